This is an optimization exercise on Yosys and OpenROAD, whose aim is small area, not a production implementation. Function was checked by simulation only, so behaviour that the tests miss may differ from the original. Order is by start time. A run may have started before the one above it ended, and the first run may already hold edits. Not every run is shown, and edits may drop behaviour that the tests do not exercise. Power figures rest on the tool's default switching activity, not on a simulated workload.

==> design/flow/design.v <==
`timescale 1ns/10ps
module decoder(out,
               in);
  parameter no_vc=13;
  parameter floorplusone_log2_no_vc=4;
  output reg [(no_vc-1):0] out;
  input [(floorplusone_log2_no_vc-1):0] in;
  integer i;
 always@*
  begin
   out={no_vc{1'b0}};
   for(i=0;i<=(no_vc-1);i=i+1)
    begin
     if(i==in) out[i]=1'b1;
    end
  end
endmodule
`timescale 1ns/10ps
module counter_on_ones(out,
                       hold,
                       in,
                       rs,
                       clk);
parameter no_vc=13;
output [(no_vc-1):0] out;
output [(no_vc-1):0] hold;
input [(no_vc-1):0] in;
input rs,clk;
reg [no_vc-1:0] count;
wire allcount_zero,all_zero;
wire [no_vc-1:0] input_bypass,count_input;
wire [no_vc-1:0] tmp;
genvar i;
assign allcount_zero=~(|((tmp|{{(no_vc-1){1'b0}},count[0]})&count));
assign input_bypass={no_vc{allcount_zero}}|(tmp&{{(no_vc-1){1'b1}},1'b0});
assign count_input=input_bypass&in;
assign tmp[0]=0;
assign tmp[1]=count[0];
assign all_zero=~|count;
assign out=(all_zero?in:count&(~tmp));
assign hold={no_vc{all_zero}}|(count&(~tmp));
generate for (i=2;i<no_vc;i=i+1) begin:tmp_loop
          assign tmp[i]= tmp[i-1]|count[i-1];
         end
endgenerate     
always@(posedge clk)
begin
  if(rs) count<=0;
  else count<=count_input;
end
endmodule
`timescale 1ns/10ps
module rcvc_arbiter(rc_ens,
                    rc_holds,
                    vc_ens,
                    handshakes,
                    rc_dones,
                    vc_dones,
                    rs,
                    clk);
 parameter no_vc=12;
 output [(no_vc-1):0] rc_ens;
 output [(no_vc-1):0] rc_holds;
 output [(no_vc-1):0] vc_ens;
 input [(no_vc-1):0] handshakes,rc_dones,vc_dones;
 input rs,clk;
 wire [no_vc:0] tmp_vc_ens,tmp_rc_ens,tmp_rc_holds,unused_vc_holds;
 wire [(no_vc-1):0] rc_needs,vc_needs;
 reg [(no_vc-1):0] tmp_rc_needs,tmp_vc_needs;
 assign rc_ens= tmp_rc_ens[no_vc:1];
 assign rc_holds= tmp_rc_holds[no_vc:1];
 assign vc_ens= tmp_vc_ens[no_vc:1];
 assign rc_needs= tmp_rc_needs|handshakes;
 assign vc_needs= tmp_vc_needs|rc_dones;
 defparam rcvc_arbiter_counter_on_ones_rc_needs.no_vc=no_vc+1;
 counter_on_ones rcvc_arbiter_counter_on_ones_rc_needs(tmp_rc_ens,tmp_rc_holds,{rc_needs,1'b0},rs,clk);
 defparam rcvc_arbiter_counter_on_ones_vc_needs.no_vc=no_vc+1;
 counter_on_ones rcvc_arbiter_counter_on_ones_vc_needs(tmp_vc_ens,unused_vc_holds,{vc_needs,1'b0},rs,clk);
 always@(posedge clk)
  begin
   if(rs)
    begin
     tmp_rc_needs<=0;
     tmp_vc_needs<=0;
    end
   else
    begin
     tmp_rc_needs<=(rc_needs|handshakes)&~rc_dones;
     tmp_vc_needs<=(vc_needs|rc_dones)&~vc_dones;
    end
 end
endmodule
`timescale 1ns/10ps
module phit_rec(outdata,
                valid,
                indata,
                new_f,
                en,
                rs,
                clk);
 parameter flit_size=1;                 
 parameter floorplusone_log2_flit_size=1;
 parameter phit_size=16;                
 output [(flit_size*phit_size)-1:0] outdata;
 output valid;
 input [(phit_size-1):0] indata;
 input new_f,en,rs,clk;
 reg [(floorplusone_log2_flit_size-1):0] pointer;
 reg [(phit_size-1):0] tmp_outdata [(flit_size-2):0];
 reg [(floorplusone_log2_flit_size-1):0] j;
 genvar i;
 assign outdata[(flit_size*phit_size)-1:(flit_size-1)*phit_size]=indata;
 generate for (i=0;i<flit_size-1;i=i+1) begin:outdata_loop
   assign outdata[((i+1)*phit_size)-1:(i*phit_size)]=tmp_outdata[i];
  end
 endgenerate
 assign valid= en & new_f & (pointer==flit_size-1);
 always@(posedge clk)
  begin
    if(rs) 
     begin
      pointer<=0;
      for(j=0;j<flit_size-1;j=j+1) tmp_outdata[j]<=0;
     end
    else
     begin
      if(en&new_f)
       begin
        if(pointer<flit_size-1)
         begin
          tmp_outdata[pointer]<=indata;
          pointer<=pointer+1;
         end
        else if(pointer==flit_size-1)
         begin
          pointer<=0;
         end
       end
     end
  end
endmodule
`timescale 1ns/10ps
module routing_computation(outport_vec,
                           allow_vcs,
                           rc_valid,
                           header,
                           rc_req,
                           busies,
                           my_addr,
                           node_links_directions,
                           have_fork_port,
                           have_express_port,
                           clk);
parameter each_cluster_dimension=2;
parameter cluster_topology=0;  
parameter cluster_first_dimension_up_bound=1;
parameter cluster_second_dimension_up_bound=1;
parameter cluster_third_dimension_up_bound=1;
parameter no_clusters=5;
parameter cluster_first_dimension_no_addr_bits=1;
parameter cluster_second_dimension_no_addr_bits=1;
parameter cluster_third_dimension_no_addr_bits=1;
parameter no_cluster_no_addr_bits=1;
parameter no_outport=6;
parameter floorplusone_log2_no_outport=2;
parameter no_vc=13;
parameter floorplusone_log2_no_vc=4;
parameter flit_size=1;                 
parameter phit_size=16;                
parameter addr_length=10;
parameter addr_place_in_header=0;      
parameter portid=0;
output [(no_outport-1):0] outport_vec;
output reg [(no_vc-1):0] allow_vcs;
output reg rc_valid;
input [(flit_size*phit_size)-1:0] header;
input rc_req;
input [(no_outport*floorplusone_log2_no_vc)-1:0] busies;
input [(addr_length-1):0] my_addr;
input [31:0] node_links_directions;
input have_fork_port,have_express_port;
input clk;
wire [(floorplusone_log2_no_vc-1):0] busy [(no_outport-1):0];
wire [3:0] links_directions [8:0];
wire [(no_cluster_no_addr_bits-1):0] des_c,cur_c;
wire [(cluster_third_dimension_no_addr_bits-1):0] des_z,cur_z;
wire [(cluster_second_dimension_no_addr_bits-1):0] des_y,cur_y;
wire [(cluster_first_dimension_no_addr_bits-1):0] des_x,cur_x;
reg [(floorplusone_log2_no_outport-1):0] outport;
genvar i;
defparam routing_computation_decoder.no_vc= no_outport;
defparam routing_computation_decoder.floorplusone_log2_no_vc=floorplusone_log2_no_outport;
decoder routing_computation_decoder(outport_vec,outport);
generate
 for(i=0;i<no_outport;i=i+1) begin: busy_loop
  assign busy[i]=busies[((i+1)*floorplusone_log2_no_vc)-1:(i*floorplusone_log2_no_vc)];
 end
endgenerate
assign links_directions[0]=0;
generate
 for(i=0;i<8;i=i+1) begin: links_directions_loop
  assign links_directions[i+1]= node_links_directions[((i+1)*4)-1:(i*4)];
 end
endgenerate
assign des_c=header[(addr_place_in_header+addr_length-1):(addr_place_in_header+addr_length-no_cluster_no_addr_bits)];
assign des_z=header[(addr_place_in_header+cluster_third_dimension_no_addr_bits+cluster_second_dimension_no_addr_bits+cluster_first_dimension_no_addr_bits-1):
                  (addr_place_in_header+cluster_second_dimension_no_addr_bits+cluster_first_dimension_no_addr_bits)];
assign des_y=header[(addr_place_in_header+cluster_second_dimension_no_addr_bits+cluster_first_dimension_no_addr_bits-1):
                                                        (addr_place_in_header+cluster_first_dimension_no_addr_bits)];
assign des_x=header[(addr_place_in_header+cluster_first_dimension_no_addr_bits-1):addr_place_in_header];
assign cur_c=my_addr[(addr_length-1):(addr_length-no_cluster_no_addr_bits)];
assign cur_z=my_addr[(cluster_third_dimension_no_addr_bits+cluster_second_dimension_no_addr_bits+cluster_first_dimension_no_addr_bits-1):
                                       (cluster_second_dimension_no_addr_bits+cluster_first_dimension_no_addr_bits)];
assign cur_y=my_addr[(cluster_second_dimension_no_addr_bits+cluster_first_dimension_no_addr_bits-1):
                                                                               cluster_first_dimension_no_addr_bits];
assign cur_x=my_addr[(cluster_first_dimension_no_addr_bits-1):0]; 
always@(posedge clk)
 begin
  if(rc_req)
   begin
    allow_vcs<={no_vc{1'b1}};
    rc_valid<=1;
    rc_valid<=1;
    if(des_x<cur_x) outport<=links_directions[2];
    else if(des_x>cur_x) outport<=links_directions[1];
    else if((des_x==cur_x) && (des_y<cur_y)) outport<=links_directions[4];
    else if((des_x==cur_x) && (des_y>cur_y)) outport<=links_directions[3];
    else if((des_x==cur_x) && (des_y==cur_y) && (des_z<cur_z)) outport<=links_directions[6];
    else if((des_x==cur_x) && (des_y==cur_y) && (des_z>cur_z)) outport<=links_directions[5];                                                                                         
    else outport<=links_directions[0]; 
   end
  else rc_valid<=0;
 end
endmodule
`timescale 1ns/10ps
module state(output [1:0] state,
             output reset,
             input hand_shake_done,rc_done,vc_done,all_done,vc_en,rs,clk);
reg [1:0] tmp_state;
assign reset= all_done || rs;
assign state[1]= tmp_state[1]?(tmp_state[0]?~all_done:1'b1):(tmp_state[0]?rc_done:1'b0);
assign state[0]= tmp_state[1]?(tmp_state[0]?~all_done:vc_done):(tmp_state[0]?~rc_done:hand_shake_done);
always@(posedge clk)
 begin
  if(rs) tmp_state<=0;
  else if(tmp_state==0 && hand_shake_done) tmp_state<=1;
  else if(tmp_state==1 && rc_done) tmp_state<=2;
  else if(tmp_state==2 && vc_done) tmp_state<=3;
  else if(tmp_state==3 && all_done) tmp_state<=0;    
 end
endmodule
`timescale 1ns/10ps
module inport_in_interface_leftside(outdata,
                                    new_f,
                                    head,
                                    tail,
                                    outport_vec,
                                    allow_vcs,
                                    header,
                                    rc_req,
                                    handshake,
                                    in_new_to_buf,
                                    valid,rc_done,
                                    full,
                                    indata,
                                    rc_valid,
                                    outport_vec_from_rc,
                                    allow_vcs_from_rc,
                                    state,
                                    insent_req,
                                    in_new,
                                    data_en,
                                    rc_en,
                                    rc_hold,
                                    reset,
                                    clk);
parameter no_outport=6;
parameter no_vc=13;
parameter flit_size=3;              
parameter floorplusone_log2_flit_size=2;
parameter phit_size=8;              
parameter switching_method=1;          
output reg [(flit_size*phit_size)-1:0] outdata;
output [(no_outport-1):0] outport_vec;
output [(no_vc-1):0] allow_vcs;
output [(flit_size*phit_size)-1:0] header;
output rc_req,rc_done;
output reg new_f,head,tail;
output handshake,in_new_to_buf,valid;
input [(phit_size-1):0] indata;
input [(no_outport-1):0] outport_vec_from_rc;
input [(no_vc-1):0] allow_vcs_from_rc;
input [1:0] state;
input rc_valid,full,insent_req,in_new,data_en,rc_en,rc_hold,reset,clk;
wire [(flit_size*phit_size)-1:0] phit_rec_outdata;
wire valid,phit_rec_en;
reg [(flit_size*phit_size)-1:0] header_reg;
reg head_zeroforce,rc_req_reg,rc_en_reg;
reg [(no_vc-1):0] allow_vcs_reg;
reg [(no_outport-1):0] outport_vec_reg;
defparam inport_in_interface_leftside_phit_rec.flit_size=flit_size;
defparam inport_in_interface_leftside_phit_rec.floorplusone_log2_flit_size=floorplusone_log2_flit_size;
defparam inport_in_interface_leftside_phit_rec.phit_size=phit_size;
phit_rec inport_in_interface_leftside_phit_rec(phit_rec_outdata,valid,indata,in_new,phit_rec_en,reset,clk);
 assign rc_req= rc_en & rc_req_reg;
 assign phit_rec_en= ~full & data_en;
 assign header= {(flit_size*phit_size){rc_en}} & header_reg;
 assign handshake= ~state[1] & ~(rc_hold & rc_req_reg) & insent_req & data_en;
 assign rc_done= rc_en_reg & rc_valid; 
 assign allow_vcs={no_vc{rc_req & rc_valid}}&allow_vcs_from_rc | allow_vcs_reg;
 assign outport_vec= {no_outport{rc_req & rc_valid}}&outport_vec_from_rc | outport_vec_reg;
 assign in_new_to_buf= in_new;
 always@(posedge clk)
  begin
   if(reset)
    begin
     allow_vcs_reg<= 0;
     outport_vec_reg<= 0;
     rc_en_reg<=0;
    end
   else
    begin
     if(rc_en_reg & rc_valid)
      begin
       allow_vcs_reg<= allow_vcs_from_rc;
       outport_vec_reg<= outport_vec_from_rc;
      end
     rc_en_reg<=rc_en;
    end
  end
  reg [(flit_size*phit_size)-1:0] outdata_n,header_reg_n;
 reg new_f_n,head_n,tail_n,head_zeroforce_n,rc_req_reg_n;
 always@*
  begin
   head_zeroforce_n=head_zeroforce;
   header_reg_n=header_reg;
   rc_req_reg_n=rc_req_reg;
   outdata_n=outdata;
   head_n=head;
   tail_n=tail;
   new_f_n=new_f;
   case(state)
     2'b00:
      begin
       if(valid)
        begin
         new_f_n= ~tail_n;
         outdata_n= phit_rec_outdata;
         header_reg_n= ({(flit_size*phit_size){~head_zeroforce_n}} & phit_rec_outdata) |
                                                              ({(flit_size*phit_size){head_zeroforce_n}} & header_reg_n);
         head_n= ~head_zeroforce_n;
         head_zeroforce_n=1;
         rc_req_reg_n= ~rc_done & ~(rc_req_reg_n & rc_valid) & (switching_method!=1);
        end
       else  
        begin
         new_f_n=0;
        end
      end
     2'b01:
      begin
       if(valid)
        begin
         rc_req_reg_n= ~rc_done & ~(rc_req_reg_n & rc_valid) & ((tail_n && switching_method==1)|
                                                            (head_zeroforce_n && switching_method!=1));
         new_f_n= ~tail_n;
         outdata_n= phit_rec_outdata;
         tail_n= ~insent_req|tail_n;
         header_reg_n= ({(flit_size*phit_size){~head_zeroforce_n}} & phit_rec_outdata) |
                                                              ({(flit_size*phit_size){head_zeroforce_n}} & header_reg_n);
         rc_req_reg_n= ~rc_done & ~(rc_req_reg_n & rc_valid) & ((tail_n && switching_method==1)||
                                                            (head_zeroforce_n && switching_method!=1));                                                              
         head_n= ~head_zeroforce_n;
         head_zeroforce_n=1;
        end
       else  
        begin
         rc_req_reg_n= ~rc_done & ~(rc_req_reg_n & rc_valid) & ((tail_n && switching_method==1)||
                                                            (head_zeroforce_n && switching_method!=1));
         new_f_n=0;
        end
      end
     2'b10:
      begin
       if(valid)
        begin
         new_f_n= ~tail_n;
         outdata_n= phit_rec_outdata;
         tail_n= (~full & ~insent_req)|tail_n;
         tail_n= ~insent_req|tail_n;
         header_reg_n= ({(flit_size*phit_size){~head_zeroforce_n}} & phit_rec_outdata) |
                                                              ({(flit_size*phit_size){head_zeroforce_n}} & header_reg_n);
         head_n= ~head_zeroforce_n;
         head_zeroforce_n=1;
         rc_req_reg_n=0;
        end
       else  
        begin
         new_f_n=0;
         rc_req_reg_n=0;
        end 
      end
     2'b11:
      begin
       if(valid)
        begin
         new_f_n= ~tail_n;
         outdata_n= phit_rec_outdata;
         tail_n= (~full & ~insent_req)|tail_n; 
         tail_n= ~insent_req|tail_n;
         head_n= ~head_zeroforce_n;
         head_zeroforce_n=1;
        end
       else  
        begin
         new_f_n=0;
        end 
      end
    endcase
  end
 always@(posedge clk)
  begin
   if(reset)
    begin
     new_f<=0;
     head<=0;
     head_zeroforce<=0;
     tail<=0;
     outdata<=0;
     header_reg<=0;
     rc_req_reg<=0;
    end
   else
    begin
     head_zeroforce<=head_zeroforce_n;
     header_reg<=header_reg_n;
     rc_req_reg<=rc_req_reg_n;
     outdata<=outdata_n;
     head<=head_n;
     tail<=tail_n;
     new_f<=new_f_n;
    end
  end
endmodule
`timescale 1ns/10ps
module inport_in_interface_buf(outdata,
                               pre_full,
                               full,
                               empty,
                               out_head,
                               out_tail,
                               indata,
                               new_f,
                               in_head,
                               in_tail,
                               want,
                               in_new,
                               valid,
                               reset,
                               clk);
parameter flit_size=2;       
parameter phit_size=16;              
parameter buf_size=10;                 
parameter floorplusone_log2_buf_size=4;
output reg [(flit_size*phit_size)-1:0] outdata;
output pre_full;
output reg full;
output reg empty,out_head,out_tail;
input [(flit_size*phit_size)-1:0] indata;
input new_f,in_head,in_tail,want,in_new,valid,reset,clk;
wire [(floorplusone_log2_buf_size-1):0] buf_head_pre,buf_tail_pre;
reg [(flit_size*phit_size)-1:0] buffer [(buf_size-1):0];
reg [1:0] ftype [(buf_size-1):0];       
reg [(floorplusone_log2_buf_size-1):0] buf_head;
reg [(floorplusone_log2_buf_size-1):0] buf_tail,pre_buf_tail_reg;
reg [(floorplusone_log2_buf_size-1):0] i; 
assign buf_head_pre= want?((buf_head<buf_size-1)?buf_head+1:0):buf_head;
assign buf_tail_pre= (in_new&valid)?((pre_buf_tail_reg<buf_size-1)?pre_buf_tail_reg+1:0):pre_buf_tail_reg;
assign pre_full=((((buf_tail_pre+1==buf_head_pre)||(buf_head_pre==0 && buf_tail_pre==buf_size-1))&& ((in_new&valid)&new_f))
                                                    || ((buf_head_pre==buf_tail_pre)&&((in_new&valid)|new_f))) | in_tail;
always@(posedge clk)
 begin
  if(reset)
   begin
    empty<=1;
    full<=0;
    outdata<=0;
    buf_head<=0;
    buf_tail<=0;
    out_head<=0;
    out_tail<=0;
    pre_buf_tail_reg<=0;
    for(i=0;i<buf_size;i=i+1)ftype[i]<=0;
   end
  else if(~reset)
   begin
    if(in_new&valid) pre_buf_tail_reg<=(pre_buf_tail_reg<buf_size-1)?pre_buf_tail_reg+1:0; 
    if(new_f & ~want)
     begin
      buffer[buf_tail]<=indata;
      ftype[buf_tail][0]<=in_head;
      ftype[buf_tail][1]<=in_tail;
      if((((buf_tail+1==buf_head)&&(buf_tail<buf_size-1))||((buf_head==0)&&(buf_tail==buf_size-1))) && new_f) full<=1;
      if(buf_tail<buf_size-1)buf_tail<=buf_tail+1;
      else if (buf_tail==buf_size-1) buf_tail<=0;
      empty<=0;
     end
    else if(~new_f & want)
     begin
      if(~empty)
       begin
        outdata<=buffer[buf_head];    
        out_head<=ftype[buf_head][0];
        out_tail<=ftype[buf_head][1];
        if(((buf_head+1==buf_tail)&&(buf_head<buf_size-1))||((buf_tail==0)&&(buf_head==buf_size-1))) empty<=1;
        if(buf_head<buf_size-1)buf_head<=buf_head+1;
        else if (buf_head==buf_size-1) buf_head<=0;
        full<=0;
       end
     end
    else if(new_f & want)
     begin
      if(~empty & ~full)
       begin  
        outdata<=buffer[buf_head];
        out_head<=ftype[buf_head][0];
        out_tail<=ftype[buf_head][1];     
        buffer[buf_tail]<=indata;
        ftype[buf_tail][0]<=in_head;
        ftype[buf_tail][1]<=in_tail;
        if(buf_head<buf_size-1)buf_head<=buf_head+1;
        else if (buf_head==buf_size-1) buf_head<=0;
        if(buf_tail<buf_size-1)buf_tail<=buf_tail+1;
        else if (buf_tail==buf_size-1) buf_tail<=0;   
       end
      else if(~empty & full)
       begin
        outdata<=buffer[buf_head];
        out_head<=ftype[buf_head][0];
        out_tail<=ftype[buf_head][1];     
        buffer[buf_tail]<=indata; 
        ftype[buf_tail][0]<=in_head;
        ftype[buf_tail][1]<=in_tail; 
        if(buf_head<buf_size-1)buf_head<=buf_head+1;
        else if (buf_head==buf_size-1) buf_head<=0;
        if(buf_tail<buf_size-1)buf_tail<=buf_tail+1;
        else if (buf_tail==buf_size-1) buf_tail<=0;
       end
      else if(empty  & ~full)
       begin
        outdata<=indata;
        out_head<=in_head;
        out_tail<=in_tail;
       end
     end
   end
 end
endmodule
`timescale 1ns/10ps
module inport_in_interface_rightside_counter(out,
                                             inc,
                                             rs_to_end,
                                             rs_to_first,
                                             clk);
parameter flit_size=1;
parameter floorplusone_log2_flit_size=1;
output [(floorplusone_log2_flit_size-1):0] out;
input inc,rs_to_end,rs_to_first,clk;
reg [(floorplusone_log2_flit_size-1):0] out_tmp;
assign out=out_tmp;
always@(posedge clk)
 begin
  if(rs_to_end) out_tmp<=flit_size;
  else if(rs_to_first) out_tmp<=0;
  else if(inc) out_tmp<=out_tmp+1;
 end
endmodule
`timescale 1ns/10ps
module inport_in_interface_rightside(outdata,
                                     sent_req_vec,
                                     new_vec,
                                     want,
                                     all_done,
                                     indata,
                                     ready_vec,
                                     calls,
                                     outport_vec,
                                     state,
                                     head,
                                     tail,
                                     empty,
                                     reset,
                                     clk);
parameter no_outport=6;
parameter floorplusone_log2_no_outport=3;
parameter flit_size=1;                 
parameter floorplusone_log2_flit_size=1;
parameter phit_size=16;                
output [(no_outport*phit_size)-1:0] outdata;
output [(no_outport-1):0] sent_req_vec;
output [(no_outport-1):0] new_vec;
output want;
output reg all_done;
input [(flit_size*phit_size)-1:0] indata;
input [(no_outport-1):0] ready_vec,calls,outport_vec;
input [1:0] state;
input head,tail,empty,reset,clk;
wire all_complete,valid;
wire [(no_outport-1):0] finish,finished,complete,my_ready_vec,tmp_finish;
wire [(floorplusone_log2_flit_size-1):0] counters [(no_outport-1):0];
wire [(floorplusone_log2_flit_size-1):0] remains [(no_outport-1):0];
wire [(phit_size-1):0] indatas [(flit_size-1):0];
wire [(phit_size-1):0] outdatas [(no_outport-1):0];
reg tmp_valid,sent_req_time;
reg [(no_outport-1):0] my_ready_vec_reg;
genvar i;
generate for(i=0;i<no_outport;i=i+1) begin:counters_loop
  inport_in_interface_rightside_counter #(flit_size,
                                          floorplusone_log2_flit_size)
  inport_in_interface_rightside_counter(counters[i],
                                        (my_ready_vec[i]&~finished[i]&valid),
                                        reset,
                                        want,
                                        clk);
 end
endgenerate
generate for(i=0;i<no_outport;i=i+1) begin:remains_loop
  assign remains[i]=flit_size-counters[i];
 end
endgenerate
generate for(i=0;i<no_outport;i=i+1) begin:finished_loop
  assign finished[i]=((~|remains[i])&outport_vec[i])|~outport_vec[i];
 end
endgenerate
generate if(flit_size>1) begin:tmp_finish_if_outloop
 for(i=0;i<no_outport;i=i+1) begin:tmp_finish_if_inloop
   assign tmp_finish[i]=~|remains[i][(floorplusone_log2_flit_size-1):1];
  end
 end
         else begin:tmp_finish_else_outloop
 for(i=0;i<no_outport;i=i+1) begin:tmp_finish_else_inloop
   assign tmp_finish[i]=1'b1;
  end
 end
endgenerate
generate for(i=0;i<no_outport;i=i+1) begin:finish_loop
  assign finish[i]=(remains[i][0]&tmp_finish[i])&(outport_vec[i]&my_ready_vec_reg[i]);
 end
endgenerate
generate for(i=0;i<no_outport;i=i+1) begin:complete_loop
  assign complete[i]=finish[i]|finished[i];
 end
endgenerate
generate for(i=0;i<no_outport;i=i+1) begin:outdata_loop
  assign outdata[((i+1)*phit_size)-1:(i*phit_size)]=outdatas[i];
 end
endgenerate
generate for(i=0;i<flit_size;i=i+1) begin:indatas_loop
  assign indatas[i]=indata[((i+1)*phit_size)-1:(i*phit_size)];
 end
endgenerate
generate for(i=0;i<no_outport;i=i+1) begin:outdatas_loop
  assign  outdatas[i]={phit_size{my_ready_vec_reg[i]}} & {phit_size{valid}} & {phit_size{~finished[i]}} & indatas[counters[i]];
 end
endgenerate
assign all_complete= &complete;
assign my_ready_vec= ready_vec&calls;
assign want= all_complete&~empty&|my_ready_vec;
assign sent_req_vec= {no_outport{(sent_req_time)}} & outport_vec & ~({no_outport{tail}}&(finish|finished)) & ~{no_outport{all_done}};
assign valid= (tmp_valid|want) & ~&finished;
assign new_vec= my_ready_vec_reg & {no_outport{valid}}&~finished;
always@(posedge clk)
 begin
  if(reset)
   begin
    tmp_valid<=0;
    all_done<=0;
    my_ready_vec_reg<=0;
    sent_req_time<=0;
   end
  else if (state==2'b11)
   begin
    my_ready_vec_reg<=my_ready_vec;
    all_done<= all_complete&tail;
    sent_req_time<= (|my_ready_vec) | sent_req_time;
    if(want) tmp_valid<=1;
   end
 end
endmodule
`timescale 1ns/10ps
`timescale 1ns/10ps
module inport_in_interface_updater(invc_req,
                                   out_vec,
                                   out_allow_vcs,
                                   vc_done,
                                   state,
                                   outport_vec,
                                   allow_vcs,
                                   ok_vec,
                                   en,
                                   reset,
                                   clk);
parameter no_outport=6;
parameter no_vc=13;
parameter floorplusone_log2_no_vc=4;
parameter vc_no=1;
output reg [(floorplusone_log2_no_vc-1):0] invc_req;
output reg [(no_outport-1):0] out_vec;
output reg [(no_vc-1):0] out_allow_vcs;
output vc_done;
input [1:0] state;
input [(no_outport-1):0] outport_vec;
input [(no_vc-1):0] allow_vcs;
input [(no_outport-1):0] ok_vec;
input en,reset,clk;
reg after_update_flag,en_reg;
reg internal_state;
reg [(no_outport-1):0] tmp_outport_vec;
wire [(no_outport-1):0] tmp_outport_vec_sig;
assign tmp_outport_vec_sig= outport_vec ^ ok_vec;
assign vc_done= en_reg & state[1] & ~|tmp_outport_vec_sig;
always@(posedge clk)
begin
  if(reset)
   begin
    internal_state<=0;
    after_update_flag<=0;
    invc_req<=0;
    out_vec<=0;
    out_allow_vcs<=0;
   end
  else if(~reset)
   begin
    if(state==2'b10 && en==1 && internal_state==0)
     begin
      invc_req<=vc_no;
      out_vec<=outport_vec;
      out_allow_vcs<=allow_vcs;
      tmp_outport_vec<=outport_vec;
      internal_state<=1;
      after_update_flag<=1;
     end
    else if(state==2'b10 && en==0 && internal_state==1)
     begin
      if (after_update_flag)
       begin
        if(|tmp_outport_vec_sig)
         begin 
          out_vec<=0;
          invc_req<=0;
          tmp_outport_vec<=tmp_outport_vec_sig;
          after_update_flag<=0;
          out_allow_vcs<=0;
         end
        if(~|tmp_outport_vec_sig)
         begin
          out_vec<=0;
          invc_req<=0;
          tmp_outport_vec<=tmp_outport_vec_sig;
          after_update_flag<=0;
          out_allow_vcs<=0;
         end
       end
      else if(~after_update_flag)
       begin
        out_vec<=0;
        invc_req<=0;
        out_allow_vcs<=0;
       end
     end
    else if(state==2'b10 && en==1 && internal_state==1)
     begin
      if(after_update_flag)
       begin
        if(|tmp_outport_vec_sig)
         begin 
          tmp_outport_vec<=tmp_outport_vec_sig;
          out_vec<=tmp_outport_vec_sig;
          invc_req<=vc_no;
          out_allow_vcs<=allow_vcs;
          after_update_flag<=1;
         end
        if(~|tmp_outport_vec_sig)
         begin
          tmp_outport_vec<=tmp_outport_vec_sig;
          out_vec<=0;
          invc_req<=0;
          out_allow_vcs<=0;
          after_update_flag<=0;
         end
       end
      if(~after_update_flag)
       begin
        if(|tmp_outport_vec_sig)
         begin
          out_vec<=tmp_outport_vec;
          invc_req<=vc_no;
          out_allow_vcs<=allow_vcs;
          after_update_flag<=1;
         end
        if(~|tmp_outport_vec_sig)
         begin
          out_vec<=0;
          invc_req<=0;
          out_allow_vcs<=0;
          after_update_flag<=0;
         end             
       end 
     end
    else
     begin
      out_allow_vcs<=0;
      invc_req<=0;
      out_vec<=0;
      out_allow_vcs<=0;
     end
   end
end
always @(posedge clk) en_reg<=en;
endmodule
`timescale 1ns/10ps
module inport_in_interface(outdatas,
                           out_sent_req_vec,
                           out_new_vec,
                           invc_req,
                           allowed_vcs,
                           out_vec_update,
                           header,
                           pre_full,
                           full,
                           rc_req,
                           handshake_done,
                           rc_done,
                           vc_done,
                           indata,
                           in_new,
                           insent_req,
                           calls,
                           ready_vec,
                           ok_vec,
                           outport_vec_from_rc,
                           allowed_vcs_from_rc,
                           rc_valid,
                           data_en,
                           rc_en,
                           rc_hold,
                           vc_en,
                           rs,
                           clk);
parameter no_outport=6;
parameter floorplusone_log2_no_outport=3;
parameter no_vc=13;
parameter floorplusone_log2_no_vc=4;
parameter flit_size=1;                
parameter floorplusone_log2_flit_size=1;
parameter phit_size=16;               
parameter buf_size=4;                 
parameter floorplusone_log2_buf_size=4;
parameter switching_method=1;         
parameter addr_length=10;             
parameter vc_no=3;      
output [(no_outport*phit_size)-1:0] outdatas;
output [(no_outport-1):0]out_sent_req_vec,out_new_vec;
output [(floorplusone_log2_no_vc-1):0] invc_req;
output [(no_vc-1):0] allowed_vcs;
output [(no_outport-1):0] out_vec_update;
output [(flit_size*phit_size)-1:0] header;
output pre_full,full;
output rc_req,handshake_done,rc_done,vc_done;
input [(phit_size)-1:0]indata;
input in_new,insent_req;
input [(no_outport-1):0] calls,ready_vec,ok_vec,outport_vec_from_rc;
input [(no_vc-1):0] allowed_vcs_from_rc;
input rc_valid,data_en,rc_en,rc_hold,vc_en,rs,clk;
wire [(flit_size*phit_size)-1:0] data_from_left_to_buf,data_from_buf_to_right;
wire [(no_outport-1):0] outport_vec_from_left;
wire [(no_vc-1):0] allowed_vcs_from_left;
wire [1:0] state;
wire reset,all_done,empty,head_from_left_to_buf,valid,
     head_from_buf_to_right,tail_from_left_to_buf,tail_from_buf_to_right,want,new_from_left,in_new_from_left_to_buf;
state inport_in_interface_state(state,
                                reset,
                                handshake_done,
                                rc_done,
                                vc_done,
                                all_done,
                                vc_en,
                                rs,
                                clk);
defparam inport_in_interface_leftside.no_outport=no_outport;
defparam inport_in_interface_leftside.no_vc=no_vc;
defparam inport_in_interface_leftside.flit_size=flit_size;              
defparam inport_in_interface_leftside.floorplusone_log2_flit_size=floorplusone_log2_flit_size;
defparam inport_in_interface_leftside.phit_size=phit_size;              
defparam inport_in_interface_leftside.switching_method=switching_method;
inport_in_interface_leftside inport_in_interface_leftside(data_from_left_to_buf,
                                                          new_from_left,
                                                          head_from_left_to_buf,
                                                          tail_from_left_to_buf,
                                                          outport_vec_from_left,
                                                          allowed_vcs_from_left,
                                                          header,
                                                          rc_req,
                                                          handshake_done,
                                                          in_new_from_left_to_buf,
                                                          valid,
                                                          rc_done,
                                                          full,
                                                          indata,
                                                          rc_valid,
                                                          outport_vec_from_rc,
                                                          allowed_vcs_from_rc,
                                                          state,
                                                          insent_req,
                                                          in_new,
                                                          data_en,
                                                          rc_en,
                                                          rc_hold,
                                                          reset,
                                                          clk);
defparam inport_in_interface_buf.flit_size=flit_size;       
defparam inport_in_interface_buf.phit_size=phit_size;              
defparam inport_in_interface_buf.buf_size=buf_size;                 
defparam inport_in_interface_buf.floorplusone_log2_buf_size=floorplusone_log2_buf_size;  
inport_in_interface_buf inport_in_interface_buf(data_from_buf_to_right,
                                                pre_full,
                                                full,
                                                empty,
                                                head_from_buf_to_right,
                                                tail_from_buf_to_right,
                                                data_from_left_to_buf,
                                                new_from_left,
                                                head_from_left_to_buf,
                                                tail_from_left_to_buf,
                                                want,
                                                in_new_from_left_to_buf,
                                                valid,
                                                reset,
                                                clk);
defparam inport_in_interface_rightside.no_outport=no_outport;
defparam inport_in_interface_rightside.floorplusone_log2_no_outport=floorplusone_log2_no_outport;
defparam inport_in_interface_rightside.flit_size=flit_size;
defparam inport_in_interface_rightside.floorplusone_log2_flit_size=floorplusone_log2_flit_size;
defparam inport_in_interface_rightside.phit_size=phit_size;
inport_in_interface_rightside inport_in_interface_rightside(outdatas,
                                                            out_sent_req_vec,
                                                            out_new_vec,
                                                            want,
                                                            all_done,
                                                            data_from_buf_to_right,
                                                            ready_vec,
                                                            calls,
                                                            outport_vec_from_left,
                                                            state,
                                                            head_from_buf_to_right,
                                                            tail_from_buf_to_right,
                                                            empty,
                                                            reset,
                                                            clk);
defparam inport_in_interface_updater.no_outport=no_outport;
defparam inport_in_interface_updater.no_vc=no_vc;
defparam inport_in_interface_updater.floorplusone_log2_no_vc=floorplusone_log2_no_vc;
defparam inport_in_interface_updater.vc_no=vc_no;
inport_in_interface_updater inport_in_interface_updater(invc_req,
                                                        out_vec_update,
                                                        allowed_vcs,
                                                        vc_done,
                                                        state,
                                                        outport_vec_from_left,
                                                        allowed_vcs_from_left,
                                                        ok_vec,
                                                        vc_en,
                                                        reset,
                                                        clk);
endmodule
`timescale 1ns/10ps
module inport_out_interface(call_invc,
                            ok_vec,
                            ready_vec,
                            outdata,
                            out_update,
                            invc_req_no_to_out,
                            in_allowed_vcs,
                            new_f,
                            sent_req,
                            ok,
                            ready,
                            invc_req_no_from_in,
                            out_allowed_vcs,
                            outdatas,
                            news,
                            sent_reqs,
                            in_update,
                            invc_no_from_outport,
                            en,
                            clk);
parameter no_outport=6;
parameter no_vc=13;
parameter floorplusone_log2_no_vc=4;
parameter phit_size=16;
parameter iden_no=0;  
parameter [(no_outport-1):0] iden_vec=2**iden_no;
output [(no_vc-1):0] call_invc;
output [(no_outport-1):0] ok_vec,ready_vec;
output [(phit_size-1):0] outdata;
output out_update;
output [(floorplusone_log2_no_vc-1):0] invc_req_no_to_out;
output [(no_vc-1):0] out_allowed_vcs;
output new_f,sent_req;
input ok;
input ready;
input [(floorplusone_log2_no_vc-1):0] invc_req_no_from_in;
input [(no_vc-1):0] in_allowed_vcs;
input [(no_vc-1):0] news;
input [(no_vc*phit_size)-1:0] outdatas;
input [(no_vc-1):0] sent_reqs;
input in_update;
input [(floorplusone_log2_no_vc)-1:0] invc_no_from_outport;
input en,clk;
wire [(no_vc-1):0] tmp_call_invc;
wire [(phit_size-1):0] out_datas [(no_vc-1):0];
wire [(floorplusone_log2_no_vc-1):0] in_vc_reqs [(no_vc-1):0];
wire [(no_vc-1):0] tmp_invc_req_no [(floorplusone_log2_no_vc-1):0];
reg en_reg;
reg [(floorplusone_log2_no_vc)-1:0] invc_no_from_outport_reg;
genvar i,j,k,l,m;
generate for(i=0;i<no_vc;i=i+1) begin: out_datas_loop
  assign out_datas[i]=outdatas[((i+1)*phit_size)-1:(i*phit_size)];
end
endgenerate
defparam inport_out_interface_decoder.no_vc=no_vc;
defparam inport_out_interface_decoder.floorplusone_log2_no_vc=floorplusone_log2_no_vc;
decoder inport_out_interface_decoder(tmp_call_invc,
                                     invc_no_from_outport);
assign call_invc={no_vc{en}}&tmp_call_invc;
assign ok_vec={no_outport{ok}}&iden_vec;
assign ready_vec=en?{no_outport{ready}}&iden_vec:0;
assign out_update= in_update;
assign out_allowed_vcs= in_allowed_vcs;
assign invc_req_no_to_out= invc_req_no_from_in;
assign outdata= {phit_size{en_reg}} & out_datas[invc_no_from_outport_reg];
assign new_f= en_reg & news[invc_no_from_outport_reg];
assign sent_req= en_reg & sent_reqs[invc_no_from_outport_reg];
always@(posedge clk)
 begin
  en_reg<=en;
  invc_no_from_outport_reg<=invc_no_from_outport;
 end
endmodule
`timescale 1ns/10ps
`timescale 1ns/10ps
module inport(outdatas,
              out_new_vec,
              outsent_req_vec,
              allow_vcs_vec,
              update_vec,
              invc_req_nos,
              ready,
              indata,
              in_new,
              insent_req,
              invc_no,
              active_vecs,
              ready_vec_from_outports,
              ok_vec_from_outports,
              invc_nos_from_outports,
              busies,
              my_addr,
              node_links_directions,
              have_fork_port,
              have_express_port,
              rs,
              clk);
parameter each_cluster_dimension=2;
parameter cluster_topology=0;  
parameter cluster_first_dimension_up_bound=7;
parameter cluster_second_dimension_up_bound=6;
parameter cluster_third_dimension_up_bound=0;
parameter no_clusters=1;
parameter cluster_first_dimension_no_addr_bits=3;
parameter cluster_second_dimension_no_addr_bits=3;
parameter cluster_third_dimension_no_addr_bits=1;
parameter no_cluster_no_addr_bits=1;
parameter no_outport=5;
parameter floorplusone_log2_no_outport=3;
parameter no_vc=4;
parameter floorplusone_log2_no_vc=3;
parameter flit_size=1;                
parameter floorplusone_log2_flit_size=1;
parameter phit_size=32;               
parameter buf_size=1;                 
parameter floorplusone_log2_buf_size=1;
parameter switching_method=3;         
parameter addr_length=8;             
parameter addr_place_in_header=0;
parameter portid=0;
output [(no_outport*phit_size)-1:0] outdatas;
output [(no_outport-1):0] out_new_vec,outsent_req_vec;
output [(no_outport*no_vc)-1:0] allow_vcs_vec;
output [(no_outport-1):0] update_vec;
output [(no_outport*floorplusone_log2_no_vc)-1:0] invc_req_nos;
output ready;
input [(phit_size-1):0] indata;
input in_new,insent_req;
input [(floorplusone_log2_no_vc-1):0] invc_no;
input [(no_outport-1):0] active_vecs;
input [(no_outport-1):0] ready_vec_from_outports;
input [(no_outport-1):0] ok_vec_from_outports;
input [(no_outport*floorplusone_log2_no_vc)-1:0] invc_nos_from_outports;
input [(no_outport*floorplusone_log2_no_vc)-1:0] busies;
input [(addr_length-1):0] my_addr;
input [31:0] node_links_directions;
input have_fork_port,have_express_port;
input rs,clk;
wire [(no_outport-1):0] ok_vec_from_out_interfaces [(no_outport-1):0];
wire [(no_outport-1):0] tmp_ok_vec_from_out_interfaces [(no_outport-1):0];
wire [(no_outport-1):0] all_ok_vec_to_in_interface;
wire [(no_outport-1):0] ready_vec_from_out_interfaces [(no_outport-1):0];
wire [(no_outport-1):0] tmp_ready_vec_from_out_interfaces [(no_outport-1):0];
wire [(no_outport-1):0] all_ready_vec_to_in_interface;
wire [(no_vc-1):0] handshakes_to_arbiter,rc_dones_to_arbiter,vc_dones_to_arbiter;
wire [(no_vc-1):0] data_en_from_decoder,rc_ens_from_arbiter,vc_ens_from_arbiter,rc_holds_from_arbiter;
wire [(no_vc-1):0] calls_from_out_interface [(no_outport-1):0];
wire [(no_outport-1):0] calls_to_in_interface [(no_vc-1):0];
wire [(no_vc-1):0] news_to_out_interfaces [(no_outport-1):0];
wire [(no_outport-1):0] news_from_in_interfaces [(no_vc-1):0];
wire [(no_vc-1):0] sent_reqs_to_out_interfaces [(no_outport-1):0];
wire [(no_outport-1):0] sent_reqs_from_in_interfaces [(no_vc-1):0];
wire [(floorplusone_log2_no_vc-1):0] invc_req_no_from_in [(no_outport-1):0];
wire all_rc_req,rc_valid_from_rc;
wire [(no_vc-1):0] rc_req_vec;
wire [(no_outport-1):0] outport_vec_from_rc;
wire [(no_vc-1):0] allowed_vcs_from_rc;
wire [(flit_size*phit_size)-1:0] header_from_in_vec [(no_vc-1):0];
wire [(no_vc-1):0] tmp_header_from_in_vec [(flit_size*phit_size)-1:0];
wire [(flit_size*phit_size)-1:0] all_header;
wire [(no_vc-1):0] allowed_vcs [(no_vc-1):0];
wire [(no_vc-1):0] tmp_allowed_vcs [(no_vc-1):0];
wire [(no_vc-1):0] all_allowed_vc;
wire [(floorplusone_log2_no_vc-1):0] invc_reqs [(no_vc-1):0];
wire [(no_vc-1):0] tmp_invc_reqs [(floorplusone_log2_no_vc-1):0];
wire [(floorplusone_log2_no_vc-1):0] all_invc_req;
wire [(no_outport-1):0] outvec_updates [(no_vc-1):0];
wire [(no_vc-1):0] tmp_outvec_updates [(no_outport-1):0];
wire [(no_outport-1):0] all_outvec_update;
wire [(no_outport*phit_size)-1:0] middle_outdatas_from_in [(no_vc-1):0];
wire [(no_vc*phit_size)-1:0] middle_outdatas_to_out_interface [(no_outport-1):0];
wire [(no_vc-1):0] pre_full_vec,full_vec;
reg [(floorplusone_log2_no_vc-1):0] invc_no_reg;
reg [(no_vc-1):0] data_en_from_decoder_reg,data_en_from_decoder_reg_inst;
genvar i,j;
generate for(i=0;i<no_outport;i=i+1) begin: middle_outdatas_to_out_interface_outloop
  for(j=0;j<no_vc;j=j+1) begin: middle_outdatas_to_out_interface_inloop
  assign middle_outdatas_to_out_interface[i][((j+1)*phit_size)-1:(j*phit_size)]=
                                                        middle_outdatas_from_in[j][((i+1)*phit_size)-1:(i*phit_size)];
       end
    end
endgenerate
generate for(i=0;i<no_vc;i=i+1) begin: tmp_allowed_vcs_outloop
            for(j=0;j<no_vc;j=j+1) begin: tmp_allowed_vcs_inloop
               assign tmp_allowed_vcs[i][j]= allowed_vcs[j][i];
            end
         end
endgenerate
generate for(i=0;i<no_vc;i=i+1) begin: all_allowed_vc_loop
            assign all_allowed_vc[i]=|tmp_allowed_vcs[i];
         end  
endgenerate
generate for(i=0;i<floorplusone_log2_no_vc;i=i+1) begin: tmp_invc_reqs_outloop
            for(j=0;j<no_vc;j=j+1) begin: tmp_invc_reqs_inloop
               assign tmp_invc_reqs[i][j]= invc_reqs[j][i];
            end
         end
endgenerate
generate for(i=0;i<floorplusone_log2_no_vc;i=i+1) begin: all_invc_req_loop
            assign all_invc_req[i]=|tmp_invc_reqs[i];
         end  
endgenerate
generate for(i=0;i<no_outport;i=i+1) begin: tmp_outvec_updates_outloop
            for(j=0;j<no_vc;j=j+1) begin: tmp_outvec_updates_inloop
               assign tmp_outvec_updates[i][j]= outvec_updates[j][i];
            end
         end
endgenerate
generate for(i=0;i<no_outport;i=i+1) begin: all_outvec_update_loop
            assign all_outvec_update[i]=|tmp_outvec_updates[i];
         end  
endgenerate
generate for(i=0;i<(flit_size*phit_size);i=i+1) begin: tmp_header_from_in_vec_outloop
            for(j=0;j<no_vc;j=j+1) begin: tmp_header_from_in_vec_inloop
               assign tmp_header_from_in_vec[i][j]= header_from_in_vec[j][i];
            end
         end
endgenerate
generate for(i=0;i<(flit_size*phit_size);i=i+1) begin: all_header_loop
            assign all_header[i]=|tmp_header_from_in_vec[i];
         end  
endgenerate
generate for(i=0;i<no_outport;i=i+1) begin: invc_req_no_from_in_loop
            assign invc_req_no_from_in[i]=
                   invc_nos_from_outports[((i+1)*floorplusone_log2_no_vc)-1:(i*floorplusone_log2_no_vc)];
         end  
endgenerate
generate for(i=0;i<no_vc;i=i+1) begin: calls_to_in_interface_outloop
            for(j=0;j<no_outport;j=j+1) begin: calls_to_in_interface_inloop
               assign calls_to_in_interface[i][j]= calls_from_out_interface[j][i];
            end
         end
endgenerate
generate for(i=0;i<no_outport;i=i+1) begin: sent_reqs_to_out_interfaces_outloop
            for(j=0;j<no_vc;j=j+1) begin: sent_reqs_to_out_interfaces_inloop
               assign sent_reqs_to_out_interfaces[i][j]= sent_reqs_from_in_interfaces[j][i];
            end
         end
endgenerate
generate for(i=0;i<no_outport;i=i+1) begin: news_to_out_interfaces_outloop
            for(j=0;j<no_vc;j=j+1) begin: news_to_out_interfaces_inloop
               assign news_to_out_interfaces[i][j]= news_from_in_interfaces[j][i];
            end
         end
endgenerate
generate for(i=0;i<no_outport;i=i+1) begin: tmp_ok_vec_from_out_interfaces_outloop
            for(j=0;j<no_outport;j=j+1) begin: tmp_ok_vec_from_out_interfaces_inloop
               assign tmp_ok_vec_from_out_interfaces[i][j]= ok_vec_from_out_interfaces[j][i];
            end
         end
endgenerate
generate for(i=0;i<no_outport;i=i+1) begin: all_ok_vec_to_in_interface_loop
            assign all_ok_vec_to_in_interface[i]=|tmp_ok_vec_from_out_interfaces[i];
         end  
endgenerate
generate for(i=0;i<no_outport;i=i+1) begin: tmp_ready_vec_from_out_interfaces_outloop
            for(j=0;j<no_outport;j=j+1) begin: tmp_ready_vec_from_out_interfaces_inloop
               assign tmp_ready_vec_from_out_interfaces[i][j]= ready_vec_from_out_interfaces[j][i];
            end
         end
endgenerate
generate for(i=0;i<no_outport;i=i+1) begin: all_ready_vec_to_in_interface_loop
            assign all_ready_vec_to_in_interface[i]=|tmp_ready_vec_from_out_interfaces[i];
         end  
endgenerate
defparam rcvc_arbiter.no_vc=no_vc;
rcvc_arbiter rcvc_arbiter(rc_ens_from_arbiter,rc_holds_from_arbiter,vc_ens_from_arbiter,handshakes_to_arbiter,rc_dones_to_arbiter,
                                                                                 vc_dones_to_arbiter,rs,clk);
defparam decoder.no_vc=no_vc;
defparam decoder.floorplusone_log2_no_vc=floorplusone_log2_no_vc;
decoder decoder(data_en_from_decoder,invc_no);
defparam routing_computation.each_cluster_dimension=each_cluster_dimension;
defparam routing_computation.cluster_topology=cluster_topology;
defparam routing_computation.cluster_first_dimension_up_bound=cluster_first_dimension_up_bound;
defparam routing_computation.cluster_second_dimension_up_bound=cluster_second_dimension_up_bound;
defparam routing_computation.cluster_third_dimension_up_bound=cluster_third_dimension_up_bound;
defparam routing_computation.no_clusters=no_clusters;
defparam routing_computation.cluster_first_dimension_no_addr_bits=cluster_first_dimension_no_addr_bits;
defparam routing_computation.cluster_second_dimension_no_addr_bits=cluster_second_dimension_no_addr_bits;
defparam routing_computation.cluster_third_dimension_no_addr_bits=cluster_third_dimension_no_addr_bits;
defparam routing_computation.no_cluster_no_addr_bits=no_cluster_no_addr_bits;
defparam routing_computation.no_outport=no_outport;
defparam routing_computation.floorplusone_log2_no_outport=floorplusone_log2_no_outport;
defparam routing_computation.no_vc=no_vc;
defparam routing_computation.floorplusone_log2_no_vc=floorplusone_log2_no_vc;
defparam routing_computation.flit_size=flit_size;
defparam routing_computation.phit_size=phit_size;
defparam routing_computation.addr_length=addr_length;
defparam routing_computation.addr_place_in_header=addr_place_in_header;
defparam routing_computation.portid=portid;
routing_computation routing_computation(outport_vec_from_rc,
                                        allowed_vcs_from_rc,
                                        rc_valid_from_rc,
                                        all_header,
                                        all_rc_req,
                                        busies,
                                        my_addr,
                                        node_links_directions,
                                        have_fork_port,
                                        have_express_port,
                                        clk);
generate for(i=0;i<no_vc;i=i+1) begin: inport_in_interface_loop
 inport_in_interface #(no_outport,
                       floorplusone_log2_no_outport,
                       no_vc,
                       floorplusone_log2_no_vc,
                       flit_size,
                       floorplusone_log2_flit_size,
                       phit_size,
                       buf_size,
                       floorplusone_log2_buf_size,
                       switching_method,
                       addr_length,
                       i)
 inport_in_interface  (middle_outdatas_from_in[i],
                       sent_reqs_from_in_interfaces[i],
                       news_from_in_interfaces[i],
                       invc_reqs[i],
                       allowed_vcs[i],
                       outvec_updates[i],
                       header_from_in_vec[i],
                       pre_full_vec[i],
                       full_vec[i],
                       rc_req_vec[i],
                       handshakes_to_arbiter[i],
                       rc_dones_to_arbiter[i],
                       vc_dones_to_arbiter[i],
                       indata,
                       in_new,
                       insent_req,
                       calls_to_in_interface[i],
                       all_ready_vec_to_in_interface,
                       all_ok_vec_to_in_interface,
                       outport_vec_from_rc,
                       allowed_vcs_from_rc,
                       rc_valid_from_rc,
                       data_en_from_decoder_reg_inst[i],
                       rc_ens_from_arbiter[i],
                       rc_holds_from_arbiter[i],
                       vc_ens_from_arbiter[i],
                       rs,
                       clk);
      end
endgenerate
generate for(i=0;i<no_outport;i=i+1) begin: inport_out_interface_loop
 inport_out_interface #(no_outport,
                        no_vc,
                        floorplusone_log2_no_vc,
                        phit_size,
                        i)
 inport_out_interface  (calls_from_out_interface[i],
                        ok_vec_from_out_interfaces[i],
                        ready_vec_from_out_interfaces[i],
                        outdatas[((i+1)*phit_size)-1:(i*phit_size)],
                        update_vec[i],
                        invc_req_nos[((i+1)*floorplusone_log2_no_vc)-1:(i*floorplusone_log2_no_vc)],
                        all_allowed_vc,
                        out_new_vec[i],outsent_req_vec[i],
                        ok_vec_from_outports[i],
                        ready_vec_from_outports[i],
                        all_invc_req,
                        allow_vcs_vec[((i+1)*no_vc)-1:(i*no_vc)],
                        middle_outdatas_to_out_interface[i],
                        news_to_out_interfaces[i],
                        sent_reqs_to_out_interfaces[i],
                        all_outvec_update[i],
                        invc_req_no_from_in[i],
                        active_vecs[i],
                        clk);
       end     
endgenerate 
assign all_rc_req=|rc_req_vec;
assign ready= ~(pre_full_vec[invc_no_reg] | full_vec[invc_no_reg]);
always@(posedge clk)
 begin
  invc_no_reg<=invc_no;
  data_en_from_decoder_reg_inst<=data_en_from_decoder_reg;
  data_en_from_decoder_reg<=data_en_from_decoder;
 end
endmodule
==> design/flow/run.sh <==
#!/bin/bash
# synth_recipe.tcl (not shown) runs the flow's synth.tcl, then flattens the netlist and writes it again
# the make line also repeats each setting of config.mk as NAME=value (left out here)
make -C /OpenROAD-flow-scripts/flow DESIGN_CONFIG=/design/flow/config.mk WORK_HOME=/design/flow/orfs CLKGATE_MAP_FILE= SYNTH_SCRIPT=/design/flow/synth_recipe.tcl finish
==> design/flow/config.mk <==
export PLATFORM = sky130hd
export DESIGN_NAME = inport
export DESIGN_NICKNAME = inport
export VERILOG_FILES = /design/flow/design.v
export SDC_FILE = /design/flow/constraint.sdc
export NUM_CORES = 4
export LEC_CHECK = 0
export CAP_MARGIN = 20
export CORE_MARGIN = 2
export CORE_UTILIZATION = 40
export SLEW_MARGIN = 20
==> design/flow/constraint.sdc <==
create_clock -name core_clock -period 12.0 [get_ports {clk}]
set_input_delay 2.4000 -clock core_clock [delete_from_list [all_inputs] [get_ports {clk}]]
set_output_delay 2.4000 -clock core_clock [all_outputs]
set_load 0.01 [all_outputs]
==> results of run 1 <==
-- routing by layer --
layer	vias to the layer above	wire length, um
met3	499	14070
li1	13660	-
met5	-	11
met4	2	7614
met2	1885	58010
met1	14890	53400
-- per-stage QoR --
stage          hold WS (ps)  instances  instance area (um2)  setup WS, ps
6_report              326.9       4895                38410          2310
2_1_floorplan         309.6       3688                32450          5189
4_1_cts               328.2       4891                38370          2507
5_1_grt               343.8       4893                38400          2204
3_3_place_gp          314.3       4757                35820          2483
3_5_place_dp          314.3       4757                35820          2556
-- layout make-up --
cell class	instances	area share
clock inverter	24	0.007851
inverter	68	0.006645
tap	1060	0.03453
clock buffer	110	0.05867
multi-input combinational	2618	0.4267
timing repair buffer	376	0.09349
antenna	3	0.0001955
sequential	636	0.3719
-- logic make-up after synthesis --
logic type               Yosys count  share of synthesized area
AND/OR/NAND/NOR                 1384                     0.1974
AO/OA/AOI/OAI                    950                     0.2114
flip-flops                       636                     0.4404
buffers and inverters            434                    0.06299
multiplexers                     205                    0.06330
adder cells (fa/ha/maj)           40                    0.01528
XOR/XNOR                          34                   0.009181
other                              1                  0.0001156
-- report_power, final --
part / internal, W / switching [W] / leakage, nW
combinational: 0.000134 / 0.000248 / 5.93
clock: 0.00143 / 0.000923 / 1.25
sequential: 0.00221 / 0.0000314 / 5.53
-- critical path: stages --
cell             delay (ps)
clkdlybuf4s50_1         480
nand2_1                 170
nor4b_1                 730
nor4_1                  280
o31ai_4                 490
and3_1                  910
a21oi_1                 160
a311oi_1                920
clkdlybuf4s50_1         730
-- final timing paths --
| check | to | from | slack (ps) | cells past startpoint |
|---|---|---|---|---|
| setup / recovery | outdatas[60] | active_vecs[3] | 2310 | 9 |
| hold reg to reg | data_en_from_decoder_reg_inst[0] | data_en_from_decoder_reg[0] | 330 | 0 |
| setup reg to reg | register | routing_computation.outport[1] | 6290 | 13 |
| hold / removal | data_en_from_decoder_reg_inst[0] | data_en_from_decoder_reg[0] | 330 | 0 |
-- placed cells by master (no fill, tap or decap), drive strengths merged, types with 10 or more instances in the layout --
cell	netlist	final
o21ai	79	79
inv	66	68
nor3b	13	13
nand2	430	430
nor3	27	27
and3	13	13
a311oi	48	48
a221oi	125	125
nor2b	17	17
nand2b	17	17
a211oi	264	264
edfxtp	155	155
and2	21	21
or2	23	23
clkinv	2	14
nand3b	10	10
dfxtp	481	481
xnor2	27	27
nor4b	14	14
nor4	21	21
or3	10	10
a22oi	18	18
nand4	141	141
o311ai	10	10
mux2i	204	204
nand3	64	64
buf	136	77
clkbuf	230	110
a21o	11	11
a21oi	269	269
clkdlybuf4s50	0	299
a31oi	34	34
ha	38	38
nor2	526	526
==> results.toml, run 1 <==
[run_status]
status = "timing/DRC/antenna clean"

[detailed_routing]
drt_first_pass_iters = 8
ant_nets = 0
routed_via_density = 6.320
wire_per_inst_um = 27.19
first_iter_violations = 3516
num_vias = 30940
drt-total-wl_um = 133100
drc_errors = 0

[clock_tree]
cts_tree = "done"
cts_resized = 0
cts_made_buffers = 73
h-tree-depth = 3
cts.sinks = 636
hold_buffers = 0
cts-root-buf = "clkbuf_16"
post_cts_buffers = 0
cts.clk_slew.worst_paths_ps = 60
clock_path_buffers = 3
clock_latency_ps = 620

[setup_path]
end_kind = "output port"
crit_path_max_fanout = 16
arrival_ps = 7290
cp-start-kind = "input port"
crit_type = "input port to output port"
critPathRequiredTime_ps = 9600

[sta]
rsz0062_at_grt = "no"
max_freq_ghz = 0.1032
fin_crit_ps = 9690
fin_worst_skew_ps = 26.36
relSlewSlack = 0.2069
finalSetupViolations = 0
setup_tns_ps = 0
period_share = 0.8075
hold_viol = 0
slew_violations = 0
tightest_slew_ps = 1190

[synth]
synth-edff-count = 155
synthFlopType = "dfxtp_1"
yosys-top-cells-count = "526 x nor2_1, 481 x dfxtp_1, 430 x nand2_1"
ys_warn_count = 21
syn-cell-area_mm2 = 0.03243
synth_most_common_cell = "nor2_1"
yosys.cell_types.count = 100
netlist_instances = 3684
async_flop_share = 0
synth.avg_cell_area_um2 = 8.804
synth_seq_cells = 636
synth_area_leaders = "dfxtp_1 30%, edfxtp_1 14%, mux2i_1 6.3%"
yosys.area.top_type = "dfxtp_1"
synth_top_area_frac = 0.2969
seq_area_frac_synth = 0.4404

[finish]
area_growth_pct = 18.42
regArea_mm2 = 0.01428
final_core_util = 0.4776
fillCellCount = 7676
drive_gt1_frac = 0.08272
multiInputGateArea_mm2 = 0.01639
fin_nets = 3937

[worst_hold_path]
hp-class = "register to register"

[global_routing]
busiest_layer = "met2"
grt_usage = 0.3098
grt_max_degree = 74
grt_pass1_wl_um = 192800
overflow = 0
grtUsageMet2 = 0.4725
grt_pass1_vias = 29420
met3_usage = 0.06469
antenna_found_initial = 3
grt_use_met1 = 0.4127

[floorplanning]
die_h_um = 288.8
start_util = 0.4033
die_area_mm2 = 0.08338
ios = 337
rows = 104
die_x_um = 288.8
core-area_mm2 = 0.08042

[power_and_ir_drop]
p_per_area_mw_per_mm2 = 129.6
leakagePower_nw = 12.71
peakVddDrop_mv = 0.1080
power_w = 0.004980

[place]
port_buffers = 299
routabilityCongestion = 0.9393
dp_hpwl_um = 84960

[job]
drv_cap = 0
==> inputs of run 2 (changes only) <==
--- a/design/flow/design.v
+++ b/design/flow/design.v
@@ -275,2 +275,3 @@
                                     reset,
+                                    ldata,
                                     clk);
@@ -282,3 +283,4 @@
 parameter switching_method=1;          
-output reg [(flit_size*phit_size)-1:0] outdata;
+output [(flit_size*phit_size)-1:0] outdata;
+input [(flit_size*phit_size)-1:0] ldata;
 output [(no_outport-1):0] outport_vec;
@@ -312,2 +314,3 @@
  assign in_new_to_buf= in_new;
+ assign outdata= ldata;
  always@(posedge clk)
@@ -337,3 +340,2 @@
    rc_req_reg_n=rc_req_reg;
-   outdata_n=outdata;
    head_n=head;
@@ -347,3 +349,2 @@
          new_f_n= ~tail_n;
-         outdata_n= phit_rec_outdata;
          header_reg_n= ({(flit_size*phit_size){~head_zeroforce_n}} & phit_rec_outdata) |
@@ -366,3 +367,2 @@
          new_f_n= ~tail_n;
-         outdata_n= phit_rec_outdata;
          tail_n= ~insent_req|tail_n;
@@ -387,3 +387,2 @@
          new_f_n= ~tail_n;
-         outdata_n= phit_rec_outdata;
          tail_n= (~full & ~insent_req)|tail_n;
@@ -407,3 +406,2 @@
          new_f_n= ~tail_n;
-         outdata_n= phit_rec_outdata;
          tail_n= (~full & ~insent_req)|tail_n; 
@@ -428,3 +426,2 @@
      tail<=0;
-     outdata<=0;
      header_reg<=0;
@@ -437,3 +434,2 @@
      rc_req_reg<=rc_req_reg_n;
-     outdata<=outdata_n;
      head<=head_n;
@@ -486,3 +482,2 @@
     full<=0;
-    outdata<=0;
     buf_head<=0;
@@ -578,3 +573,3 @@
 `timescale 1ns/10ps
-module inport_in_interface_rightside(outdata,
+module inport_in_interface_rightside(
                                      sent_req_vec,
@@ -598,3 +593,2 @@
 parameter phit_size=16;                
-output [(no_outport*phit_size)-1:0] outdata;
 output [(no_outport-1):0] sent_req_vec;
@@ -653,6 +647,2 @@
 endgenerate
-generate for(i=0;i<no_outport;i=i+1) begin:outdata_loop
-  assign outdata[((i+1)*phit_size)-1:(i*phit_size)]=outdatas[i];
- end
-endgenerate
 generate for(i=0;i<flit_size;i=i+1) begin:indatas_loop
@@ -661,6 +651,2 @@
 endgenerate
-generate for(i=0;i<no_outport;i=i+1) begin:outdatas_loop
-  assign  outdatas[i]={phit_size{my_ready_vec_reg[i]}} & {phit_size{valid}} & {phit_size{~finished[i]}} & indatas[counters[i]];
- end
-endgenerate
 assign all_complete= &complete;
@@ -821,3 +807,3 @@
 `timescale 1ns/10ps
-module inport_in_interface(outdatas,
+module inport_in_interface(bufdata,
                            out_sent_req_vec,
@@ -848,2 +834,3 @@
                            rs,
+                           ldata,
                            clk);
@@ -861,3 +848,4 @@
 parameter vc_no=3;      
-output [(no_outport*phit_size)-1:0] outdatas;
+output [(flit_size*phit_size)-1:0] bufdata;
+input [(flit_size*phit_size)-1:0] ldata;
 output [(no_outport-1):0]out_sent_req_vec,out_new_vec;
@@ -875,2 +863,3 @@
 wire [(flit_size*phit_size)-1:0] data_from_left_to_buf,data_from_buf_to_right;
+assign bufdata= data_from_buf_to_right;
 wire [(no_outport-1):0] outport_vec_from_left;
@@ -919,2 +908,3 @@
                                                           reset,
+                                                          ldata,
                                                           clk);
@@ -944,3 +934,3 @@
 defparam inport_in_interface_rightside.phit_size=phit_size;
-inport_in_interface_rightside inport_in_interface_rightside(outdatas,
+inport_in_interface_rightside inport_in_interface_rightside(
                                                             out_sent_req_vec,
@@ -1040,3 +1030,15 @@
 assign invc_req_no_to_out= invc_req_no_from_in;
-assign outdata= {phit_size{en_reg}} & out_datas[invc_no_from_outport_reg];
+wire [(no_vc-1):0] sel_vc;
+reg [(phit_size-1):0] outdata_or;
+integer v;
+generate for(i=0;i<no_vc;i=i+1) begin: sel_vc_loop
+  assign sel_vc[i]= en_reg & news[i] & (invc_no_from_outport_reg[1:0]==i);
+end
+endgenerate
+always@*
+ begin
+  outdata_or=0;
+  for(v=0;v<no_vc;v=v+1) outdata_or=outdata_or | ({phit_size{sel_vc[v]}} & out_datas[v]);
+ end
+assign outdata= outdata_or;
 assign new_f= en_reg & news[invc_no_from_outport_reg];
@@ -1145,7 +1147,7 @@
 wire [(no_outport-1):0] all_outvec_update;
-wire [(no_outport*phit_size)-1:0] middle_outdatas_from_in [(no_vc-1):0];
+wire [phit_size-1:0] bufdatas [(no_vc-1):0];
+reg [phit_size-1:0] indata_reg;
+reg [1:0] invc_d1,invc_d2;
 wire [(no_vc*phit_size)-1:0] middle_outdatas_to_out_interface [(no_outport-1):0];
 wire [(no_vc-1):0] pre_full_vec,full_vec;
-reg [(floorplusone_log2_no_vc-1):0] invc_no_reg;
-reg [(no_vc-1):0] data_en_from_decoder_reg,data_en_from_decoder_reg_inst;
 genvar i,j;
@@ -1154,3 +1156,3 @@
   assign middle_outdatas_to_out_interface[i][((j+1)*phit_size)-1:(j*phit_size)]=
-                                                        middle_outdatas_from_in[j][((i+1)*phit_size)-1:(i*phit_size)];
+                                                        bufdatas[j];
        end
@@ -1244,5 +1246,2 @@
                                                                                  vc_dones_to_arbiter,rs,clk);
-defparam decoder.no_vc=no_vc;
-defparam decoder.floorplusone_log2_no_vc=floorplusone_log2_no_vc;
-decoder decoder(data_en_from_decoder,invc_no);
 defparam routing_computation.each_cluster_dimension=each_cluster_dimension;
@@ -1290,3 +1289,3 @@
                        i)
- inport_in_interface  (middle_outdatas_from_in[i],
+ inport_in_interface  (bufdatas[i],
                        sent_reqs_from_in_interfaces[i],
@@ -1312,3 +1311,3 @@
                        rc_valid_from_rc,
-                       data_en_from_decoder_reg_inst[i],
+                       invc_d2==i,
                        rc_ens_from_arbiter[i],
@@ -1317,2 +1316,3 @@
                        rs,
+                       indata_reg,
                        clk);
@@ -1348,8 +1348,8 @@
 assign all_rc_req=|rc_req_vec;
-assign ready= ~(pre_full_vec[invc_no_reg] | full_vec[invc_no_reg]);
+assign ready= ~(pre_full_vec[invc_d1] | full_vec[invc_d1]);
 always@(posedge clk)
  begin
-  invc_no_reg<=invc_no;
-  data_en_from_decoder_reg_inst<=data_en_from_decoder_reg;
-  data_en_from_decoder_reg<=data_en_from_decoder;
+  invc_d1<=invc_no[1:0];
+  invc_d2<=invc_d1;
+  indata_reg<=indata;
  end
--- a/design/flow/config.mk
+++ b/design/flow/config.mk
@@ -7,2 +7,3 @@
 export LEC_CHECK = 0
+export ABC_AREA = 1
 export CAP_MARGIN = 20
==> run 2 against run 1 <==
Still clean. Non-clock buffer count fell by 26. Clock skew rose by 1.5 ps. Global-route usage fell by 1.9 points. First-iteration DRC count rose by 2.8%. Cell area fell by 11%. Clock power fell by 23%. Worst setup slack improved by 220 ps. Worst hold slack improved by 120 ps. Wire length fell by 16%. Synthesized area fell by 11%. Synthesized cell count fell by 1.6%. Via count fell by 12%. Critical path type unchanged.
==> results.toml, run 2 <==
[detailed_routing]
drc_errors = 0
drt-total-wl_um = 111700
first_iter_violations = 3616
ant_nets = 0
num_vias = 27360
wire_per_inst_um = 23.29
drt_first_pass_iters = 6
routed_via_density = 5.703

[synth]
synth_fa_ha_area_frac = 0.01737
yosys.area_share.simple = 0.3118
synth_top_family_by_area = "simple AND/OR/NAND/NOR gates"
synth_most_common_cell = "nor2_1"
syn-cell-area_mm2 = 0.02881
yosys.area.top_type = "edfxtp_1"
synth_compound_area_frac = 0.09512
ys_warn_count = 21
synth_top_area_frac = 0.2950
yosys.cell_types.count = 56
synth-edff-count = 283
netlist_instances = 3626
yosys-top-cells-count = "663 x nor2_1, 491 x nand2_1, 380 x inv_1"
async_flop_share = 0
synthFlopType = "edfxtp_1"
seq_area_frac_synth = 0.4694
synth_seq_cells = 534
synth_area_leaders = "edfxtp_1 30%, dfxtp_1 17%, nor2_1 8.6%"
synth.avg_cell_area_um2 = 7.944
synthMuxAreaShare = 0
yosys.area_share.xor_xnor = 0.006081

[clock_tree]
h-tree-depth = 2
hold_buffers = 0
cts.clk_slew.worst_paths_ps = 60
cts_made_buffers = 58
post_cts_buffers = 0
cts.sinks = 534
cts-root-buf = "clkbuf_16"
clock_path_buffers = 3
clock_latency_ps = 640
cts_tree = "done"
cts_resized = 0

[floorplanning]
die_area_mm2 = 0.07418
rows = 98
start_util = 0.4037
die_x_um = 272.4
ios = 337
core-area_mm2 = 0.07136
die_h_um = 272.4

[global_routing]
antenna_found_initial = 2
grt_max_degree = 130
met3_usage = 0.07000
busiest_layer = "met2"
grt_use_met1 = 0.3985
grtUsageMet2 = 0.4359
overflow = 0
grt_pass1_vias = 25450
grt_pass1_wl_um = 162400
grt_usage = 0.2908

[run_status]
status = "timing/DRC/antenna clean"

[sta]
relSlewSlack = 0.2015
max_freq_ghz = 0.1056
slew_violations = 0
setup_tns_ps = 0
fin_worst_skew_ps = 27.87
finalSetupViolations = 0
fin_crit_ps = 9473
rsz0062_at_grt = "no"
whs_ps = 445.6
hold_viol = 0
period_share = 0.7894
tightest_slew_ps = 1194

[finish]
area_growth_pct = 18.11
fillCellCount = 7017
final_cell_mix = "633 x nor2_1, 487 x nand2_1, 379 x inv_1"
final_common_cell = "nor2_1"
drive_gt1_frac = 0.06939
antenna_cells = 0
fin_nets = 3966

[setup_path]
critPathBufInv = 5
crit_type = "input port to output port"
end_kind = "output port"
cpMaxStageDelayCell = "nor4_1"
critPathRequiredTime_ps = 9600
cp_top_family = "buffers and inverters"
cp-start-kind = "input port"
crit_chain = "clkdlybuf4s50_1, nand2_1, nor4_1, inv_1, nand3_1, nand4_4, a21oi_4, buf_4, buf_4, nand4_1, nand3_1, clkdlybuf4s50_1"
arrival_ps = 7070
crit_path_max_fanout = 70
reg2reg_slack_ps = 6980
critical-path-max-stage-delay_ps = 890

[power_and_ir_drop]
p_per_area_mw_per_mm2 = 122.0
leakagePower_nw = 13.61
peakVddDrop_mv = 0.1030

[place]
dp_hpwl_um = 71340
port_buffers = 298
routabilityCongestion = 0.9328

[worst_hold_path]
hp-class = "register to register"

[job]
drv_cap = 0
## run 2: layout make-up
cell class,instances,area (um2),share of cell area
sequential,534,13520,0.3975
multi-input combinational,2466,12550,0.3690
timing repair buffer,350,3386,0.09951
clock buffer,74,1583,0.04652
inverter,390,1469,0.04317
tap,950,1189,0.03494
clock inverter,34,319.1,0.009378
## run 2: cell families (layout without fill, tap and decap cells)
| logic type | after synthesis | after routing |
|---|---|---|
| buffers and inverters | 630 | 848 |
| AO/OA/AOI/OAI | 490 | 490 |
| flip-flops | 534 | 534 |
| XOR/XNOR | 20 | 20 |
| adder cells (fa/ha/maj) | 40 | 40 |
| other | 1 | 5 |
| AND/OR/NAND/NOR | 1911 | 1911 |
## run 2: path summary, 6_finish.rpt
check                                     from      endpoint  cells after the start
worst max-delay path            active_vecs[2]  outdatas[52]                     12
worst min-delay path                invc_d1[1]    invc_d2[1]                      0
worst max register to register        register      register                     18
worst min register to register      invc_d1[1]    invc_d2[1]                      0
## run 2: stage by stage
stage	utilization	power [W]	std cells	cell area, um2	setup slack [ps]
6_report	0.4768	0.004150	4798	34020	2527
2_1_floorplan	-	0.002232	3630	28820	5508
3_3_place_gp	0.4500	0.002372	4690	32110	2624
5_1_grt	0.4768	0.004279	4798	34020	2341
3_5_place_dp	0.4500	0.002375	4690	32110	2633
4_1_cts	0.4767	0.004167	4798	34020	2628
## run 2: where the power goes
group / leakage, nW / total (W) / internal (W) / switching [W]
clock network: 0.919 / 0.00181 / 0.00104 / 0.000766
logic: 8.08 / 0.000345 / 0.000105 / 0.000240
registers: 4.61 / 0.00200 / 0.00197 / 0.0000308
total: 13.6 / 0.00415 / 0.00311 / 0.00104
## run 2: per-layer routing
metal	vias up	wire length (um)	part of all wire
met5	-	0	0
met1	12670	46340	0.41
met4	0	5046	0.045
li1	12730	-	-
met3	330	12630	0.11
met2	1630	47720	0.43
==> inputs of run 3 (changes only) <==
==> design/flow/flow/run.sh (new file) <==
#!/bin/bash
# Standard layout, with the port buffers made from the smallest buffer cell.
set -euo pipefail
bash standard.sh "BUFFER_PORTS_ARGS=-buffer_cell sky130_fd_sc_hd__buf_1" finish > standard_flow.log 2>&1
==> design/flow/standard.sh (new file) <==
#!/bin/bash
# synth_recipe.tcl (not shown) runs the flow's synth.tcl, then flattens the netlist and writes it again
# the make line also repeats each setting of config.mk as NAME=value (left out here)
make -C /OpenROAD-flow-scripts/flow DESIGN_CONFIG=/design/flow/config.mk WORK_HOME=/design/flow/orfs CLKGATE_MAP_FILE= SYNTH_SCRIPT=/design/flow/synth_recipe.tcl "${@:-finish}"
removed: design/flow/run.sh
==> run 3 against run 2 <==
Clock skew increased by 7.7 ps. Worst setup slack improved by 670 ps. Cell count about the same. Register-to-register slack improved by 100 ps. Synthesized area unchanged. Flip-flop and latch count unchanged. Sequential power about the same. Total power increased by 0.19%. Non-clock buffer count increased by 2. Via count increased by 0.88%. Clock power about the same.
==> results.toml, run 3 <==
[sta]
rsz0062_at_grt = "no"
slew_violations = 0
fin_worst_skew_ps = 35.54
period_share = 0.7334
setup_tns_ps = 0
relSlewSlack = 0.2331
max_freq_ghz = 0.1136
tightest_slew_ps = 1140
fin_crit_ps = 8801
finalSetupViolations = 0
hold_viol = 0
whs_ps = 437.9

[global_routing]
grt_max_degree = 77
antenna_found_initial = 4
overflow = 0
grt_pass1_vias = 25520
grt_pass1_wl_um = 160100
grt_usage = 0.2862

[setup_path]
cp_top_family = "simple AND/OR/NAND/NOR gates"
crit_top_cell = "nor2_1"
crit_path_max_fanout = 39
critical-path-max-stage-delay_ps = 870
cp-start-kind = "input port"
cpMaxStageDelayCell = "nand4_4"
arrival_ps = 6400
crit_type = "input port to output port"
critPathBufInv = 4
crit_chain = "buf_1, inv_1, nor4_1, nor3_1, nor2_1, nand3_2, nand2_2, buf_4, nand4_4, nor2_1, nor2_1, nand3_1, buf_1"
critPathRequiredTime_ps = 9600
end_kind = "output port"

[clock_tree]
cts_made_buffers = 57
cts_resized = 0
cts.clk_slew.worst_paths_ps = 60
hold_buffers = 0
h-tree-depth = 2
cts-root-buf = "clkbuf_16"
clock_latency_ps = 630
cts.sinks = 534
clock_path_buffers = 3
post_cts_buffers = 0
cts_tree = "done"

[finish]
final_common_cell = "nor2_1"
fillCellCount = 7169
drive_gt1_frac = 0.06883
fin_nets = 3967
final_cell_mix = "633 x nor2_1, 487 x nand2_1, 379 x inv_1"
area_growth_pct = 11.84

[detailed_routing]
num_vias = 27600
drc_errors = 0
drt_first_pass_iters = 6
wire_per_inst_um = 22.84
drt-total-wl_um = 109600
first_iter_violations = 3589
routed_via_density = 5.749
ant_nets = 0

[synth]
ys_warn_count = 21
async_flop_share = 0
synth_most_common_cell = "nor2_1"
yosys.cell_types.count = 56
netlist_instances = 3626
syn-cell-area_mm2 = 0.02881
seq_area_frac_synth = 0.4694
yosys-top-cells-count = "663 x nor2_1, 491 x nand2_1, 380 x inv_1"
synth_area_leaders = "edfxtp_1 30%, dfxtp_1 17%, nor2_1 8.6%"
synth_seq_cells = 534
synthFlopType = "edfxtp_1"
synth-edff-count = 283
synth_top_area_frac = 0.2950
yosys.area.top_type = "edfxtp_1"
synth.avg_cell_area_um2 = 7.944

[place]
dp_hpwl_um = 70130
port_buffers = 298
routabilityCongestion = 0.9241

[floorplanning]
start_util = 0.4037
die_area_mm2 = 0.07418
ios = 337
core-area_mm2 = 0.07136
die_x_um = 272.4
die_h_um = 272.4
rows = 98

[power_and_ir_drop]
p_per_area_mw_per_mm2 = 129.1
leakagePower_nw = 12.95
peakVddDrop_mv = 0.1048

[run_status]
status = "timing/DRC/antenna clean"

[worst_hold_path]
hp-class = "register to register"

[job]
drv_cap = 0
[run 3: cell counts after synthesis]
No cell type changed its count.
[run 3: per-layer routing]
metal	up-vias	track usage	share of wire
li1	12750	-	-
met1	12860	0.3963	0.41
met2	1635	0.4211	0.42
met3	353	0.06762	0.11
met4	4	0.1339	0.049
met5	-	0	0.00025
[run 3: area by class of cell]
cell class / count / area [um2] / area share
Timing Repair Buffer: 352 / 1536 / 0.04769
Antenna cell: 1 / 2.502 / 0.00007767
Clock inverter: 28 / 294.0 / 0.009127
Tap cell: 950 / 1189 / 0.03689
Sequential cell: 534 / 13520 / 0.4197
Multi-Input combinational cell: 2466 / 12550 / 0.3895
Clock buffer: 80 / 1655 / 0.05138
Inverter: 390 / 1469 / 0.04559
[run 3: path summary, 6_finish.rpt]
path / startpoint / endpoint / slack [ps] / cells past startpoint
worst max-delay path: invc_nos_from_outports[4] / outdatas[9] / 3200 / 13
worst min-delay path: invc_d1[1] / invc_d2[1] / 440 / 0
worst max register to register: register / register / 7080 / 18
worst min register to register: invc_d1[1] / invc_d2[1] / 440 / 0
[run 3: logic make-up after synthesis]
group / after synthesis / synth area share
xor gates and xnor gates: 20 / 0.006081
buffers and inverters: 630 / 0.1000
DFF: 534 / 0.4694
and+or+nand+nor: 1911 / 0.3118
AOI/OAI and AO/OA: 490 / 0.09512
other: 1 / 0.0001302
adders and majority gates: 40 / 0.01737
[run 3: stage by stage]
step | util | setup WS, ps | std cells | power [W] | cell area (um2)
finish | 0.4515 | 3199 | 4801 | 0.004158 | 32220
global placement | 0.4238 | 3403 | 4691 | 0.002348 | 30250
detailed placement | 0.4238 | 3442 | 4691 | 0.002351 | 30250
global route | 0.4515 | 3085 | 4801 | 0.004279 | 32220
CTS | 0.4511 | 3403 | 4799 | 0.004176 | 32190
floorplan | - | 5508 | 3630 | 0.002232 | 28820
[run 3: power by group]
group / internal [W] / leakage, nW / total [W] / switching (W)
Combinational: 0.0000823 / 7.39 / 0.000321 / 0.000238
Clock: 0.00109 / 0.956 / 0.00184 / 0.000751
Sequential: 0.00197 / 4.61 / 0.00200 / 0.0000303

## afterwards: timing with drivers on the ports
How much do the figures lean on ideal ports? The routed layouts below were timed once more, with nothing changed but the port constraints.
Step 1 sets driving cells, clkbuf_16 on the clock port and buf_2 on the other inputs (assumed; they add their load-dependent delay and slew).
Step 2 times the ports against the registers' clock, not the clock port: input delays grow and output delays shrink by t, the midpoint of the rising clock arrivals with the driver on.
Slacks: no drivers / after step 1 / after step 2; pairs: no drivers / after step 1.
run	shift t [ns]	setup WS [ns]	worst register clock-pin slew, ns
run 1	0.674	2.310 / 2.282 / 2.282	0.07 / 0.07
run 2	0.681	2.527 / 2.500 / 2.500	0.07 / 0.07
run 3	0.676	3.199 / 3.175 / 3.175	0.07 / 0.07
After both steps setup and hold are still met in every run listed. For run 1, which loses most, drivers alone change the setup slack by -0.028 ns; drivers and shift together by -0.028 ns.
